This design comes from an exercise in tuning for small area, a short achievable clock period and few clock cycles on the open sky130 flow, not from production work.
At most, simulation tests tie the RTL to the original design; equivalence was not proved.
Runs are listed by start time; runs that overlapped did not see each other's results, and the first one shown may already differ from the original design.
Some runs may be left out. An edit can pass the tests and still lose a function that they never use.
The RTL of runs 1 and 2 was laid out without a check of its function.
Power is estimated from default activity; no workload was simulated.

==> flow/design.v <==
module RISCV(clk,
            rst_n,
            mem_wen_D,
            mem_addr_D,
            mem_wdata_D,
            mem_rdata_D,
            mem_addr_I,
            mem_rdata_I
    );
    input             clk, rst_n ;
    output            mem_wen_D  ;
    output     [29:0] mem_addr_D ;
    output     [63:0] mem_wdata_D;
    input      [63:0] mem_rdata_D;
    output     [29:0] mem_addr_I ;
    input      [31:0] mem_rdata_I;
    integer k;
    reg        e_valid;
    reg [31:2] e_pc;
    reg [63:0] e_a;         
    reg [63:0] e_b;         
    reg [63:0] e_s;         
    reg [20:0] e_imm;       
    reg [4:0]  e_rd;
    reg        e_we;        
    reg        e_ld, e_sd, e_br, e_bne, e_jal, e_jalr;
    reg        e_add, e_sub, e_sll, e_slt, e_xor, e_srl, e_sra, e_or, e_and;
    reg [63:0] rf [1:31];
    wire [63:0] ld_data = {mem_rdata_D[7:0],   mem_rdata_D[15:8],  mem_rdata_D[23:16], mem_rdata_D[31:24],
                           mem_rdata_D[39:32], mem_rdata_D[47:40], mem_rdata_D[55:48], mem_rdata_D[63:56]};
    wire [31:0] imm32 = {{11{e_imm[20]}}, e_imm};
    wire [31:0] agu   = e_a[31:0] + imm32;            
    wire [31:0] btgt  = {e_pc, 2'b00} + imm32;        
    wire [32:2] pc4   = {1'b0, e_pc} + 31'd1;
    wire [63:0] sum   = e_a + (e_sub ? ~e_b : e_b) + {63'd0, e_sub};
    wire        lt    = $signed(e_a) < $signed(e_b);
    wire [5:0]  sh    = e_b[5:0];
    wire [63:0] sl    = e_a << sh;
    wire [63:0] sr    = $signed({e_sra & e_a[63], e_a}) >>> sh;
    reg  [63:0] alu;
    always @(*) begin
        alu = 64'd0;
        if (e_add | e_sub) alu = alu | sum;
        if (e_slt)         alu = alu | {63'd0, lt};
        if (e_xor)         alu = alu | (e_a ^ e_b);
        if (e_or)          alu = alu | (e_a | e_b);
        if (e_and)         alu = alu | (e_a & e_b);
        if (e_sll)         alu = alu | sl;
        if (e_srl | e_sra) alu = alu | sr;
        if (e_jal | e_jalr) alu = alu | {31'd0, pc4, 2'b00};
    end
    wire [63:0] wb = e_ld ? ld_data : alu;
    wire taken = e_jal | (e_br & ((e_a == e_s) ^ e_bne));
    wire [31:2] npc = !e_valid ? e_pc :
                      e_jalr   ? agu[31:2] :
                      taken    ? btgt[31:2] : pc4[31:2];
    assign mem_addr_I  = npc;
    assign mem_wen_D   = e_valid & e_sd;
    assign mem_addr_D  = agu[31:2];
    assign mem_wdata_D = {e_s[7:0],   e_s[15:8],  e_s[23:16], e_s[31:24],
                          e_s[39:32], e_s[47:40], e_s[55:48], e_s[63:56]};
    wire wr = e_valid & e_we;
    always @(posedge clk) begin
        for (k = 1; k < 32; k = k + 1)
            if (!rst_n || (wr && e_rd == k))
                rf[k] <= rst_n ? wb : 64'd0;
    end
    wire [31:0] ins = {mem_rdata_I[7:0], mem_rdata_I[15:8], mem_rdata_I[23:16], mem_rdata_I[31:24]};
    wire [4:0]  op  = ins[6:2];
    wire [2:0]  f3  = ins[14:12];
    wire [4:0]  rs1 = ins[19:15];
    wire [4:0]  rs2 = ins[24:20];
    wire [4:0]  rd  = ins[11:7];
    wire d_r    = op == 5'b01100;
    wire d_i    = op == 5'b00100;
    wire d_ld   = op == 5'b00000;
    wire d_sd   = op == 5'b01000;
    wire d_br   = op == 5'b11000;
    wire d_jal  = op == 5'b11011;
    wire d_jalr = op == 5'b11001;
    reg [63:0] r1, r2;
    always @(*) begin
        r1 = 64'd0;
        r2 = 64'd0;
        for (k = 1; k < 32; k = k + 1) begin
            if (rs1 == k) r1 = rf[k];
            if (rs2 == k) r2 = rf[k];
        end
        if (wr && e_rd == rs1) r1 = wb;
        if (wr && e_rd == rs2) r2 = wb;
    end
    wire [11:0] imm_i = ins[31:20];
    wire [11:0] imm_s = {ins[31:25], ins[11:7]};
    wire [12:0] imm_b = {ins[31], ins[7], ins[30:25], ins[11:8], 1'b0};
    wire [20:0] imm_j = {ins[31], ins[19:12], ins[20], ins[30:21], 1'b0};
    always @(posedge clk) begin
        if (!rst_n) begin
            e_valid <= 1'b0;
            e_pc    <= 30'd0;
        end else begin
            e_valid <= 1'b1;
            e_pc    <= npc;
        end
        e_a   <= r1;
        e_s   <= r2;
        e_b   <= d_i ? {{52{imm_i[11]}}, imm_i} : r2;
        e_imm <= d_sd ? {{9{imm_s[11]}}, imm_s} :
                 d_br ? {{8{imm_b[12]}}, imm_b} :
                 d_jal ? imm_j : {{9{imm_i[11]}}, imm_i};
        e_rd  <= rd;
        e_we  <= (d_r | d_i | d_ld | d_jal | d_jalr) & (rd != 5'd0);
        e_ld  <= d_ld;
        e_sd  <= d_sd;
        e_br  <= d_br;
        e_bne <= f3[0];
        e_jal <= d_jal;
        e_jalr <= d_jalr;
        e_add <= (d_r & f3 == 3'b000 & !ins[30]) | (d_i & f3 == 3'b000);
        e_sub <= d_r & f3 == 3'b000 & ins[30];
        e_sll <= (d_r | d_i) & f3 == 3'b001;
        e_slt <= (d_r | d_i) & f3 == 3'b010;
        e_xor <= (d_r | d_i) & f3 == 3'b100;
        e_srl <= (d_r | d_i) & f3 == 3'b101 & !ins[30];
        e_sra <= (d_r | d_i) & f3 == 3'b101 & ins[30];
        e_or  <= (d_r | d_i) & f3 == 3'b110;
        e_and <= (d_r | d_i) & f3 == 3'b111;
    end
endmodule
==> flow/run.sh <==
#!/bin/bash
# synth_recipe.tcl (not shown) runs the flow's synth.tcl, then flattens the netlist and writes it again
# the make line also repeats each setting of config.mk as NAME=value (left out here)
make -C /OpenROAD-flow-scripts/flow DESIGN_CONFIG=/design/flow/config.mk WORK_HOME=/design/flow/orfs CLKGATE_MAP_FILE= SYNTH_SCRIPT=/design/flow/synth_recipe.tcl finish
==> flow/config.mk <==
export PLATFORM = sky130hd
export DESIGN_NAME = RISCV
export DESIGN_NICKNAME = RISCV
export VERILOG_FILES = /design/flow/design.v
export SDC_FILE = /design/flow/constraint.sdc
export NUM_CORES = 8
export LEC_CHECK = 0
export CAP_MARGIN = 35
export CORE_MARGIN = 2
export CORE_UTILIZATION = 40
export SETUP_SLACK_MARGIN = 0.5
export SLEW_MARGIN = 35
==> flow/constraint.sdc <==
create_clock -name core_clock -period 17.0 [get_ports {clk}]
set_input_delay 3.4000 -clock core_clock [delete_from_list [all_inputs] [get_ports {clk}]]
set_output_delay 3.4000 -clock core_clock [all_outputs]
set_load 0.01 [all_outputs]
==> impl_metrics.tcl, run 1 <==
set metrics [dict create \
    drv_slew 0 \
    finalHoldViolations 0 \
    io_pins 223 \
    ys.warnings.count 2 \
    die_area_sq_um 302000 \
    netlist_area_sq_um 119000 \
    p_sw_share_pct 33.6 \
    clock_power_share_pct 33.9 \
    peakVddDrop_mv 0.0962 \
    fill_cells 27200 \
    status "no timing/DRC/antenna violations" \
    slowest_stage "dfxtp_1" \
    final_nets 11100 \
    multi_input_area_sq_um 51300 \
    min_period_ps 9810 \
    routed_wl_mm 610 \
    syn_inst 10500 \
    fmax_ghz 0.102 \
    grt_pass1_vias 97500 \
    die_w_um 550 \
    via_per_inst 7.18 \
    setup_ws_ps 7190 \
    place_congestion 1.04 \
    drive_gt1_share_pct 13.2 \
    start_kind "flop" \
    critPathMaxStageDelay_ps 750 \
    r2r_cells 13 \
    finalSetupTns_ps 0 \
    cp_num_cells 12 \
    required_ps 13600 \
    synth_nets 10900 \
    postCtsSetupRepairBufs 0 \
    pwr-share-seq_pct 41.6 \
    seq_area_frac_synth_pct 54.4 \
    cts_resized 0 \
    tightestPinTransition_ps 1140 \
    grt_pass1_wl_mm 822 \
    ys_types 118 \
    critPathBufInv 2 \
    cts_buffers 247 \
    ant_nets 0 \
    ys_ff_latch 2249 \
    num_rows 200 \
    intPower_mw 10.6 \
    power.leakage_nw 49.4 \
    firstDrtPassIters 13 \
    grt_max_degree 62 \
    finClkSkew_ps 135 \
    min_period_over_period_pct 57.7 \
    avgSynthCellArea_sq_um 11.3 \
    core-area_sq_um 297000 \
    clk_latency_ps 980 \
    htreeDepth 4 \
    layout_commonest_cell "edfxtp_1" \
    antenna_found_initial 48 \
    clock-sinks 2249 \
    synth-edff-count 1984 \
    holdPathStages 2 \
    pwr-share-comb_pct 24.5 \
    syn_to_final_growth_pct 13.9 \
    cts-root-buf "clkbuf_16" \
    powerDensity_nw_per_um2 118 \
    tritoncts "yes" \
    arrival_ps 6410 \
    setup_violations 0 \
    end_kind "primary output" \
    min_path_type "flop to flop" \
    gr-total-overflow 0 \
    power.switching_mw 5.37 \
    synth_ff_type "edfxtp_1" \
    dr.first_iter.drc_count 21800 \
    slew_headroom_pct 22.3 \
    post_drt_wl_per_cell_um 41.2 \
    cp_top_family "simple AND/OR/NAND/NOR gates" \
    clk_pin_slew_worst_paths_ps 70 \
    post-place-ws_ps 8050 \
    drv_cap 0 \
    grt_setup_unrepaired "false" \
    ctsHoldBuffers 0 \
    dieHeight_um 550 \
    hpwl_mm 422 \
    worst_path_most_repeated_cell "mux2i_1" \
    layout_common_cells "edfxtp_1 (1984), nor2_1 (778), a21oi_1 (660), o21ai_0 (605), a22oi_1 (543)" \
    drc_errors 0 \
    clk_path_buf_depth 4 \
    seq_area_sq_um 64900 \
    critical_path_class "flop to primary output" \
    gr-usage-all-layers_pct 38.8 \
    async_flop_share_pct 0 \
    vias 106000 \
    port_buffers 220 \
    critPathMaxFanout 39 \
    start_util_pct 40.2 \
    crit_chain "xor2_1 -> nor4_1 -> nand4_1 -> nor4_4 -> mux2i_1 -> nor2_4 -> buf_4 -> or4b_2 -> mux2i_1 -> a2111oi_1 -> o22ai_1 -> clkdlybuf4s50_1" \
]
worst min-delay path, stage by stage (launching register included):
cell and delay (ps):
dfxtp_1 340, nand2_1 90, a31oi_1 80
power groups by stage:
stage	clock, mW	combinational (mW)	sequential, mW
2_1_floorplan	0	2.00	6.69
3_3_place_gp	0	3.70	6.74
3_5_place_dp	0	3.72	6.76
4_1_cts	5.42	3.74	6.64
5_1_grt	5.63	3.99	6.68
6_report	5.43	3.92	6.67
synthesized netlist by cell type, types with 46 or more instances:
master,number,share of area (%)
a221oi_1,189,1.4
a22oi_1,543,3.4
ha_1,315,3.3
a31oi_1,124,0.65
o21a_1,63,0.40
mux4_2,143,2.7
a21o_1,96,0.60
edfxtp_1,1984,50
dfxtp_1,265,4.4
clkbuf_1,556,1.8
a222oi_1,78,0.65
nand2_1,559,1.8
nand2b_1,72,0.38
and2_1,70,0.37
xor2_1,171,1.3
o221ai_1,113,0.83
a211oi_1,143,0.90
a221o_1,46,0.39
a21oi_1,667,2.8
nor2b_1,49,0.26
buf_2,157,0.66
a2111oi_0,55,0.40
buf_1,92,0.29
mux2_2,115,1.1
o22ai_1,471,2.5
mux2i_1,244,2.0
nor2_1,868,2.7
nand3_1,176,0.74
o21ai_0,648,2.7
o211ai_1,70,0.44
nor3_1,205,0.86
and3_1,92,0.48
nor4_1,69,0.36
nand4_1,94,0.49
xnor2_1,71,0.52
inv_1,220,0.69
final timing paths:
kind | startpoint | end | slack, ps
worst max-delay path | e_a[62] | mem_addr_I[28] | 7190
worst min-delay path | e_pc[22] | e_pc[22] | 560
worst max register to register | e_b[0] | rf[30][52] | 9600
worst min register to register | e_pc[22] | e_pc[22] | 560
state kept, by name, summed over array words and instances, names as in the netlist, 5 cells and up:
signal / count
e_pc: 30
e_s: 64
e_b: 64
e_rd: 5
e_imm: 21
rf: 1984
e_a: 64
cell families after synthesis:
family,count (synthesis),synth area share [%]
fa+ha+maj,317,3.34
compound gates,3753,21.4
mux,516,6.10
simple gates,2396,9.35
buf+inv,1052,3.63
flops,2249,54.4
xor+xnor,242,1.78
per-layer routing:
layer / wire, um / up-vias / track usage [%]
li1: - / 42000 / -
met5: 110 / - / 0
met1: 222000 / 52700 / 50.9
met4: 43000 / 18 / 21.7
met3: 88600 / 1737 / 11.7
met2: 257000 / 9956 / 57.2
final cells by class:
cell class | count | share of cell area, %
sequential | 2249 | 47.8
multi-input combinational | 7224 | 37.7
clock buffer | 308 | 4.82
timing repair buffer | 700 | 4.33
tap | 3939 | 3.63
clock inverter | 146 | 1.03
inverter | 226 | 0.628
antenna | 28 | 0.0516
stage by stage:
stage	instance area (sq um)	instances	hold WS [ps]	util [%]	total power [mW]
finish	136000	14800	561	45.8	16.0
global route	136000	14800	563	45.8	16.3
CTS	136000	14800	548	45.7	15.8
detailed placement	128000	14300	538	43.0	10.5
global placement	127000	14300	523	42.9	10.4
floorplan	119000	10500	490	-	8.69
==> run 2: changes to the inputs <==
--- a/flow/design.v
+++ b/flow/design.v
@@ -19,7 +19,6 @@
     reg [31:2] e_pc;
     reg [63:0] e_a;         
     reg [63:0] e_b;         
-    reg [63:0] e_s;         
     reg [20:0] e_imm;       
     reg [4:0]  e_rd;
     reg        e_we;        
@@ -33,14 +32,17 @@
     wire [31:0] btgt  = {e_pc, 2'b00} + imm32;        
     wire [32:2] pc4   = {1'b0, e_pc} + 31'd1;
     wire [63:0] sum   = e_a + (e_sub ? ~e_b : e_b) + {63'd0, e_sub};
-    wire        lt    = $signed(e_a) < $signed(e_b);
+    wire        lt    = (e_a[63] ^ e_b[63]) ? e_a[63] : sum[63];
     wire [5:0]  sh    = e_b[5:0];
-    wire [63:0] sl    = e_a << sh;
-    wire [63:0] sr    = $signed({e_sra & e_a[63], e_a}) >>> sh;
+    reg  [63:0] a_rev, sl;
+    always @(*) for (k = 0; k < 64; k = k + 1) a_rev[k] = e_a[63-k];
+    wire [63:0] sin   = e_sll ? a_rev : e_a;
+    wire [63:0] sr    = $signed({e_sra & e_a[63], sin}) >>> sh;
+    always @(*) for (k = 0; k < 64; k = k + 1) sl[k] = sr[63-k];
     reg  [63:0] alu;
     always @(*) begin
         alu = 64'd0;
-        if (e_add | e_sub) alu = alu | sum;
+        if (e_add | (e_sub & !e_slt)) alu = alu | sum;
         if (e_slt)         alu = alu | {63'd0, lt};
         if (e_xor)         alu = alu | (e_a ^ e_b);
         if (e_or)          alu = alu | (e_a | e_b);
@@ -50,15 +52,15 @@
         if (e_jal | e_jalr) alu = alu | {31'd0, pc4, 2'b00};
     end
     wire [63:0] wb = e_ld ? ld_data : alu;
-    wire taken = e_jal | (e_br & ((e_a == e_s) ^ e_bne));
+    wire taken = e_jal | (e_br & ((e_a == e_b) ^ e_bne));
     wire [31:2] npc = !e_valid ? e_pc :
                       e_jalr   ? agu[31:2] :
                       taken    ? btgt[31:2] : pc4[31:2];
     assign mem_addr_I  = npc;
     assign mem_wen_D   = e_valid & e_sd;
     assign mem_addr_D  = agu[31:2];
-    assign mem_wdata_D = {e_s[7:0],   e_s[15:8],  e_s[23:16], e_s[31:24],
-                          e_s[39:32], e_s[47:40], e_s[55:48], e_s[63:56]};
+    assign mem_wdata_D = {e_b[7:0],   e_b[15:8],  e_b[23:16], e_b[31:24],
+                          e_b[39:32], e_b[47:40], e_b[55:48], e_b[63:56]};
     wire wr = e_valid & e_we;
     always @(posedge clk) begin
         for (k = 1; k < 32; k = k + 1)
@@ -83,8 +85,8 @@
         r1 = 64'd0;
         r2 = 64'd0;
         for (k = 1; k < 32; k = k + 1) begin
-            if (rs1 == k) r1 = rf[k];
-            if (rs2 == k) r2 = rf[k];
+            r1 = r1 | (rf[k] & {64{rs1 == k}});
+            r2 = r2 | (rf[k] & {64{rs2 == k}});
         end
         if (wr && e_rd == rs1) r1 = wb;
         if (wr && e_rd == rs2) r2 = wb;
@@ -102,7 +104,6 @@
             e_pc    <= npc;
         end
         e_a   <= r1;
-        e_s   <= r2;
         e_b   <= d_i ? {{52{imm_i[11]}}, imm_i} : r2;
         e_imm <= d_sd ? {{9{imm_s[11]}}, imm_s} :
                  d_br ? {{8{imm_b[12]}}, imm_b} :
@@ -116,7 +117,7 @@
         e_jal <= d_jal;
         e_jalr <= d_jalr;
         e_add <= (d_r & f3 == 3'b000 & !ins[30]) | (d_i & f3 == 3'b000);
-        e_sub <= d_r & f3 == 3'b000 & ins[30];
+        e_sub <= (d_r & f3 == 3'b000 & ins[30]) | ((d_r | d_i) & f3 == 3'b010);
         e_sll <= (d_r | d_i) & f3 == 3'b001;
         e_slt <= (d_r | d_i) & f3 == 3'b010;
         e_xor <= (d_r | d_i) & f3 == 3'b100;
==> flow/flow/run.sh (new file) <==
#!/bin/bash
set -euo pipefail
MARGIN=11
sed -E "s/SETUP_SLACK_MARGIN=[^ ]+/SETUP_SLACK_MARGIN=$MARGIN/" standard.sh > standard_margin.sh
grep -q "SETUP_SLACK_MARGIN=$MARGIN" standard_margin.sh
bash standard_margin.sh > make_flow.log 2>&1
==> flow/standard.sh (new file) <==
#!/bin/bash
# synth_recipe.tcl (not shown) runs the flow's synth.tcl, then flattens the netlist and writes it again
# the make line also repeats each setting of config.mk as NAME=value (left out here)
make -C /OpenROAD-flow-scripts/flow DESIGN_CONFIG=/design/flow/config.mk WORK_HOME=/design/flow/orfs CLKGATE_MAP_FILE= SYNTH_SCRIPT=/design/flow/synth_recipe.tcl "${@:-finish}"
--- a/flow/config.mk
+++ b/flow/config.mk
@@ -8,5 +8,5 @@
 export CAP_MARGIN = 35
 export CORE_MARGIN = 2
 export CORE_UTILIZATION = 40
-export SETUP_SLACK_MARGIN = 0.5
+export SETUP_SLACK_MARGIN = 5
 export SLEW_MARGIN = 35
removed: flow/run.sh
==> run 2 against run 1 <==
Net effect:
- still clean on timing, DRC and antenna
- combinational power fell by 19%
- die area is 9.9% lower
- clock power shrank 4.4%
- sequential power is 3% lower
- synthesized area fell by 9.9%
- routed wire length is 0.61% higher
- total power shrank 7.4%
- critical path type is now flop to flop
- largest cell class unchanged
- largest power group unchanged
==> impl_metrics.tcl, run 2 <==
set metrics [dict create \
    fill_cells 23200 \
    synth_xor_area_share_pct 1.51 \
    end_kind "flop" \
    synth-compound-area-share_pct 21.8 \
    synth_area_leaders "edfxtp_1 (55%), a22oi_1 (6.1%), a221oi_1 (4.1%), a22o_1 (4.0%), dfxtp_1 (3.7%)" \
    post-place-ws_ps 8530 \
    synth_ff_type "edfxtp_1" \
    die_area_sq_um 273000 \
    hpwl_mm 340 \
    slowest_stage "nor4_4" \
    place_area_sq_um 116000 \
    synthMuxAreaShare_pct 3.65 \
    async_flop_share_pct 0 \
    seq_area_frac_synth_pct 59.2 \
    synth_nets 8816 \
    place_congestion 1.06 \
    r2r-start "e_b[35]" \
    tightestPinTransition_ps 1280 \
    grt_setup_unrepaired "true" \
    core-area_sq_um 267000 \
    finClkSkew_ps 113 \
    synth.top_cell.area_share_pct 55.5 \
    worst_path_most_repeated_cell "buf_4" \
    start_util_pct 40.2 \
    ctsHoldBuffers 0 \
    clock-sinks 2185 \
    gr-usage-all-layers_pct 43.1 \
    p_sw_share_pct 31.4 \
    start_kind "flop" \
    setup_ws_ps 8870 \
    final_nets 9211 \
    holdPathStages 2 \
    critical_path_class "flop to flop" \
    grt_pass1_wl_mm 804 \
    antenna_found_initial 43 \
    tritoncts "yes" \
    reg2reg_slack_ps 8870 \
    vias 101000 \
    yosys.area_share.simple_pct 7.81 \
    intPower_mw 10.2 \
    synth_common_cells "edfxtp_1 (1984), a22oi_1 (868), clkbuf_1 (514)" \
    cts_buffers 222 \
    pwr-share-seq_pct 43.7 \
    die_w_um 522 \
    placed_cells 11900 \
    required_ps 17830 \
    finalSetupTns_ps 0 \
    clk_latency_ps 960 \
    route.top_layer_used "met5" \
    drc_errors 0 \
    grt_pass1_vias 92300 \
    min-delay-start "e_pc[21]" \
    synthAdderAreaFrac_pct 2.95 \
    ys_types 94 \
    avgSynthCellArea_sq_um 12.7 \
    syn_to_final_growth_pct 20.3 \
    dr.first_iter.drc_count 24500 \
    largest_reg_flops 1984 \
    post-synth-top-count-cell "edfxtp_1" \
    clk_pin_slew_worst_paths_ps 70 \
    powerDensity_nw_per_um2 115 \
    synth_top_family_by_area "compound AO/OA/AOI/OAI gates" \
    grt_max_degree 67 \
    via_per_inst 8.02 \
    drv_slew 0 \
    post_drt_wl_per_cell_um 48.6 \
    synth-edff-count 1984 \
    final_cells 12600 \
    clock_power_share_pct 35.0 \
    netlist_area_sq_um 107000 \
    power.leakage_nw 46.2 \
    met1_length_mm 200 \
    htreeDepth 4 \
    setup_violations 0 \
    firstDrtPassIters 22 \
    cts-root-buf "clkbuf_16" \
    layout_common_cells "edfxtp_1 (1984), a22oi_1 (868), a221oi_1 (498), a22o_1 (487), nand2_1 (372)" \
    drive_gt1_share_pct 19.1 \
    largest-register "rf" \
    min_to "e_pc[21]" \
    critPathMaxStageDelay_ps 530 \
    num_rows 190 \
    r2r_cells 53 \
    status "no timing/DRC/antenna violations" \
    port_buffers 220 \
    fmax_ghz 0.123 \
    finalHoldViolations 0 \
    slew_headroom_pct 14.6 \
    timing.rr.end "e_pc[9]" \
    routed-wl-met3_mm 114 \
    drv_cap 0 \
    design_area_sq_um 129000 \
    syn_inst 8466 \
    dieHeight_um 522 \
    clk_path_buf_depth 4 \
    ant_nets 0 \
    ys_ff_latch 2185 \
    min_period_ps 8130 \
    io_pins 223 \
    layout_commonest_cell "edfxtp_1" \
    power.switching_mw 4.65 \
    min_period_over_period_pct 47.8 \
    peakVddDrop_mv 0.0995 \
    final_util_pct 48.3 \
    ys.warnings.count 2 \
    gr-total-overflow 0 \
    critPathMaxFanout 3 \
    pwr-share-comb_pct 21.4 \
    arrival_ps 8960 \
    routed_wl_mm 614 \
    min_path_type "flop to flop" \
    seq_area_sq_um 63900 \
    multi_input_area_sq_um 43700 \
    synth_top_cell_by_area "edfxtp_1" \
    largest_registers "rf: 1984 flops, e_a: 64 flops, e_b: 64 flops" \
    wl_met2_mm 240 \
]
run 2: worst max path at each step:
stage	slack (ps)	end	startpoint	depth (start not counted)
2_1_floorplan	10690	mem_addr_I[17]	e_b[2]	17
3_3_place_gp	8540	e_b[46]	mem_rdata_I[12]	12
3_5_place_dp	8530	mem_addr_I[16]	e_a[62]	11
4_1_cts	9150	mem_addr_I[25]	e_b[35]	13
5_1_grt	8850	e_pc[9]	e_b[35]	53
6_report	8870	e_pc[9]	e_b[35]	53
run 2: logic make-up after synthesis:
kind of cell / after synthesis
multiplexers: 253
adder cells (fa/ha/maj): 252
AND/OR/NAND/NOR: 1683
XOR/XNOR: 185
AO/OA/AOI/OAI: 3067
buffers and inverters: 841
flip-flops: 2185
run 2: what timing repair did:
action / in CTS / in global routing
cloned: 7 / 5
buffers inserted: 176 / 57
gates resized for setup: 871 / 189
setup endpoints to repair: 779 / 514
pin swaps: 96 / 65
run 2: per-layer routing:
layer  track usage (%)  up-vias
met3              21.0     3747
met2              59.4    12500
met4              30.0       44
li1                  -    36000
met5             0.720        -
met1              52.3    49100
run 2: critical path: cells and delay by family (launching register included):
| family | cells | cell delay, ps |
|---|---|---|
| fa+ha+maj | 1 | 250 |
| flops | 1 | 460 |
| simple gates | 3 | 1250 |
| compound gates | 4 | 520 |
| xor+xnor | 1 | 250 |
| buf+inv | 44 | 5250 |
run 2: layout make-up:
class | count | share of cell area, %
multi-input combinational | 5441 | 33.9
tap | 3552 | 3.44
timing repair buffer | 802 | 6.74
clock inverter | 150 | 1.28
clock buffer | 258 | 4.48
sequential | 2185 | 49.5
inverter | 208 | 0.638
antenna | 46 | 0.0891
timing repair inverter | 1 | 0.00872
run 2: stage by stage:
step                      hold slack, ps  total power [mW]
after global placement               584              9.13
after CTS                            600              14.5
after detailed placement             588              9.15
after global routing                 647              15.0
after floorplan                      518              7.80
final                                629              14.8
run 2: power by group through the flow:
stage / logic [mW] / clock network, mW / registers (mW)
6_report: 3.17 / 5.19 / 6.48
5_1_grt: 3.17 / 5.32 / 6.48
4_1_cts: 2.88 / 5.13 / 6.45
3_5_place_dp: 2.55 / 0 / 6.60
3_3_place_gp: 2.54 / 0 / 6.59
2_1_floorplan: 1.32 / 0 / 6.48
==> run 3: changes to the inputs <==
==> flow/design.v (replaced) <==
module RISCV(clk,
            rst_n,
            mem_wen_D,
            mem_addr_D,
            mem_wdata_D,
            mem_rdata_D,
            mem_addr_I,
            mem_rdata_I
    );
    input             clk, rst_n ;
    output            mem_wen_D  ;
    output     [29:0] mem_addr_D ;
    output     [63:0] mem_wdata_D;
    input      [63:0] mem_rdata_D;
    output     [29:0] mem_addr_I ;
    input      [31:0] mem_rdata_I;
    integer k;
    reg [63:0] e_a;         
    reg [63:0] e_b;         
    reg [31:2] e_agu;       
    reg [31:2] e_btgt;      
    reg [32:2] e_pc4;       
    reg        e_taken;     
    reg        e_jalr;
    reg [4:0]  e_rd;
    reg        e_we;        
    reg        e_ld, e_sd, e_link;
    reg [8:0]  e_op;        
    reg  [63:0]   rf [1:31];
    reg  [1983:0] rf_flat;
    always @(*)
        for (k = 1; k < 32; k = k + 1)
            rf_flat[64*(k-1) +: 64] = rf[k];
    wire [63:0] wb;
    wire [29:0] npc;
    stage_e se (
        .e_a(e_a), .e_b(e_b), .e_agu(e_agu), .e_btgt(e_btgt), .e_pc4(e_pc4),
        .e_taken(e_taken), .e_jalr(e_jalr), .e_ld(e_ld), .e_link(e_link), .e_op(e_op),
        .mem_rdata_D(mem_rdata_D), .wb(wb), .npc(npc));
    assign mem_addr_I  = npc;
    assign mem_wen_D   = e_sd;
    assign mem_addr_D  = e_agu;
    assign mem_wdata_D = {e_b[7:0],   e_b[15:8],  e_b[23:16], e_b[31:24],
                          e_b[39:32], e_b[47:40], e_b[55:48], e_b[63:56]};
    always @(posedge clk) begin
        for (k = 1; k < 32; k = k + 1)
            if (!rst_n || (e_we && e_rd == k))
                rf[k] <= rst_n ? wb : 64'd0;
    end
    wire [63:0] f_a, f_b;
    wire [29:0] f_agu, f_btgt;
    wire [30:0] f_pc4;
    wire        f_taken, f_jalr, f_we, f_ld, f_sd, f_link, f_stall;
    wire [4:0]  f_rd;
    wire [8:0]  f_op;
    stage_f sf (
        .mem_rdata_I(mem_rdata_I), .rf_flat(rf_flat), .wb(wb), .e_rd(e_rd), .e_we(e_we),
        .npc(npc),
        .f_a(f_a), .f_b(f_b), .f_agu(f_agu), .f_btgt(f_btgt), .f_pc4(f_pc4),
        .f_taken(f_taken), .f_jalr(f_jalr), .f_rd(f_rd), .f_we(f_we), .f_ld(f_ld),
        .f_sd(f_sd), .f_link(f_link), .f_op(f_op), .f_stall(f_stall));
    always @(posedge clk) begin
        if (!rst_n || f_stall) begin
            e_pc4   <= rst_n ? {1'b0, npc} : 31'd0;
            e_taken <= 1'b0;
            e_jalr  <= 1'b0;
            e_we    <= 1'b0;
            e_sd    <= 1'b0;
        end else begin
            e_pc4   <= f_pc4;
            e_taken <= f_taken;
            e_jalr  <= f_jalr;
            e_we    <= f_we;
            e_sd    <= f_sd;
        end
        e_agu  <= f_agu;
        e_btgt <= f_btgt;
        e_a    <= f_a;
        e_b    <= f_b;
        e_rd   <= f_rd;
        e_ld   <= f_ld;
        e_link <= f_link;
        e_op   <= f_op;
    end
endmodule
module stage_e(e_a, e_b, e_agu, e_btgt, e_pc4, e_taken, e_jalr, e_ld, e_link, e_op,
               mem_rdata_D, wb, npc);
    input  [63:0] e_a, e_b;
    input  [29:0] e_agu, e_btgt;
    input  [30:0] e_pc4;
    input         e_taken, e_jalr, e_ld, e_link;
    input  [8:0]  e_op;
    input  [63:0] mem_rdata_D;
    output [63:0] wb;
    output [29:0] npc;
    wire [63:0] ld_data = {mem_rdata_D[7:0],   mem_rdata_D[15:8],  mem_rdata_D[23:16], mem_rdata_D[31:24],
                           mem_rdata_D[39:32], mem_rdata_D[47:40], mem_rdata_D[55:48], mem_rdata_D[63:56]};
    wire        sub   = e_op[1] | e_op[3];
    wire [63:0] sum   = e_a + (sub ? ~e_b : e_b) + {63'd0, sub};
    wire        lt    = (e_a[63] ^ e_b[63]) ? e_a[63] : sum[63];
    wire [5:0]  sh    = e_b[5:0];
    wire [63:0] sl    = e_a << sh;
    wire [63:0] sr    = $signed({e_op[6] & e_a[63], e_a}) >>> sh;
    reg  [63:0] alu;
    always @(*) begin
        alu = 64'd0;
        if (e_op[0] | e_op[1])  alu = alu | sum;
        if (e_op[3])                  alu = alu | {63'd0, lt};
        if (e_op[4])                  alu = alu | (e_a ^ e_b);
        if (e_op[7])                   alu = alu | (e_a | e_b);
        if (e_op[8])                  alu = alu | (e_a & e_b);
        if (e_op[2])                  alu = alu | sl;
        if (e_op[5] | e_op[6])  alu = alu | sr;
        if (e_link)                         alu = alu | {31'd0, e_pc4, 2'b00};
    end
    assign wb  = e_ld ? ld_data : alu;
    assign npc = e_jalr  ? e_agu  :
                 e_taken ? e_btgt : e_pc4[29:0];
endmodule
module stage_f(mem_rdata_I, rf_flat, wb, e_rd, e_we, npc,
               f_a, f_b, f_agu, f_btgt, f_pc4, f_taken, f_jalr, f_rd, f_we, f_ld,
               f_sd, f_link, f_op, f_stall);
    input  [31:0]   mem_rdata_I;
    input  [1983:0] rf_flat;
    input  [63:0]   wb;
    input  [4:0]    e_rd;
    input           e_we;
    input  [29:0]   npc;
    output [63:0]   f_a, f_b;
    output [29:0]   f_agu, f_btgt;
    output [30:0]   f_pc4;
    output          f_taken, f_jalr, f_we, f_ld, f_sd, f_link, f_stall;
    output [4:0]    f_rd;
    output [8:0]    f_op;
    integer k;
    wire [31:0] ins = {mem_rdata_I[7:0], mem_rdata_I[15:8], mem_rdata_I[23:16], mem_rdata_I[31:24]};
    wire [4:0]  op  = ins[6:2];
    wire [2:0]  f3  = ins[14:12];
    wire [4:0]  rs1 = ins[19:15];
    wire [4:0]  rs2 = ins[24:20];
    wire [4:0]  rd  = ins[11:7];
    wire d_r    = op == 5'b01100;
    wire d_i    = op == 5'b00100;
    wire d_ld   = op == 5'b00000;
    wire d_sd   = op == 5'b01000;
    wire d_br   = op == 5'b11000;
    wire d_jal  = op == 5'b11011;
    wire d_jalr = op == 5'b11001;
    wire [63:0] q1, q2;
    rf_read u_rd (.rf_flat(rf_flat), .rs1(rs1), .rs2(rs2), .q1(q1), .q2(q2));
    wire [63:0] r1 = (e_we && e_rd == rs1) ? wb : q1;
    wire [63:0] r2 = (e_we && e_rd == rs2) ? wb : q2;
    wire [31:0] imm_i = {{20{ins[31]}}, ins[31:20]};
    wire [31:0] imm_s = {{20{ins[31]}}, ins[31:25], ins[11:7]};
    wire [31:0] imm_b = {{20{ins[31]}}, ins[7], ins[30:25], ins[11:8], 1'b0};
    wire [31:0] imm_j = {{12{ins[31]}}, ins[19:12], ins[20], ins[30:21], 1'b0};
    wire [31:2] agu;
    agu_add u_agu (.a(q1[31:0]), .imm(d_sd ? imm_s[11:0] : imm_i[11:0]), .s(agu));
    wire [31:0] btgt = {npc, 2'b00} + (d_br ? imm_b : imm_j);
    assign f_stall = e_we & (e_rd == rs1) & (d_ld | d_sd | d_jalr);
    assign f_agu   = agu;
    assign f_btgt  = btgt[31:2];
    assign f_pc4   = {1'b0, npc} + 31'd1;
    wire eq;
    br_eq u_eq (.q1(q1), .q2(q2), .wb(wb), .fwd1(e_we && e_rd == rs1), .fwd2(e_we && e_rd == rs2), .eq(eq));
    assign f_taken = d_jal | (d_br & (eq ^ f3[0]));
    assign f_jalr  = d_jalr;
    assign f_we    = (d_r | d_i | d_ld | d_jal | d_jalr) & (rd != 5'd0);
    assign f_sd    = d_sd;
    assign f_a     = r1;
    assign f_b     = d_i ? {{32{imm_i[31]}}, imm_i} : r2;
    assign f_rd    = rd;
    assign f_ld    = d_ld;
    assign f_link  = d_jal | d_jalr;
    assign f_op[0] = (d_r & f3 == 3'b000 & !ins[30]) | (d_i & f3 == 3'b000);
    assign f_op[1] = d_r & f3 == 3'b000 & ins[30];
    assign f_op[2] = (d_r | d_i) & f3 == 3'b001;
    assign f_op[3] = (d_r | d_i) & f3 == 3'b010;
    assign f_op[4] = (d_r | d_i) & f3 == 3'b100;
    assign f_op[5] = (d_r | d_i) & f3 == 3'b101 & !ins[30];
    assign f_op[6] = (d_r | d_i) & f3 == 3'b101 & ins[30];
    assign f_op[7]  = (d_r | d_i) & f3 == 3'b110;
    assign f_op[8] = (d_r | d_i) & f3 == 3'b111;
endmodule
module rf_read(rf_flat, rs1, rs2, q1, q2);
    input  [1983:0] rf_flat;
    input  [4:0]    rs1, rs2;
    output [63:0]   q1, q2;
    rf_port p1 (.rf_flat(rf_flat), .rs(rs1), .q(q1));
    rf_port p2 (.rf_flat(rf_flat), .rs(rs2), .q(q2));
endmodule
module rf_port(rf_flat, rs, q);
    input  [1983:0] rf_flat;
    input  [4:0]    rs;
    output reg [63:0] q;
    wire [2047:0] r = {rf_flat, 64'd0};      
    reg  [511:0]  l1;
    integer g;
    always @(*) begin
        for (g = 0; g < 8; g = g + 1)
            case (rs[1:0])
                2'd0:    l1[64*g +: 64] = r[256*g       +: 64];
                2'd1:    l1[64*g +: 64] = r[256*g +  64 +: 64];
                2'd2:    l1[64*g +: 64] = r[256*g + 128 +: 64];
                default: l1[64*g +: 64] = r[256*g + 192 +: 64];
            endcase
        q = 64'd0;
        for (g = 0; g < 8; g = g + 1)
            q = q | (l1[64*g +: 64] & {64{rs[4:2] == g}});
    end
endmodule
module agu_add(a, imm, s);
    input  [31:0] a;
    input  [11:0] imm;
    output [31:2] s;
    wire [12:0]  lo     = {1'b0, a[11:0]} + {1'b0, imm};
    wire [31:12] hi_inc = a[31:12] + 20'd1;
    wire [31:12] hi_dec = a[31:12] - 20'd1;
    wire [31:12] hi     = (lo[12] == imm[11]) ? a[31:12] : lo[12] ? hi_inc : hi_dec;
    assign s = {hi, lo[11:2]};
endmodule
module br_eq(q1, q2, wb, fwd1, fwd2, eq);
    input  [63:0] q1, q2, wb;
    input         fwd1, fwd2;
    output        eq;
    wire [63:0] r1 = fwd1 ? wb : q1;
    wire [63:0] r2 = fwd2 ? wb : q2;
    assign eq = r1 == r2;
endmodule
==> flow/flow/run.sh (replaced) <==
#!/bin/bash
set -euo pipefail
here=$(pwd)
MARGIN=11.5
rm -rf scripts_local
cp -r "$FLOW_HOME/scripts" scripts_local
cp flow/abc_speed.script scripts_local/abc_speed.script
sed -E "s#SETUP_SLACK_MARGIN=[^ ]+#SETUP_SLACK_MARGIN=$MARGIN ADDER_MAP_FILE= SCRIPTS_DIR=$here/scripts_local#" standard.sh > standard_own.sh
grep -q "SETUP_SLACK_MARGIN=$MARGIN" standard_own.sh
bash standard_own.sh > make_flow.log 2>&1
==> flow/flow/abc_speed.script (new file) <==
&get -n
&st
&dch
&nf -R 1000
&put
buffer -c
topo
stime -c
upsize -c
dnsize -c
--- a/flow/config.mk
+++ b/flow/config.mk
@@ -10,3 +10,4 @@
 export CORE_UTILIZATION = 40
 export SETUP_SLACK_MARGIN = 5
 export SLEW_MARGIN = 35
+export SYNTH_HIERARCHICAL = 1
==> run 3 against run 2 <==
Net effect:
- clock power shrank 3%
- still clean
- critical path type is now primary input to flop
- synthesized area grew 4.8%
- largest power group unchanged
- routed wire length shrank 3.7%
==> impl_metrics.tcl, run 3 <==
set metrics [dict create \
    tritoncts "yes" \
    pwr-share-seq_pct 44.3 \
    largest_reg_flops 1984 \
    slew_headroom_pct 24.4 \
    die_w_um 534 \
    core-area_sq_um 280000 \
    post-place-ws_ps 6390 \
    powerDensity_nw_per_um2 113 \
    min_path_type "flop to flop" \
    ant_nets 0 \
    crit_chain "buf_16 -> and2_4 -> buf_16 -> buf_12 -> a22oi_1 -> a21oi_1 -> nor4_1 -> nand2_2 -> mux2i_1 -> xnor2_1 -> nand4_1 -> nor4_2 -> buf_4 -> nand2_1 -> nor3_4 -> xor2_1 -> a22o_1 -> and2_1" \
    clk_latency_ps 970 \
    antenna_found_initial 41 \
    synth.top_cell.area_share_pct 52.9 \
    ys.warnings.count 10 \
    drv_cap 0 \
    end_kind "flop" \
    syn_inst 10600 \
    p_total_mw 15.1 \
    syn_to_final_growth_pct 19.4 \
    worst_path_most_repeated_cell "buf_16" \
    clock-sinks 2223 \
    largest-register "rf" \
    start_util_pct 40.3 \
    min_to "e_a[57]" \
    intPower_mw 10.2 \
    arrival_ps 8020 \
    fmax_ghz 0.138 \
    tightestPinTransition_ps 1130 \
    synth-compound-area-share_pct 20.8 \
    finalHoldViolations 0 \
    min-delay-start "rf[7][57]" \
    port_buffers 220 \
    routed_wl_mm 591 \
    async_flop_share_pct 0 \
    post-synth-top-count-cell "edfxtp_1" \
    post_drt_wl_per_cell_um 40.3 \
    power.switching_mw 4.95 \
    gr-total-overflow 0 \
    hpwl_mm 338 \
    firstDrtPassIters 15 \
    cts_buffers 238 \
    r2r-start "e_op[1]" \
    start_kind "primary input" \
    layout_commonest_cell "edfxtp_1" \
    synth_common_cells "edfxtp_1 (1984), nand2_1 (1943), a21oi_1 (1468)" \
    synth_nets 10700 \
    clk_path_buf_depth 4 \
    pwr-share-comb_pct 22.3 \
    p_sw_share_pct 32.7 \
    netlist_area_sq_um 113000 \
    critical_path_class "primary input to flop" \
    clk_pin_slew_worst_paths_ps 60 \
    vias 105000 \
    required_ps 17790 \
    r2r_cells 24 \
    slowest_stage "nor4_1" \
    io_pins 223 \
    num_rows 194 \
    status "no timing/DRC/antenna violations" \
    critPathMaxFanout 140 \
    ys_ff_latch 2223 \
    dr.first_iter.drc_count 24800 \
    gr-usage-all-layers_pct 39.4 \
    grt_pass1_wl_mm 789 \
    setup_ws_ps 9770 \
    power.leakage_nw 45.9 \
    grt_max_degree 152 \
    via_per_inst 7.14 \
    largest_registers "rf: 1984 flops, e_a: 64 flops, e_b: 64 flops" \
    synth_area_leaders "edfxtp_1 (53%), a222oi_1 (8.0%), a21oi_1 (6.5%), nand2_1 (6.5%), dfxtp_1 (4.3%)" \
    ctsHoldBuffers 0 \
    grt_setup_unrepaired "true" \
    setup_violations 0 \
    drive_gt1_share_pct 14.8 \
    finClkSkew_ps 119 \
    synth_xor_area_share_pct 3.30 \
    htreeDepth 4 \
    peakVddDrop_mv 0.110 \
    finalSetupTns_ps 0 \
    synthMuxAreaShare_pct 2.73 \
    min_period_over_period_pct 42.5 \
    layout_common_cells "edfxtp_1 (1984), nand2_1 (1888), a21oi_1 (1448), a222oi_1 (902), o21ai_0 (440)" \
    synth_ff_type "edfxtp_1" \
    min_period_ps 7230 \
    final_nets 10900 \
    critPathMaxStageDelay_ps 410 \
    synth_top_cell_by_area "edfxtp_1" \
    holdPathStages 6 \
    synth_top_family_by_area "compound AO/OA/AOI/OAI gates" \
    place_congestion 1.06 \
    avgSynthCellArea_sq_um 10.7 \
    drv_slew 0 \
    final_util_pct 48.1 \
    yosys.area_share.simple_pct 12.2 \
    cts-root-buf "clkbuf_16" \
    design_area_sq_um 134000 \
    dieHeight_um 534 \
    drc_errors 0 \
    synthAdderAreaFrac_pct 0.0823 \
    ys_types 100 \
    synth-edff-count 1984 \
    place_area_sq_um 119000 \
    die_area_sq_um 286000 \
    clock_power_share_pct 33.4 \
    reg2reg_slack_ps 9900 \
    grt_pass1_vias 96000 \
    seq_area_frac_synth_pct 57.2 \
    timing.rr.end "e_taken" \
]
==> run 3: cell types whose count changed in the layout (fill, tap and decap cells not counted), moves of 215 or more <==
cell,change
nand2_1,+1516
a222oi_1,+773
o21ai_0,+287
a21oi_1,+1169
nand4_1,-215
ha_1,-217
a221oi_1,-479
a22o_1,-486
a22oi_1,-743
==> run 3: power by group through the flow <==
stage	sequential (mW)	clock (mW)	combinational (mW)
after floorplan	6.57	0	1.58
after global placement	6.77	0	2.75
after detailed placement	6.79	0	2.76
after CTS	6.67	5.05	3.15
after global routing	6.70	5.26	3.44
final	6.70	5.05	3.38
==> run 3: area by class of cell <==
cell class,instances,area (sq um)
Antenna cell,17,42.5
Inverter,58,236
Sequential cell,2223,64500
Timing Repair Buffer,867,11100
Multi-Input combinational cell,7366,46600
Clock buffer,295,6200
Clock inverter,135,1120
Tap cell,3724,4660
Fill cell,25000,145000
==> run 3: critical path: cells and delay by family <==
family / cells / cell delay, ps
xor+xnor: 2 / 280
mux: 1 / 260
compound gates: 3 / 630
simple gates: 8 / 2050
buf+inv: 4 / 940
==> run 3: through the flow <==
step,hold WS (ps),instances
floorplan,687,10600
global placement,779,13800
detailed placement,790,13800
CTS,771,14600
global route,838,14700
finish,799,14700
==> run 3: routing by layer <==
metal | track usage, % | wire (um)
met5 | 0 | 141
met4 | 24.1 | 42700
met3 | 13.5 | 94800
met2 | 55.1 | 239000
met1 | 52.4 | 214000
==> run 3: logic make-up (layout without fill, tap and decap cells) <==
family | count (synthesis) | count (layout)
AOI/OAI and AO/OA | 3473 | 3473
and+or+nand+nor | 3166 | 3177
DFF | 2223 | 2223
buffers and inverters | 990 | 1355
xor gates and xnor gates | 406 | 407
muxes | 300 | 300
adders and majority gates | 9 | 9
other | 0 | 17
==> run 3: what timing repair did <==
action / in CTS / in global routing
gates resized for setup: 818 / 153
setup endpoints to repair: 1929 / 748
gates cloned: 91 / 1
setup buffers: 247 / 53
pin swaps: 145 / 62
==> run 3: how the worst max path moves through the flow <==
stage	end	startpoint	cells past startpoint	slack, ps
after floorplan	e_agu[29]	mem_rdata_I[23]	22	9950
after global placement	e_agu[29]	mem_rdata_I[8]	23	6350
after detailed placement	e_agu[29]	mem_rdata_I[8]	23	6390
after CTS	e_taken	mem_rdata_I[23]	18	10140
after global routing	e_agu[29]	mem_rdata_I[23]	26	9790
final	e_taken	mem_rdata_I[23]	18	9770
==> run 3: modules after synthesis (local to each module, per instance), a selection <==
module | area (sq um) | flip-flops and latches | copies in the design
br_eq | 2120 | 0 | 1
rf_port | 11700 | 0 | 2
agu_add | 1430 | 0 | 1
RISCV | 65600 | 2223 | 1
stage_f | 4510 | 0 | 1
stage_e | 15500 | 0 | 1
Testbench counts for the RTL of run 3, summed over its fixed seeds: cycles 140,026.
==> run 4: changes to the inputs <==
--- a/flow/design.v
+++ b/flow/design.v
@@ -17,10 +17,13 @@
     integer k;
     reg [63:0] e_a;         
     reg [63:0] e_b;         
-    reg [31:2] e_agu;       
+    reg [11:2]  e_alo;
+    reg [31:12] e_ahi, e_ahi_inc, e_ahi_dec;
+    reg         e_asel_inc, e_asel_dec;
     reg [31:2] e_btgt;      
     reg [32:2] e_pc4;       
-    reg        e_taken;     
+    reg        e_jal, e_br, e_bne;
+    reg        e_eq;        
     reg        e_jalr;
     reg [4:0]  e_rd;
     reg        e_we;        
@@ -33,9 +36,11 @@
             rf_flat[64*(k-1) +: 64] = rf[k];
     wire [63:0] wb;
     wire [29:0] npc;
+    wire [31:12] ahi = e_asel_inc ? e_ahi_inc : e_asel_dec ? e_ahi_dec : e_ahi;
+    wire [29:0] e_agu = {ahi, e_alo};
     stage_e se (
         .e_a(e_a), .e_b(e_b), .e_agu(e_agu), .e_btgt(e_btgt), .e_pc4(e_pc4),
-        .e_taken(e_taken), .e_jalr(e_jalr), .e_ld(e_ld), .e_link(e_link), .e_op(e_op),
+        .e_jal(e_jal), .e_br(e_br), .e_bne(e_bne), .e_eq(e_eq), .e_jalr(e_jalr), .e_ld(e_ld), .e_link(e_link), .e_op(e_op),
         .mem_rdata_D(mem_rdata_D), .wb(wb), .npc(npc));
     assign mem_addr_I  = npc;
     assign mem_wen_D   = e_sd;
@@ -48,34 +53,47 @@
                 rf[k] <= rst_n ? wb : 64'd0;
     end
     wire [63:0] f_a, f_b;
-    wire [29:0] f_agu, f_btgt;
+    wire [29:0] f_btgt;
+    wire [11:2]  f_alo;
+    wire [31:12] f_ahi, f_ahi_inc, f_ahi_dec;
+    wire         f_asel_inc, f_asel_dec;
     wire [30:0] f_pc4;
-    wire        f_taken, f_jalr, f_we, f_ld, f_sd, f_link, f_stall;
+    wire        f_eq, f_jal, f_br, f_bne, f_jalr, f_we, f_ld, f_sd, f_link, f_stall;
     wire [4:0]  f_rd;
     wire [8:0]  f_op;
     stage_f sf (
         .mem_rdata_I(mem_rdata_I), .rf_flat(rf_flat), .wb(wb), .e_rd(e_rd), .e_we(e_we),
         .npc(npc),
-        .f_a(f_a), .f_b(f_b), .f_agu(f_agu), .f_btgt(f_btgt), .f_pc4(f_pc4),
-        .f_taken(f_taken), .f_jalr(f_jalr), .f_rd(f_rd), .f_we(f_we), .f_ld(f_ld),
+        .f_a(f_a), .f_b(f_b), .f_alo(f_alo), .f_ahi(f_ahi), .f_ahi_inc(f_ahi_inc),
+        .f_ahi_dec(f_ahi_dec), .f_asel_inc(f_asel_inc), .f_asel_dec(f_asel_dec), .f_btgt(f_btgt), .f_pc4(f_pc4),
+        .f_jal(f_jal), .f_br(f_br), .f_bne(f_bne), .f_eq(f_eq), .f_jalr(f_jalr), .f_rd(f_rd), .f_we(f_we), .f_ld(f_ld),
         .f_sd(f_sd), .f_link(f_link), .f_op(f_op), .f_stall(f_stall));
     always @(posedge clk) begin
         if (!rst_n || f_stall) begin
             e_pc4   <= rst_n ? {1'b0, npc} : 31'd0;
-            e_taken <= 1'b0;
+            e_jal   <= 1'b0;
+            e_br    <= 1'b0;
             e_jalr  <= 1'b0;
             e_we    <= 1'b0;
             e_sd    <= 1'b0;
         end else begin
             e_pc4   <= f_pc4;
-            e_taken <= f_taken;
+            e_jal   <= f_jal;
+            e_br    <= f_br;
             e_jalr  <= f_jalr;
             e_we    <= f_we;
             e_sd    <= f_sd;
         end
-        e_agu  <= f_agu;
+        e_alo      <= f_alo;
+        e_ahi      <= f_ahi;
+        e_ahi_inc  <= f_ahi_inc;
+        e_ahi_dec  <= f_ahi_dec;
+        e_asel_inc <= f_asel_inc;
+        e_asel_dec <= f_asel_dec;
         e_btgt <= f_btgt;
         e_a    <= f_a;
+        e_bne  <= f_bne;
+        e_eq   <= f_eq;
         e_b    <= f_b;
         e_rd   <= f_rd;
         e_ld   <= f_ld;
@@ -83,12 +101,12 @@
         e_op   <= f_op;
     end
 endmodule
-module stage_e(e_a, e_b, e_agu, e_btgt, e_pc4, e_taken, e_jalr, e_ld, e_link, e_op,
+module stage_e(e_a, e_b, e_agu, e_btgt, e_pc4, e_jal, e_br, e_bne, e_eq, e_jalr, e_ld, e_link, e_op,
                mem_rdata_D, wb, npc);
     input  [63:0] e_a, e_b;
     input  [29:0] e_agu, e_btgt;
     input  [30:0] e_pc4;
-    input         e_taken, e_jalr, e_ld, e_link;
+    input         e_jal, e_br, e_bne, e_eq, e_jalr, e_ld, e_link;
     input  [8:0]  e_op;
     input  [63:0] mem_rdata_D;
     output [63:0] wb;
@@ -114,11 +132,12 @@
         if (e_link)                         alu = alu | {31'd0, e_pc4, 2'b00};
     end
     assign wb  = e_ld ? ld_data : alu;
+    wire   e_taken = e_jal | (e_br & (e_eq ^ e_bne));
     assign npc = e_jalr  ? e_agu  :
                  e_taken ? e_btgt : e_pc4[29:0];
 endmodule
 module stage_f(mem_rdata_I, rf_flat, wb, e_rd, e_we, npc,
-               f_a, f_b, f_agu, f_btgt, f_pc4, f_taken, f_jalr, f_rd, f_we, f_ld,
+               f_a, f_b, f_eq, f_jal, f_br, f_bne, f_alo, f_ahi, f_ahi_inc, f_ahi_dec, f_asel_inc, f_asel_dec, f_btgt, f_pc4, f_jalr, f_rd, f_we, f_ld,
                f_sd, f_link, f_op, f_stall);
     input  [31:0]   mem_rdata_I;
     input  [1983:0] rf_flat;
@@ -127,9 +146,12 @@
     input           e_we;
     input  [29:0]   npc;
     output [63:0]   f_a, f_b;
-    output [29:0]   f_agu, f_btgt;
+    output [29:0]   f_btgt;
+    output [11:2]   f_alo;
+    output [31:12]  f_ahi, f_ahi_inc, f_ahi_dec;
+    output          f_asel_inc, f_asel_dec;
     output [30:0]   f_pc4;
-    output          f_taken, f_jalr, f_we, f_ld, f_sd, f_link, f_stall;
+    output          f_eq, f_jal, f_br, f_bne, f_jalr, f_we, f_ld, f_sd, f_link, f_stall;
     output [4:0]    f_rd;
     output [8:0]    f_op;
     integer k;
@@ -154,16 +176,17 @@
     wire [31:0] imm_s = {{20{ins[31]}}, ins[31:25], ins[11:7]};
     wire [31:0] imm_b = {{20{ins[31]}}, ins[7], ins[30:25], ins[11:8], 1'b0};
     wire [31:0] imm_j = {{12{ins[31]}}, ins[19:12], ins[20], ins[30:21], 1'b0};
-    wire [31:2] agu;
-    agu_add u_agu (.a(q1[31:0]), .imm(d_sd ? imm_s[11:0] : imm_i[11:0]), .s(agu));
+    agu_add u_agu (.a(q1[31:0]), .imm(d_sd ? imm_s[11:0] : imm_i[11:0]),
+                   .lo(f_alo), .hi(f_ahi), .hi_inc(f_ahi_inc), .hi_dec(f_ahi_dec),
+                   .sel_inc(f_asel_inc), .sel_dec(f_asel_dec));
     wire [31:0] btgt = {npc, 2'b00} + (d_br ? imm_b : imm_j);
     assign f_stall = e_we & (e_rd == rs1) & (d_ld | d_sd | d_jalr);
-    assign f_agu   = agu;
     assign f_btgt  = btgt[31:2];
     assign f_pc4   = {1'b0, npc} + 31'd1;
-    wire eq;
-    br_eq u_eq (.q1(q1), .q2(q2), .wb(wb), .fwd1(e_we && e_rd == rs1), .fwd2(e_we && e_rd == rs2), .eq(eq));
-    assign f_taken = d_jal | (d_br & (eq ^ f3[0]));
+    br_eq u_eq (.q1(q1), .q2(q2), .wb(wb), .fwd1(e_we && e_rd == rs1), .fwd2(e_we && e_rd == rs2), .eq(f_eq));
+    assign f_jal   = d_jal;
+    assign f_br    = d_br;
+    assign f_bne   = f3[0];
     assign f_jalr  = d_jalr;
     assign f_we    = (d_r | d_i | d_ld | d_jal | d_jalr) & (rd != 5'd0);
     assign f_sd    = d_sd;
@@ -209,15 +232,19 @@
             q = q | (l1[64*g +: 64] & {64{rs[4:2] == g}});
     end
 endmodule
-module agu_add(a, imm, s);
-    input  [31:0] a;
-    input  [11:0] imm;
-    output [31:2] s;
-    wire [12:0]  lo     = {1'b0, a[11:0]} + {1'b0, imm};
-    wire [31:12] hi_inc = a[31:12] + 20'd1;
-    wire [31:12] hi_dec = a[31:12] - 20'd1;
-    wire [31:12] hi     = (lo[12] == imm[11]) ? a[31:12] : lo[12] ? hi_inc : hi_dec;
-    assign s = {hi, lo[11:2]};
+module agu_add(a, imm, lo, hi, hi_inc, hi_dec, sel_inc, sel_dec);
+    input  [31:0]  a;
+    input  [11:0]  imm;
+    output [11:2]  lo;
+    output [31:12] hi, hi_inc, hi_dec;
+    output         sel_inc, sel_dec;
+    wire [12:0] sum = {1'b0, a[11:0]} + {1'b0, imm};
+    assign lo      = sum[11:2];
+    assign hi      = a[31:12];
+    assign hi_inc  = a[31:12] + 20'd1;
+    assign hi_dec  = a[31:12] - 20'd1;
+    assign sel_inc = sum[12] & !imm[11];
+    assign sel_dec = !sum[12] & imm[11];
 endmodule
 module br_eq(q1, q2, wb, fwd1, fwd2, eq);
     input  [63:0] q1, q2, wb;
==> flow/flow/run.sh (replaced) <==
#!/bin/bash
# The standard layout (standard.sh, ORFS), with these changes to how it is made:
#  - synthesis maps logic with ABC: modules on the critical paths each with a delay target
#    (flow/abc_per_module.tcl), the rest with flow/abc_speed.script (area-oriented);
#  - synthesis does not extract full/half adder cells (ADDER_MAP_FILE empty), so ABC sees
#    the adders' logic and its timing.
# Flip-flops are mapped exactly as in the standard synthesis. Each tool's log is in
# orfs/logs/; make's own output is in make_flow.log.
set -euo pipefail
here=$(pwd)
MARGIN=11.5
PER_MODULE="rf_port=1200 agu_add=800 br_eq=600 stage_e=2500 stage_f=1500"
rm -rf scripts_local
cp -r "$FLOW_HOME/scripts" scripts_local
cp flow/abc_speed.script scripts_local/abc_speed.script
sed -i "s#^  log_cmd abc {\*}\$abc_args\$#  source $here/flow/abc_per_module.tcl#" scripts_local/synth.tcl
grep -q "abc_per_module.tcl" scripts_local/synth.tcl
sed -E "s#SETUP_SLACK_MARGIN=[^ ]+#SETUP_SLACK_MARGIN=$MARGIN ADDER_MAP_FILE= SCRIPTS_DIR=$here/scripts_local 'ABC_PER_MODULE=$PER_MODULE'#" standard.sh > standard_own.sh
grep -q "SETUP_SLACK_MARGIN=$MARGIN" standard_own.sh
bash standard_own.sh > make_flow.log 2>&1
==> flow/flow/abc_per_module.tcl (new file) <==
# Replaces synth.tcl's single "abc" call. The modules named in ABC_PER_MODULE
# (module=target_ps ...) are mapped first, each with ABC's delay-constrained
# mapper at its own delay target; then the rest with the default script
# (abc_speed.script). Flip-flops are already mapped at this point, so the
# registers are those of the standard synthesis.
if { [env_var_exists_and_non_empty ABC_PER_MODULE] } {
  foreach item $::env(ABC_PER_MODULE) {
    lassign [split $item =] mod target
    set scr $::env(OBJECTS_DIR)/abc_$mod.script
    set f [open $scr w]
    puts $f "&get -n\n&st\n&dch\n&nf -D $target\n&put\nbuffer -c\ntopo\nstime -c\nupsize -c\ndnsize -c"
    close $f
    log_cmd abc {*}[lreplace $abc_args 1 1 $scr] $mod
  }
}
log_cmd abc {*}$abc_args
--- a/flow/config.mk
+++ b/flow/config.mk
@@ -8,6 +8,7 @@
 export CAP_MARGIN = 35
 export CORE_MARGIN = 2
 export CORE_UTILIZATION = 40
+export CTS_BUF_LIST = sky130_fd_sc_hd__clkbuf_8
 export SETUP_SLACK_MARGIN = 5
 export SLEW_MARGIN = 35
 export SYNTH_HIERARCHICAL = 1
==> run 4 against run 3 <==
Net effect:
- still clean
- via count decreased by 3.9%
- critical path depth fell by 5
- flip-flop and latch count up 45
- fmax rose by 15%
- critical endpoint is now e_eq
- largest power group unchanged
==> impl_metrics.tcl, run 4 <==
set metrics [dict create \
    min_period_over_period_pct 37.0 \
    min_path_type "flop to flop" \
    place_congestion 1.03 \
    final_cells 14600 \
    clk_latency_ps 1080 \
    placed_cells 13600 \
    post_drt_wl_per_cell_um 38.6 \
    clk_pin_slew_worst_paths_ps 60 \
    layout_common_cells "edfxtp_1 (1984), nand2_1 (1253), mux4_2 (669), o21ai_0 (594), a21oi_1 (483)" \
    worst_path_most_repeated_cell "buf_16" \
    whs_ps 819 \
    slew_headroom_pct 28.6 \
    min_period_ps 6290 \
    gr-usage-all-layers_pct 34.7 \
    finalHoldViolations 0 \
    critPathMaxFanout 23 \
    start_kind "primary input" \
    power.leakage_nw 51.3 \
    gr-total-overflow 0 \
    firstDrtPassIters 10 \
    tightestPinTransition_ps 1070 \
    fmax_ghz 0.159 \
    dr.first_iter.drc_count 16800 \
    layout_commonest_cell "edfxtp_1" \
    synth_common_cells "edfxtp_1 (1984), nand2_1 (1262), o21ai_0 (693)" \
    via_per_inst 6.92 \
    final_nets 10300 \
    slowest_stage "mux4_2" \
    htreeDepth 5 \
    critPathMaxStageDelay_ps 520 \
    start_util_pct 40.2 \
    critical_path_class "primary input to flop" \
    ctsHoldBuffers 0 \
    ys_types 110 \
    grt_max_degree 112 \
    ant_nets 0 \
    largest_reg_flops 1984 \
    core-area_sq_um 306000 \
    largest_registers "rf: 1984 flops, e_a: 64 flops, e_b: 64 flops" \
    drive_gt1_share_pct 23.7 \
    vias 101000 \
    drv_slew 0 \
    setup_violations 0 \
    crit_chain "buf_16 -> buf_16 -> buf_16 -> mux4_2 -> a22oi_1 -> and3_1 -> nand4_1 -> mux2i_1 -> xnor2_1 -> nand4_1 -> nor4_2 -> nand2_2 -> nor3_2" \
    post-place-ws_ps 7340 \
    powerDensity_nw_per_um2 104 \
    cp_top_family "simple AND/OR/NAND/NOR gates" \
    antenna_found_initial 39 \
    status "no timing/DRC/antenna violations" \
    die_w_um 558 \
    required_ps 17870 \
    netlist_area_sq_um 123000 \
    clk_path_buf_depth 4 \
    peakVddDrop_mv 0.0706 \
    cts-root-buf "clkbuf_8" \
    ys_ff_latch 2268 \
    tritoncts "yes" \
    async_flop_share_pct 0 \
    largest-register "rf" \
    grt_pass1_wl_mm 756 \
    drc_errors 0 \
    clock-sinks 2268 \
    arrival_ps 7160 \
    post-synth-top-count-cell "edfxtp_1" \
    end_kind "flop" \
    hpwl_mm 331 \
    setup_ws_ps 10710 \
    synth_area_leaders "edfxtp_1 (49%), mux4_2 (12%), dfxtp_1 (4.6%), nand2_1 (3.9%), mux2i_1 (2.9%)" \
    critPathBufInv 3 \
    synth.top_cell.area_share_pct 48.5 \
    synth_ff_type "edfxtp_1" \
    routed_wl_mm 563 \
    die_area_sq_um 311000 \
    avgSynthCellArea_sq_um 12.5 \
    num_rows 203 \
    io_pins 223 \
    synth_top_cell_by_area "edfxtp_1" \
    finClkSkew_ps 135 \
    synth_nets 9947 \
    ys.warnings.count 10 \
    grt_setup_unrepaired "true" \
    dieHeight_um 558 \
    p_total_mw 15.0 \
    syn_inst 9849 \
    seq_area_frac_synth_pct 53.2 \
    drv_cap 0 \
    synth-edff-count 1984 \
    finalSetupTns_ps 0 \
    grt_pass1_vias 95900 \
    cts_buffers 370 \
    port_buffers 220 \
    syn_to_final_growth_pct 17.1 \
]
==> run 4: cell count changes in the layout (fill, tap and decap cells not counted), moves of 228 or more <==
cell,change
a21oi_1,-965
nand2_1,-635
a222oi_1,-760
mux4_2,+668
clkbuf_16,-228
clkbuf_8,+384
==> run 4: per-stage QoR <==
stage | instance area [sq um] | utilization (%)
final | 144000 | 47.0
after global routing | 144000 | 47.0
after CTS | 142000 | 46.6
after detailed placement | 130000 | 42.5
after global placement | 129000 | 42.4
after floorplan | 124000 | -
==> run 4: logic make-up (layout without fill, tap and decap cells) <==
kind of cell / Yosys count / in the layout / synth area share, %
adder cells (fa/ha/maj): 10 / 10 / 0.0816
AO/OA/AOI/OAI: 2392 / 2392 / 12.9
XOR/XNOR: 339 / 339 / 3.34
flip-flops: 2268 / 2268 / 53.2
other: 0 / 28 / 0
multiplexers: 1123 / 1123 / 16.1
AND/OR/NAND/NOR: 2736 / 2743 / 10.6
buffers and inverters: 981 / 1581 / 3.79
==> run 4: worst paths after layout <==
check / startpoint / endpoint / slack, ps / cells after the start
setup / recovery: mem_rdata_I[12] / e_eq / 10710 / 13
hold / removal: rf[7][37] / e_a[37] / 820 / 5
setup reg to reg: e_op[1] / e_eq / 10950 / 17
hold reg to reg: rf[7][37] / e_a[37] / 820 / 5
==> run 4: per-module statistics from Yosys, one instance, submodules excluded, a selection <==
| module | cell area (sq um) | flip-flops and latches | cells |
|---|---|---|---|
| RISCV | 66900 | 2268 | 2573 |
| stage_e | 18100 | 0 | 2799 |
| rf_port | 14800 | 0 | 1590 |
| stage_f | 4710 | 0 | 868 |
| br_eq | 2120 | 0 | 228 |
| agu_add | 1320 | 0 | 201 |
==> run 4: routing by layer <==
layer,wire length [um],part of all wire [%],vias to the layer above,global-route usage (%)
met5,305,0.054,-,0
met4,40000,7.1,36,20.4
met3,79700,14,1900,10.4
met1,196000,35,51100,43.9
met2,247000,44,8415,52.8
li1,-,-,39500,-
==> run 4: power breakdown <==
part | leakage, nW | total [mW] | internal (mW) | switching, mW
registers | 22.9 | 6.74 | 6.41 | 0.335
logic | 24.4 | 3.45 | 1.28 | 2.17
clock network | 4.02 | 4.76 | 2.47 | 2.29
total | 51.3 | 15.0 | 10.2 | 4.80
==> run 4: layout make-up <==
cell class              count  area, sq um
fillers                 27000       162000
flip-flops and latches   2268        65500
multi-input cells        6607        55100
repair buffers            819        10400
clock buffers             385         5300
well taps                4100         5130
clock inverters           272         1820
inverters                 104          427
diodes                     28         70.1
repair inverters            1         8.76
==> run 4: worst reg2reg max path, stage by stage, from the launching register on <==
cell and delay (ps):
dfxtp_2 490, or2_2 170, buf_4 510, xnor3_2 460, or4_4 590, nor2_2 140
o21ai_2 110, a2111oi_4 530, o2111ai_1 300, and3_1 260, o311ai_2 710, a21oi_4 350
mux2i_1 300, xnor2_1 140, nand4_1 180, nor4_2 340, nand2_2 210, nor3_2 160
==> run 4: what timing repair did <==
action / CTS / global route
gates cloned: 75 / 12
gates resized for setup: 829 / 160
pin swaps: 71 / 49
buffers inserted: 148 / 57
setup endpoints to repair: 1900 / 321
Testbench counts for the RTL of run 4, summed over its fixed seeds: cycles 140,026.
==> run 5: changes to the inputs <==
--- a/flow/design.v
+++ b/flow/design.v
@@ -20,10 +20,9 @@
     reg [11:2]  e_alo;
     reg [31:12] e_ahi, e_ahi_inc, e_ahi_dec;
     reg         e_asel_inc, e_asel_dec;
-    reg [31:2] e_btgt;      
+    reg [31:2] e_n1, e_n0;  
     reg [32:2] e_pc4;       
-    reg        e_jal, e_br, e_bne;
-    reg        e_eq;        
+    reg [1:0]  e_eqh;       
     reg        e_jalr;
     reg [4:0]  e_rd;
     reg        e_we;        
@@ -39,8 +38,8 @@
     wire [31:12] ahi = e_asel_inc ? e_ahi_inc : e_asel_dec ? e_ahi_dec : e_ahi;
     wire [29:0] e_agu = {ahi, e_alo};
     stage_e se (
-        .e_a(e_a), .e_b(e_b), .e_agu(e_agu), .e_btgt(e_btgt), .e_pc4(e_pc4),
-        .e_jal(e_jal), .e_br(e_br), .e_bne(e_bne), .e_eq(e_eq), .e_jalr(e_jalr), .e_ld(e_ld), .e_link(e_link), .e_op(e_op),
+        .e_a(e_a), .e_b(e_b), .e_agu(e_agu), .e_n1(e_n1), .e_n0(e_n0), .e_pc4(e_pc4),
+        .e_eqh(e_eqh), .e_jalr(e_jalr), .e_ld(e_ld), .e_link(e_link), .e_op(e_op),
         .mem_rdata_D(mem_rdata_D), .wb(wb), .npc(npc));
     assign mem_addr_I  = npc;
     assign mem_wen_D   = e_sd;
@@ -53,33 +52,34 @@
                 rf[k] <= rst_n ? wb : 64'd0;
     end
     wire [63:0] f_a, f_b;
-    wire [29:0] f_btgt;
+    wire [29:0] f_n1, f_n0;
+    wire [1:0]  f_eqh;
     wire [11:2]  f_alo;
     wire [31:12] f_ahi, f_ahi_inc, f_ahi_dec;
     wire         f_asel_inc, f_asel_dec;
     wire [30:0] f_pc4;
-    wire        f_eq, f_jal, f_br, f_bne, f_jalr, f_we, f_ld, f_sd, f_link, f_stall;
+    wire        f_jalr, f_we, f_ld, f_sd, f_link, f_stall;
     wire [4:0]  f_rd;
     wire [8:0]  f_op;
     stage_f sf (
         .mem_rdata_I(mem_rdata_I), .rf_flat(rf_flat), .wb(wb), .e_rd(e_rd), .e_we(e_we),
         .npc(npc),
         .f_a(f_a), .f_b(f_b), .f_alo(f_alo), .f_ahi(f_ahi), .f_ahi_inc(f_ahi_inc),
-        .f_ahi_dec(f_ahi_dec), .f_asel_inc(f_asel_inc), .f_asel_dec(f_asel_dec), .f_btgt(f_btgt), .f_pc4(f_pc4),
-        .f_jal(f_jal), .f_br(f_br), .f_bne(f_bne), .f_eq(f_eq), .f_jalr(f_jalr), .f_rd(f_rd), .f_we(f_we), .f_ld(f_ld),
+        .f_ahi_dec(f_ahi_dec), .f_asel_inc(f_asel_inc), .f_asel_dec(f_asel_dec), .f_n1(f_n1), .f_n0(f_n0), .f_pc4(f_pc4),
+        .f_eqh(f_eqh), .f_jalr(f_jalr), .f_rd(f_rd), .f_we(f_we), .f_ld(f_ld),
         .f_sd(f_sd), .f_link(f_link), .f_op(f_op), .f_stall(f_stall));
     always @(posedge clk) begin
         if (!rst_n || f_stall) begin
             e_pc4   <= rst_n ? {1'b0, npc} : 31'd0;
-            e_jal   <= 1'b0;
-            e_br    <= 1'b0;
+            e_n1    <= rst_n ? npc : 30'd0;
+            e_n0    <= rst_n ? npc : 30'd0;
             e_jalr  <= 1'b0;
             e_we    <= 1'b0;
             e_sd    <= 1'b0;
         end else begin
             e_pc4   <= f_pc4;
-            e_jal   <= f_jal;
-            e_br    <= f_br;
+            e_n1    <= f_n1;
+            e_n0    <= f_n0;
             e_jalr  <= f_jalr;
             e_we    <= f_we;
             e_sd    <= f_sd;
@@ -90,10 +90,8 @@
         e_ahi_dec  <= f_ahi_dec;
         e_asel_inc <= f_asel_inc;
         e_asel_dec <= f_asel_dec;
-        e_btgt <= f_btgt;
         e_a    <= f_a;
-        e_bne  <= f_bne;
-        e_eq   <= f_eq;
+        e_eqh  <= f_eqh;
         e_b    <= f_b;
         e_rd   <= f_rd;
         e_ld   <= f_ld;
@@ -101,12 +99,13 @@
         e_op   <= f_op;
     end
 endmodule
-module stage_e(e_a, e_b, e_agu, e_btgt, e_pc4, e_jal, e_br, e_bne, e_eq, e_jalr, e_ld, e_link, e_op,
+module stage_e(e_a, e_b, e_agu, e_n1, e_n0, e_pc4, e_eqh, e_jalr, e_ld, e_link, e_op,
                mem_rdata_D, wb, npc);
     input  [63:0] e_a, e_b;
-    input  [29:0] e_agu, e_btgt;
+    input  [29:0] e_agu, e_n1, e_n0;
+    input  [1:0]  e_eqh;
     input  [30:0] e_pc4;
-    input         e_jal, e_br, e_bne, e_eq, e_jalr, e_ld, e_link;
+    input         e_jalr, e_ld, e_link;
     input  [8:0]  e_op;
     input  [63:0] mem_rdata_D;
     output [63:0] wb;
@@ -132,12 +131,10 @@
         if (e_link)                         alu = alu | {31'd0, e_pc4, 2'b00};
     end
     assign wb  = e_ld ? ld_data : alu;
-    wire   e_taken = e_jal | (e_br & (e_eq ^ e_bne));
-    assign npc = e_jalr  ? e_agu  :
-                 e_taken ? e_btgt : e_pc4[29:0];
+    assign npc = e_jalr ? e_agu : (&e_eqh) ? e_n1 : e_n0;
 endmodule
 module stage_f(mem_rdata_I, rf_flat, wb, e_rd, e_we, npc,
-               f_a, f_b, f_eq, f_jal, f_br, f_bne, f_alo, f_ahi, f_ahi_inc, f_ahi_dec, f_asel_inc, f_asel_dec, f_btgt, f_pc4, f_jalr, f_rd, f_we, f_ld,
+               f_a, f_b, f_eqh, f_alo, f_ahi, f_ahi_inc, f_ahi_dec, f_asel_inc, f_asel_dec, f_n1, f_n0, f_pc4, f_jalr, f_rd, f_we, f_ld,
                f_sd, f_link, f_op, f_stall);
     input  [31:0]   mem_rdata_I;
     input  [1983:0] rf_flat;
@@ -146,12 +143,13 @@
     input           e_we;
     input  [29:0]   npc;
     output [63:0]   f_a, f_b;
-    output [29:0]   f_btgt;
+    output [29:0]   f_n1, f_n0;
+    output [1:0]    f_eqh;
     output [11:2]   f_alo;
     output [31:12]  f_ahi, f_ahi_inc, f_ahi_dec;
     output          f_asel_inc, f_asel_dec;
     output [30:0]   f_pc4;
-    output          f_eq, f_jal, f_br, f_bne, f_jalr, f_we, f_ld, f_sd, f_link, f_stall;
+    output          f_jalr, f_we, f_ld, f_sd, f_link, f_stall;
     output [4:0]    f_rd;
     output [8:0]    f_op;
     integer k;
@@ -181,12 +179,12 @@
                    .sel_inc(f_asel_inc), .sel_dec(f_asel_dec));
     wire [31:0] btgt = {npc, 2'b00} + (d_br ? imm_b : imm_j);
     assign f_stall = e_we & (e_rd == rs1) & (d_ld | d_sd | d_jalr);
-    assign f_btgt  = btgt[31:2];
+    wire   t1 = d_jal | (d_br & !f3[0]);
+    wire   t0 = d_jal | (d_br & f3[0]);
+    assign f_n1    = t1 ? btgt[31:2] : f_pc4[29:0];
+    assign f_n0    = t0 ? btgt[31:2] : f_pc4[29:0];
     assign f_pc4   = {1'b0, npc} + 31'd1;
-    br_eq u_eq (.q1(q1), .q2(q2), .wb(wb), .fwd1(e_we && e_rd == rs1), .fwd2(e_we && e_rd == rs2), .eq(f_eq));
-    assign f_jal   = d_jal;
-    assign f_br    = d_br;
-    assign f_bne   = f3[0];
+    br_eq u_eq (.q1(q1), .q2(q2), .wb(wb), .fwd1(e_we && e_rd == rs1), .fwd2(e_we && e_rd == rs2), .eqh(f_eqh));
     assign f_jalr  = d_jalr;
     assign f_we    = (d_r | d_i | d_ld | d_jal | d_jalr) & (rd != 5'd0);
     assign f_sd    = d_sd;
@@ -246,11 +244,12 @@
     assign sel_inc = sum[12] & !imm[11];
     assign sel_dec = !sum[12] & imm[11];
 endmodule
-module br_eq(q1, q2, wb, fwd1, fwd2, eq);
+module br_eq(q1, q2, wb, fwd1, fwd2, eqh);
     input  [63:0] q1, q2, wb;
     input         fwd1, fwd2;
-    output        eq;
+    output [1:0]  eqh;
     wire [63:0] r1 = fwd1 ? wb : q1;
     wire [63:0] r2 = fwd2 ? wb : q2;
-    assign eq = r1 == r2;
-endmodule
+    assign eqh[0] = r1[31:0]  == r2[31:0];
+    assign eqh[1] = r1[63:32] == r2[63:32];
+endmodule
==> flow/flow/run.sh (replaced) <==
#!/bin/bash
# The standard layout (standard.sh, ORFS), with these changes to how it is made:
#  - synthesis maps logic with ABC: modules on the critical paths each with a delay target
#    (flow/abc_per_module.tcl), the rest with flow/abc_speed.script (area-oriented);
#  - synthesis does not extract full/half adder cells (ADDER_MAP_FILE empty), so ABC sees
#    the adders' logic and its timing;
#  - the clock delay buffers (clkdlybuf4s*) are not used, in addition to the platform's
#    don't-use cells, so that port buffers are not sized into them.
# Flip-flops are mapped exactly as in the standard synthesis. Each tool's log is in
# orfs/logs/; make's own output is in make_flow.log.
set -euo pipefail
here=$(pwd)
MARGIN=11.5
PER_MODULE="rf_port=1200 agu_add=800 br_eq=600 stage_e=2500 stage_f=1500"
DONT_USE="$(grep -A40 'DONT_USE_CELLS +=' "$FLOW_HOME/platforms/sky130hd/config.mk" | grep -o 'sky130_fd_sc_hd__[a-z0-9_]*' | tr '\n' ' ')"
for c in 15_1 15_2 18_1 18_2 25_1 25_2 50_1 50_2; do DONT_USE="$DONT_USE sky130_fd_sc_hd__clkdlybuf4s$c"; done
rm -rf scripts_local
cp -r "$FLOW_HOME/scripts" scripts_local
cp flow/abc_speed.script scripts_local/abc_speed.script
sed -i "s#^  log_cmd abc {\*}\$abc_args\$#  source $here/flow/abc_per_module.tcl#" scripts_local/synth.tcl
grep -q "abc_per_module.tcl" scripts_local/synth.tcl
sed -E "s#SETUP_SLACK_MARGIN=[^ ]+#SETUP_SLACK_MARGIN=$MARGIN ADDER_MAP_FILE= SCRIPTS_DIR=$here/scripts_local 'ABC_PER_MODULE=$PER_MODULE' 'DONT_USE_CELLS=$DONT_USE'#" standard.sh > standard_own.sh
grep -q "SETUP_SLACK_MARGIN=$MARGIN" standard_own.sh
bash standard_own.sh > make_flow.log 2>&1
--- a/flow/config.mk
+++ b/flow/config.mk
@@ -12,3 +12,4 @@
 export SETUP_SLACK_MARGIN = 5
 export SLEW_MARGIN = 35
 export SYNTH_HIERARCHICAL = 1
+export TNS_END_PERCENT = 20
==> run 5 against run 4 <==
Net effect:
- via count up 2.7%
- fmax up 5.6%
- synthesized area up 0.94%
- critical path type unchanged
==> impl_metrics.tcl, run 5 <==
set metrics [dict create \
    status "no timing/DRC/antenna violations" \
    antenna_found_initial 34 \
    routed_wl_mm 571 \
    num_rows 204 \
    seq_area_frac_synth_pct 53.1 \
    clk_latency_ps 1120 \
    setup_violations 0 \
    synth_top_cell_by_area "edfxtp_1" \
    critPathMaxStageDelay_ps 490 \
    min_period_over_period_pct 35.1 \
    synth_ff_type "edfxtp_1" \
    clock-sinks 2296 \
    grt_setup_unrepaired "true" \
    place_congestion 1.06 \
    gr-total-overflow 0 \
    htreeDepth 5 \
    port_buffers 220 \
    arrival_ps 6870 \
    reg2reg_slack_ps 11110 \
    min-delay-start "rf[11][8]" \
    fmax_ghz 0.168 \
    end_kind "flop" \
    min_to "e_a[8]" \
    fill_cells 27400 \
    largest_reg_flops 1984 \
    synth_nets 10100 \
    start_kind "primary input" \
    final_nets 10600 \
    holdPathStages 5 \
    netlist_area_sq_um 124000 \
    r2r_cells 16 \
    slowest_stage "buf_6" \
    grt_max_degree 130 \
    firstDrtPassIters 17 \
    vias 104000 \
    layout_common_cells "edfxtp_1 (1984), nand2_1 (1245), o21ai_0 (707), mux4_2 (664), a21oi_1 (542)" \
    tritoncts "yes" \
    cts_buffers 375 \
    synth.top_cell.area_share_pct 48.1 \
    gr-usage-all-layers_pct 34.7 \
    die_w_um 561 \
    hpwl_mm 341 \
    syn_inst 10000 \
    synth_area_leaders "edfxtp_1 (48%), mux4_2 (12%), dfxtp_1 (5.0%), nand2_1 (3.8%), o21ai_0 (3.2%)" \
    start_util_pct 40.1 \
    clk_path_buf_depth 4 \
    required_ps 17910 \
    cts-root-buf "clkbuf_8" \
    powerDensity_nw_per_um2 103 \
    drc_errors 0 \
    post-place-ws_ps 7430 \
    io_pins 223 \
    critPathMaxFanout 24 \
    synth_common_cells "edfxtp_1 (1984), nand2_1 (1260), o21ai_0 (796)" \
    min_path_type "flop to flop" \
    core-area_sq_um 309000 \
    avgSynthCellArea_sq_um 12.4 \
    layout_commonest_cell "edfxtp_1" \
    peakVddDrop_mv 0.0666 \
    syn_to_final_growth_pct 15.7 \
    finalSetupTns_ps 0 \
    finalHoldViolations 0 \
    ys_ff_latch 2296 \
    largest-register "rf" \
    min_period_ps 5960 \
    power.leakage_nw 50.9 \
    dr.first_iter.drc_count 18800 \
    grt_pass1_wl_mm 771 \
    ys.warnings.count 10 \
    drive_gt1_share_pct 21.9 \
    finClkSkew_ps 183 \
    final_cells 14900 \
    post_drt_wl_per_cell_um 38.3 \
    timing.rr.end "e_eqh[1]" \
    via_per_inst 6.94 \
    post-synth-top-count-cell "edfxtp_1" \
    critical_path_class "primary input to flop" \
    ant_nets 0 \
    synth-edff-count 1984 \
    clk_pin_slew_worst_paths_ps 70 \
    slew_headroom_pct 23.6 \
    dieHeight_um 561 \
    drv_slew 0 \
    die_area_sq_um 314000 \
    r2r-start "e_b[3]" \
    grt_pass1_vias 97500 \
    drv_cap 0 \
    ys_types 113 \
    async_flop_share_pct 0 \
    placed_cells 13800 \
    tightestPinTransition_ps 1140 \
    worst_path_most_repeated_cell "buf_4" \
    largest_registers "rf: 1984 flops, e_a: 64 flops, e_b: 64 flops" \
    crit_chain "buf_4 -> buf_4 -> and3b_4 -> buf_4 -> buf_6 -> o21ai_0 -> o211ai_1 -> or3_1 -> mux2i_1 -> xor2_1 -> nor4_1 -> nand4_1 -> nor2_1" \
    setup_ws_ps 11040 \
]
-- run 5: cell count changes after synthesis, moves of 29 or more --
| cell | delta |
|---|---|
| a21oi_1 | +49 |
| a22o_1 | +92 |
| buf_1 | -29 |
| clkbuf_1 | +72 |
| inv_1 | -37 |
| nand3_1 | -30 |
| o21ai_0 | +103 |
| xnor2_1 | -46 |
| xor2_1 | +29 |
-- run 5: power breakdown --
part           internal [mW]  switching [mW]
Clock                   2.29            2.34
Sequential              6.46           0.382
Combinational           1.19            2.14
-- run 5: per-module statistics from Yosys (local to each module, per instance), a selection --
module / area, sq um / times used / cells inside / flops+latches
stage_e: 17600 / 1 / 2758 / 0
agu_add: 1350 / 1 / 201 / 0
br_eq: 2150 / 1 / 228 / 0
rf_port: 14700 / 2 / 1591 / 0
stage_f: 5440 / 1 / 1043 / 0
RISCV: 68000 / 1 / 2609 / 2296
-- run 5: logic make-up after synthesis --
logic type                 count (synthesis)  share of synthesized area, %
xor gates and xnor gates                 314                          3.05
adders and majority gates                  4                        0.0323
AOI/OAI and AO/OA                       2563                          13.6
and+or+nand+nor                         2757                          10.7
DFF                                     2296                          53.1
buffers and inverters                    963                          3.68
muxes                                   1124                          15.9
-- run 5: critical path: cells and delay by family --
kind,cells,cell delay [ps]
compound gates,2,430
xor+xnor,1,210
buf+inv,4,1420
mux,1,130
simple gates,5,1220
-- run 5: repair_timing --
action,CTS,global route
gates cloned,78,11
endpoints found under the setup margin,2097,1007
gates resized for setup,726,211
hold buffers,0,0
setup buffers,191,123
pin swaps,79,62
-- run 5: how the worst max path moves through the flow --
stage	startpoint	to	cells past startpoint
2_1_floorplan	rst_n	rf[16][0]	3
3_3_place_gp	mem_rdata_I[13]	e_eqh[0]	13
3_5_place_dp	mem_rdata_I[23]	e_eqh[1]	14
4_1_cts	e_b[0]	mem_wdata_D[56]	2
5_1_grt	e_asel_dec	mem_addr_I[24]	8
6_report	mem_rdata_I[14]	e_eqh[1]	13
-- run 5: stage by stage --
step                util (%)  total power [mW]  hold WS (ps)  area, sq um
global route            46.4              15.1           844       143000
floorplan                  -              8.55           705       124000
CTS                     45.9              14.6           751       142000
global placement        41.5              9.72           777       128000
detailed placement      41.7              9.77           774       129000
finish                  46.5              14.8           789       143000
-- run 5: routing by layer --
metal  routed length (um)  GRT usage, %  part of all wire [%]
met3                81200          9.87                    14
met2               248000          52.0                    43
met5                  313             0                 0.055
met4                43100          22.0                   7.6
met1               198000          44.4                    35
-- run 5: area by class of cell --
type	instances	area (sq um)	area share [%]
multi-input combinational	6773	55600	38.8
antenna	30	75.1	0.0524
clock buffer	392	5400	3.76
clock inverter	278	1490	1.04
sequential	2296	65900	45.9
tap	4120	5150	3.60
inverter	66	290	0.202
timing repair buffer	958	9510	6.63
Testbench counts for the RTL of run 5, summed over its fixed seeds: cycles 140,026.
==> run 6: changes to the inputs <==
--- a/flow/flow/run.sh
+++ b/flow/flow/run.sh
@@ -1,7 +1,8 @@
 #!/bin/bash
 # The standard layout (standard.sh, ORFS), with these changes to how it is made:
-#  - synthesis maps logic with ABC: modules on the critical paths each with a delay target
-#    (flow/abc_per_module.tcl), the rest with flow/abc_speed.script (area-oriented);
+#  - synthesis maps logic with ABC per module: the datapath modules with the delay-oriented
+#    mapper and a per-module delay relaxation (flow/abc_per_module.tcl), the rest with
+#    flow/abc_speed.script (area-oriented);
 #  - synthesis does not extract full/half adder cells (ADDER_MAP_FILE empty), so ABC sees
 #    the adders' logic and its timing;
 #  - the clock delay buffers (clkdlybuf4s*) are not used, in addition to the platform's
@@ -11,7 +12,7 @@
 set -euo pipefail
 here=$(pwd)
 MARGIN=11.5
-PER_MODULE="rf_port=1200 agu_add=800 br_eq=600 stage_e=2500 stage_f=1500"
+PER_MODULE="rf_port=50 agu_add=0 br_eq=0 stage_e=50 stage_f=50"
 DONT_USE="$(grep -A40 'DONT_USE_CELLS +=' "$FLOW_HOME/platforms/sky130hd/config.mk" | grep -o 'sky130_fd_sc_hd__[a-z0-9_]*' | tr '\n' ' ')"
 for c in 15_1 15_2 18_1 18_2 25_1 25_2 50_1 50_2; do DONT_USE="$DONT_USE sky130_fd_sc_hd__clkdlybuf4s$c"; done
 rm -rf scripts_local
==> flow/flow/abc_per_module.tcl (replaced) <==
# Replaces synth.tcl's single "abc" call. The modules named in ABC_PER_MODULE
# (module=relaxation ...) are mapped first, each with ABC's delay-oriented
# mapper &nf and its own delay relaxation (-R, in percent; 0 maps for the
# shortest delay); then the rest with the default script (abc_speed.script,
# area-oriented). Flip-flops are already mapped at this point, so the
# registers are those of the standard synthesis.
if { [env_var_exists_and_non_empty ABC_PER_MODULE] } {
  foreach item $::env(ABC_PER_MODULE) {
    lassign [split $item =] mod target
    set scr $::env(OBJECTS_DIR)/abc_$mod.script
    set f [open $scr w]
    puts $f "&get -n\n&st\n&dch\n&nf -R $target\n&put\nbuffer -c\ntopo\nstime -c\nupsize -c\ndnsize -c"
    close $f
    log_cmd abc {*}[lreplace $abc_args 1 1 $scr] $mod
  }
}
log_cmd abc {*}$abc_args
==> run 6 against run 5 <==
Net effect:
- still clean on timing, DRC and antenna
- clock-buffer cell count up 6
- register-to-register slack better by 80 ps
- clock skew down 57 ps
- die area down 5.8%
- hold slack better by 22 ps
- cell count up 3.5%
- sequential power down 0.6%
- highest routed layer unchanged
==> impl_metrics.tcl, run 6 <==
set metrics [dict create \
    pwr-share-seq_pct 47.2 \
    die_area_sq_um 296000 \
    htreeDepth 5 \
    min_to "e_a[61]" \
    synth_nets 11000 \
    cts_buffers 376 \
    power.switching_mw 4.81 \
    clk_path_buf_depth 4 \
    r2r-start "e_b[0]" \
    finalHoldViolations 0 \
    critPathMaxFanout 16 \
    setup_ws_ps 11100 \
    min_path_type "flop to flop" \
    largest-register "rf" \
    synth-compound-area-share_pct 21.5 \
    cts-root-buf "clkbuf_8" \
    syn_to_final_growth_pct 15.8 \
    largest_registers "rf: 1984 flops, e_a: 64 flops, e_b: 64 flops" \
    gr-total-overflow 0 \
    min-delay-start "rf[15][61]" \
    async_flop_share_pct 0 \
    netlist_area_sq_um 117000 \
    final_nets 11300 \
    post-place-ws_ps 7400 \
    num_rows 198 \
    powerDensity_nw_per_um2 107 \
    synthMuxAreaShare_pct 2.74 \
    power.leakage_nw 46.6 \
    antenna_found_initial 45 \
    min_period_over_period_pct 34.7 \
    post-synth-top-count-cell "edfxtp_1" \
    hpwl_mm 320 \
    fmax_ghz 0.169 \
    end_kind "flop" \
    seq_area_frac_synth_pct 56.4 \
    layout_common_cells "edfxtp_1 (1984), nand2_1 (1818), a21oi_1 (1484), a222oi_1 (902), o21ai_0 (492)" \
    min_period_ps 5900 \
    critical_path_class "primary input to flop" \
    via_per_inst 6.93 \
    clk_latency_ps 1090 \
    multi_input_area_sq_um 49100 \
    required_ps 17960 \
    p_sw_share_pct 33.4 \
    synth-edff-count 1984 \
    synth.top_cell.area_share_pct 51.1 \
    clock_power_share_pct 31.7 \
    clock-sinks 2296 \
    yosys.area_share.simple_pct 12.4 \
    routed_wl_mm 558 \
    grt_pass1_wl_mm 755 \
    slew_headroom_pct 20.5 \
    holdPathStages 6 \
    intPower_mw 9.61 \
    finalSetupTns_ps 0 \
    drc_errors 0 \
    timing.rr.end "e_eqh[1]" \
    seq_area_sq_um 65900 \
    fill_cells 26500 \
    ys.warnings.count 10 \
    drv_slew 0 \
    ys_ff_latch 2296 \
    clk_pin_slew_worst_paths_ps 60 \
    tightestPinTransition_ps 1190 \
    grt_setup_unrepaired "true" \
    vias 107000 \
    synth_top_cell_by_area "edfxtp_1" \
    synth_ff_type "edfxtp_1" \
    synth_xor_area_share_pct 2.77 \
    ctsHoldBuffers 0 \
    grt_max_degree 100 \
    dr.first_iter.drc_count 23100 \
    synth_common_cells "edfxtp_1 (1984), nand2_1 (1907), a21oi_1 (1500)" \
    firstDrtPassIters 22 \
    syn_inst 10900 \
    peakVddDrop_mv 0.0620 \
    synthAdderAreaFrac_pct 0.0257 \
    reg2reg_slack_ps 11190 \
    setup_violations 0 \
    arrival_ps 6870 \
    finClkSkew_ps 125 \
    start_util_pct 40.2 \
    port_buffers 220 \
    die_w_um 544 \
    start_kind "primary input" \
    r2r_cells 16 \
    dieHeight_um 544 \
    drv_cap 0 \
    tritoncts "yes" \
    place_congestion 1.07 \
    largest_reg_flops 1984 \
    ant_nets 0 \
    pwr-share-comb_pct 21.1 \
    ys_types 117 \
    synth_area_leaders "edfxtp_1 (51%), a222oi_1 (7.7%), a21oi_1 (6.4%), nand2_1 (6.1%), dfxtp_1 (5.4%)" \
    layout_commonest_cell "edfxtp_1" \
    status "no timing/DRC/antenna violations" \
    io_pins 223 \
    post_drt_wl_per_cell_um 36.2 \
    gr-usage-all-layers_pct 35.8 \
    drive_gt1_share_pct 15.0 \
    core-area_sq_um 291000 \
    grt_pass1_vias 98800 \
    synth_top_family_by_area "compound AO/OA/AOI/OAI gates" \
    avgSynthCellArea_sq_um 10.7 \
]
-- run 6: kinds of logic (layout without fill, tap and decap cells) --
group | after synthesis | in the layout
AO/OA/AOI/OAI | 3710 | 3710
XOR/XNOR | 321 | 321
adder cells (fa/ha/maj) | 3 | 3
buffers and inverters | 1058 | 1594
flip-flops | 2296 | 2296
multiplexers | 310 | 310
other | 0 | 41
AND/OR/NAND/NOR | 3240 | 3260
-- run 6: worst max-delay path by stage --
stage	startpoint	to	slack [ps]	cells after the start
finish	mem_rdata_I[14]	e_eqh[1]	11100	12
global route	mem_rdata_I[23]	e_eqh[1]	11150	15
floorplan	rst_n	rf[16][0]	10790	3
CTS	rst_n	rf[19][4]	11160	6
global placement	mem_rdata_I[23]	e_eqh[1]	7360	14
detailed placement	mem_rdata_I[23]	e_eqh[1]	7400	14
-- run 6: final cells by class --
class | count | share of cell area, %
flip-flops and latches | 2296 | 48.8
multi-input cells | 7604 | 36.3
repair buffers | 845 | 5.87
clock buffers | 398 | 4.06
well taps | 3900 | 3.61
clock inverters | 274 | 1.02
inverters | 75 | 0.239
diodes | 41 | 0.0760
repair inverters | 2 | 0.0130
-- run 6: what timing repair did --
item,in CTS,in global routing
gates cloned,60,15
pin swaps,145,86
setup endpoints to repair,1967,1220
resized for setup,809,211
buffers inserted,199,76
-- run 6: worst max-delay path, stage by stage --
cell	delay, ps
buf_2	290
buf_4	330
or3_4	500
buf_6	390
a21oi_1	80
nor4_1	470
nand2_1	350
mux2i_1	250
xor2_1	110
nor4_2	350
nand4_1	160
nor2_1	110
-- run 6: stage by stage --
stage	utilization, %	total power [mW]	hold slack (ps)	area (sq um)	instances
final	46.5	14.4	811	135000	15400
after global routing	46.5	14.7	850	135000	15400
after CTS	45.8	14.1	784	133000	15300
after detailed placement	41.5	9.44	799	121000	14400
after global placement	41.3	9.41	785	120000	14400
after floorplan	-	8.29	687	117000	10900
-- run 6: per-layer routing --
layer | vias up | track usage, % | share of wire, %
li1 | 43400 | - | -
met1 | 51800 | 44.6 | 34
met2 | 9561 | 53.5 | 43
met3 | 2141 | 10.8 | 15
met4 | 24 | 23.7 | 8.1
met5 | - | 0 | 0.087
-- run 6: Yosys stat by module, one instance, submodules excluded, excerpt --
module   area (sq um)  times used  flops+latches
RISCV           68000           1           2296
rf_port         11800           2              0
br_eq            2150           1              0
agu_add          1350           1              0
stage_f          5150           1              0
stage_e         16500           1              0
-- run 6: power by group through the flow --
| stage | combinational, mW | sequential [mW] | clock (mW) |
|---|---|---|---|
| floorplan | 1.56 | 6.73 | 0 |
| global placement | 2.53 | 6.88 | 0 |
| detailed placement | 2.54 | 6.89 | 0 |
| CTS | 2.79 | 6.77 | 4.58 |
| global route | 3.10 | 6.81 | 4.82 |
| finish | 3.04 | 6.80 | 4.57 |
==> run 7: changes to the inputs <==
--- a/flow/design.v
+++ b/flow/design.v
@@ -18,7 +18,7 @@
     reg [63:0] e_a;         
     reg [63:0] e_b;         
     reg [11:2]  e_alo;
-    reg [31:12] e_ahi, e_ahi_inc, e_ahi_dec;
+    reg [31:12] e_ahi_inc, e_ahi_dec;    
     reg         e_asel_inc, e_asel_dec;
     reg [31:2] e_n1, e_n0;  
     reg [32:2] e_pc4;       
@@ -35,7 +35,7 @@
             rf_flat[64*(k-1) +: 64] = rf[k];
     wire [63:0] wb;
     wire [29:0] npc;
-    wire [31:12] ahi = e_asel_inc ? e_ahi_inc : e_asel_dec ? e_ahi_dec : e_ahi;
+    wire [31:12] ahi = e_asel_inc ? e_ahi_inc : e_asel_dec ? e_ahi_dec : e_a[31:12];
     wire [29:0] e_agu = {ahi, e_alo};
     stage_e se (
         .e_a(e_a), .e_b(e_b), .e_agu(e_agu), .e_n1(e_n1), .e_n0(e_n0), .e_pc4(e_pc4),
@@ -55,7 +55,7 @@
     wire [29:0] f_n1, f_n0;
     wire [1:0]  f_eqh;
     wire [11:2]  f_alo;
-    wire [31:12] f_ahi, f_ahi_inc, f_ahi_dec;
+    wire [31:12] f_ahi_inc, f_ahi_dec;
     wire         f_asel_inc, f_asel_dec;
     wire [30:0] f_pc4;
     wire        f_jalr, f_we, f_ld, f_sd, f_link, f_stall;
@@ -64,7 +64,7 @@
     stage_f sf (
         .mem_rdata_I(mem_rdata_I), .rf_flat(rf_flat), .wb(wb), .e_rd(e_rd), .e_we(e_we),
         .npc(npc),
-        .f_a(f_a), .f_b(f_b), .f_alo(f_alo), .f_ahi(f_ahi), .f_ahi_inc(f_ahi_inc),
+        .f_a(f_a), .f_b(f_b), .f_alo(f_alo), .f_ahi_inc(f_ahi_inc),
         .f_ahi_dec(f_ahi_dec), .f_asel_inc(f_asel_inc), .f_asel_dec(f_asel_dec), .f_n1(f_n1), .f_n0(f_n0), .f_pc4(f_pc4),
         .f_eqh(f_eqh), .f_jalr(f_jalr), .f_rd(f_rd), .f_we(f_we), .f_ld(f_ld),
         .f_sd(f_sd), .f_link(f_link), .f_op(f_op), .f_stall(f_stall));
@@ -85,7 +85,6 @@
             e_sd    <= f_sd;
         end
         e_alo      <= f_alo;
-        e_ahi      <= f_ahi;
         e_ahi_inc  <= f_ahi_inc;
         e_ahi_dec  <= f_ahi_dec;
         e_asel_inc <= f_asel_inc;
@@ -116,8 +115,12 @@
     wire [63:0] sum   = e_a + (sub ? ~e_b : e_b) + {63'd0, sub};
     wire        lt    = (e_a[63] ^ e_b[63]) ? e_a[63] : sum[63];
     wire [5:0]  sh    = e_b[5:0];
-    wire [63:0] sl    = e_a << sh;
-    wire [63:0] sr    = $signed({e_op[6] & e_a[63], e_a}) >>> sh;
+    reg  [63:0] a_rev, sl;
+    integer k;
+    always @(*) for (k = 0; k < 64; k = k + 1) a_rev[k] = e_a[63-k];
+    wire [63:0] sin   = e_op[2] ? a_rev : e_a;
+    wire [63:0] sr    = $signed({e_op[6] & e_a[63], sin}) >>> sh;
+    always @(*) for (k = 0; k < 64; k = k + 1) sl[k] = sr[63-k];
     reg  [63:0] alu;
     always @(*) begin
         alu = 64'd0;
@@ -131,10 +134,12 @@
         if (e_link)                         alu = alu | {31'd0, e_pc4, 2'b00};
     end
     assign wb  = e_ld ? ld_data : alu;
-    assign npc = e_jalr ? e_agu : (&e_eqh) ? e_n1 : e_n0;
+    wire [29:0] nx1 = e_jalr ? e_agu : e_n1;
+    wire [29:0] nx0 = e_jalr ? e_agu : e_n0;
+    assign npc = (&e_eqh) ? nx1 : nx0;
 endmodule
 module stage_f(mem_rdata_I, rf_flat, wb, e_rd, e_we, npc,
-               f_a, f_b, f_eqh, f_alo, f_ahi, f_ahi_inc, f_ahi_dec, f_asel_inc, f_asel_dec, f_n1, f_n0, f_pc4, f_jalr, f_rd, f_we, f_ld,
+               f_a, f_b, f_eqh, f_alo, f_ahi_inc, f_ahi_dec, f_asel_inc, f_asel_dec, f_n1, f_n0, f_pc4, f_jalr, f_rd, f_we, f_ld,
                f_sd, f_link, f_op, f_stall);
     input  [31:0]   mem_rdata_I;
     input  [1983:0] rf_flat;
@@ -146,7 +151,7 @@
     output [29:0]   f_n1, f_n0;
     output [1:0]    f_eqh;
     output [11:2]   f_alo;
-    output [31:12]  f_ahi, f_ahi_inc, f_ahi_dec;
+    output [31:12]  f_ahi_inc, f_ahi_dec;
     output          f_asel_inc, f_asel_dec;
     output [30:0]   f_pc4;
     output          f_jalr, f_we, f_ld, f_sd, f_link, f_stall;
@@ -175,7 +180,7 @@
     wire [31:0] imm_b = {{20{ins[31]}}, ins[7], ins[30:25], ins[11:8], 1'b0};
     wire [31:0] imm_j = {{12{ins[31]}}, ins[19:12], ins[20], ins[30:21], 1'b0};
     agu_add u_agu (.a(q1[31:0]), .imm(d_sd ? imm_s[11:0] : imm_i[11:0]),
-                   .lo(f_alo), .hi(f_ahi), .hi_inc(f_ahi_inc), .hi_dec(f_ahi_dec),
+                   .lo(f_alo), .hi_inc(f_ahi_inc), .hi_dec(f_ahi_dec),
                    .sel_inc(f_asel_inc), .sel_dec(f_asel_dec));
     wire [31:0] btgt = {npc, 2'b00} + (d_br ? imm_b : imm_j);
     assign f_stall = e_we & (e_rd == rs1) & (d_ld | d_sd | d_jalr);
@@ -230,15 +235,14 @@
             q = q | (l1[64*g +: 64] & {64{rs[4:2] == g}});
     end
 endmodule
-module agu_add(a, imm, lo, hi, hi_inc, hi_dec, sel_inc, sel_dec);
+module agu_add(a, imm, lo, hi_inc, hi_dec, sel_inc, sel_dec);
     input  [31:0]  a;
     input  [11:0]  imm;
     output [11:2]  lo;
-    output [31:12] hi, hi_inc, hi_dec;
+    output [31:12] hi_inc, hi_dec;
     output         sel_inc, sel_dec;
     wire [12:0] sum = {1'b0, a[11:0]} + {1'b0, imm};
     assign lo      = sum[11:2];
-    assign hi      = a[31:12];
     assign hi_inc  = a[31:12] + 20'd1;
     assign hi_dec  = a[31:12] - 20'd1;
     assign sel_inc = sum[12] & !imm[11];
--- a/flow/config.mk
+++ b/flow/config.mk
@@ -9,6 +9,8 @@
 export CORE_MARGIN = 2
 export CORE_UTILIZATION = 40
 export CTS_BUF_LIST = sky130_fd_sc_hd__clkbuf_8
+export CTS_CLUSTER_DIAMETER = 50
+export CTS_CLUSTER_SIZE = 16
 export SETUP_SLACK_MARGIN = 5
 export SLEW_MARGIN = 35
 export SYNTH_HIERARCHICAL = 1
==> run 7 against run 6 <==
Net effect:
- still clean on timing, DRC and antenna
- design area fell by 3.9%
- flip-flop and latch count fell by 20
- first-iteration DRC count fell by 0.88%
- critical endpoint unchanged
==> impl_metrics.tcl, run 7 <==
set metrics [dict create \
    place_area_sq_um 118000 \
    syn_to_final_growth_pct 14.5 \
    peakVddDrop_mv 0.0792 \
    grt_pass1_vias 92900 \
    met2_usage_pct 51.3 \
    design_area_sq_um 130000 \
    clk_path_buf_depth 4 \
    clock-sinks 2276 \
    ys_ff_latch 2276 \
    synth_area_leaders "edfxtp_1 (53%), a222oi_1 (8.0%), a21oi_1 (6.3%), nand2_1 (5.9%), dfxtp_1 (5.2%)" \
    dr.first_iter.drc_count 22900 \
    min_period_over_period_pct 35.1 \
    synth_ff_type "edfxtp_1" \
    async_flop_share_pct 0 \
    hpwl_mm 307 \
    start_kind "primary input" \
    place_congestion 1.06 \
    dieHeight_um 536 \
    tritoncts "yes" \
    layout_common_cells "edfxtp_1 (1984), nand2_1 (1708), a21oi_1 (1382), a222oi_1 (902), o21ai_0 (460)" \
    htreeDepth 4 \
    use_met1_pct 43.6 \
    setup_violations 0 \
    grt_max_degree 99 \
    largest-register "rf" \
    clk_latency_ps 1100 \
    routed_wl_mm 526 \
    cts-root-buf "clkbuf_8" \
    finalHoldViolations 0 \
    synth.top_cell.area_share_pct 52.6 \
    setup_ws_ps 11040 \
    drv_cap 0 \
    start_util_pct 40.2 \
    required_ps 17940 \
    placed_cells 13800 \
    port_buffers 220 \
    largest_registers "rf: 1984 flops, e_a: 64 flops, e_b: 64 flops" \
    gr-total-overflow 0 \
    finClkSkew_ps 130 \
    gr-usage-all-layers_pct 34.2 \
    synth_top_cell_by_area "edfxtp_1" \
    seq_area_frac_synth_pct 57.8 \
    final_util_pct 46.0 \
    end_kind "flop" \
    drv_slew 0 \
    drc_errors 0 \
    synth_nets 10500 \
    final_nets 10700 \
    post_drt_wl_per_cell_um 36.1 \
    io_pins 223 \
    num_rows 195 \
    status "no timing/DRC/antenna violations" \
    core-area_sq_um 282000 \
    ys.warnings.count 10 \
    layout_commonest_cell "edfxtp_1" \
    netlist_area_sq_um 113000 \
    slew_headroom_pct 29.2 \
    final_cells 14600 \
    arrival_ps 6900 \
    min_period_ps 5960 \
    fmax_ghz 0.168 \
    grt_setup_unrepaired "true" \
    post-place-ws_ps 7760 \
    avgSynthCellArea_sq_um 10.9 \
    grt_use_met3_pct 10.8 \
    synth_common_cells "edfxtp_1 (1984), nand2_1 (1795), a21oi_1 (1420)" \
    ctsHoldBuffers 0 \
    die_w_um 536 \
    tightestPinTransition_ps 1050 \
    via_per_inst 6.99 \
    power.leakage_nw 43.6 \
    powerDensity_nw_per_um2 102 \
    drive_gt1_share_pct 14.6 \
    grt_pass1_wl_mm 706 \
    finalSetupTns_ps 0 \
    die_area_sq_um 287000 \
    critical_path_class "primary input to flop" \
    ant_nets 0 \
    post-synth-top-count-cell "edfxtp_1" \
    critPathMaxFanout 16 \
    busiest_layer "met2" \
    vias 102000 \
    syn_inst 10400 \
    antenna_found_initial 30 \
    clk_pin_slew_worst_paths_ps 90 \
    firstDrtPassIters 22 \
    ys_types 107 \
    synth-edff-count 1984 \
    cts_buffers 216 \
    min_path_type "flop to flop" \
    largest_reg_flops 1984 \
]
## run 7: changes by cell type after synthesis, sizes merged, moves of 22 or more
cell,before,now
clkbuf,622,582
nand3,185,136
o22ai,47,11
buf,360,305
a21oi,1510,1422
nor2,471,441
inv,73,97
o21ai,666,591
nand2,1929,1797
a2bb2oi,25,3
xnor2,144,172
## run 7: through the flow
stage	hold slack (ps)	power, mW
finish	838	13.2
global route	903	13.5
CTS	825	12.9
detailed placement	793	9.15
global placement	798	9.11
floorplan	657	8.06
## run 7: worst paths after layout
path | start | end | slack (ps) | cells past startpoint
worst max-delay path | mem_rdata_I[14] | e_eqh[1] | 11040 | 13
worst min-delay path | rf[2][61] | e_a[61] | 840 | 6
worst max register to register | e_op[3] | e_eqh[1] | 11070 | 20
worst min register to register | rf[2][61] | e_a[61] | 840 | 6
## run 7: final cells by class
class	count	area [sq um]
fill	25800	152000
timing repair buffer	908	7780
inverter	98	410
antenna	27	67.6
clock buffer	224	3080
tap	3743	4680
clock inverter	147	1490
sequential	2276	65600
multi-input combinational	7150	46700
## run 7: kinds of logic (layout without fill, tap and decap cells)
kind of cell / count (synthesis) / in the layout / share of synthesized area (%)
xor gates and xnor gates: 354 / 354 / 2.98
AOI/OAI and AO/OA: 3473 / 3473 / 20.8
muxes: 332 / 332 / 3.09
and+or+nand+nor: 2967 / 2988 / 11.4
DFF: 2276 / 2276 / 57.8
other: 0 / 27 / 0
adders and majority gates: 3 / 3 / 0.0265
buffers and inverters: 985 / 1377 / 3.92
## run 7: repair_timing
item | 4_1_cts | 5_1_grt
endpoints found under the setup margin | 2364 | 1773
buffers inserted | 174 | 143
gates resized for setup | 751 | 342
pin swaps | 103 | 151
gates cloned | 37 | 31
## run 7: per-module statistics from Yosys, one instance, submodules excluded, a selection
| module | cells inside | flip-flops and latches | area, sq um | times used |
|---|---|---|---|---|
| br_eq | 228 | 0 | 2150 | 1 |
| rf_port | 2014 | 0 | 11800 | 2 |
| RISCV | 2589 | 2276 | 67600 | 1 |
| stage_f | 1003 | 0 | 5150 | 1 |
| stage_e | 2361 | 0 | 13600 | 1 |
| agu_add | 181 | 0 | 1200 | 1 |
## run 7: worst max-delay path: stages
cell and delay (ps):
buf_2 240, buf_2 320, nand3_4 180, buf_2 380, buf_6 330, a21oi_1 80, nor4_1 460, nand2_2 280
mux2i_1 280, xor2_2 190, nor4_2 310, nand4_1 230, nor2_1 150
## run 7: metal layers
| metal | up-vias | part of all wire (%) |
|---|---|---|
| li1 | 41200 | - |
| met1 | 49700 | 34 |
| met2 | 9143 | 43 |
| met3 | 1860 | 16 |
| met4 | 31 | 7.1 |
| met5 | - | 0.055 |
## run 7: power by group
group | switching (mW) | internal, mW
Sequential | 0.326 | 6.39
Clock | 2.12 | 1.56
Combinational | 1.97 | 0.834
Testbench counts for the RTL of run 7, summed over its fixed seeds: cycles 140,026.
==> run 8: changes to the inputs <==
--- a/flow/config.mk
+++ b/flow/config.mk
@@ -14,4 +14,4 @@
 export SETUP_SLACK_MARGIN = 5
 export SLEW_MARGIN = 35
 export SYNTH_HIERARCHICAL = 1
-export TNS_END_PERCENT = 20
+export TNS_END_PERCENT = 5
==> run 8 against run 7 <==
Net effect:
- still clean on timing, DRC and antenna
- cell count down 0.75%
- largest power group unchanged
- clock-buffer cell count unchanged
- clock power barely moved
- first-iteration DRC count shrank 3.2%
- clock skew fell by 4.8 ps
- routed wire length shrank 0.88%
- flip-flop and latch count unchanged
- register-to-register slack better by 70 ps
- fmax is 0.64% lower
- sequential power about the same
- sequential share of layout area grew 0.54 points
==> impl_metrics.tcl, run 8 <==
set metrics [dict create \
    powerDensity_nw_per_um2 102 \
    die_area_sq_um 287000 \
    p_total_mw 13.1 \
    routed_wl_mm 521 \
    arrival_ps 6940 \
    layout_common_cells "edfxtp_1 (1984), nand2_1 (1715), a21oi_1 (1394), a222oi_1 (902), o21ai_0 (468)" \
    peakVddDrop_mv 0.0780 \
    layout_commonest_cell "edfxtp_1" \
    synth.top_cell.area_share_pct 52.6 \
    seq_area_frac_synth_pct 57.8 \
    synth_area_leaders "edfxtp_1 (53%), a222oi_1 (8.0%), a21oi_1 (6.3%), nand2_1 (5.9%), dfxtp_1 (5.2%)" \
    vias 101000 \
    whs_ps 836 \
    cp_top_family "simple AND/OR/NAND/NOR gates" \
    intPower_mw 8.75 \
    syn_to_final_growth_pct 13.3 \
    grt_pass1_vias 92600 \
    critPathMaxFanout 14 \
    grt_setup_unrepaired "true" \
    required_ps 17940 \
    reg2reg_slack_ps 11140 \
    die_w_um 536 \
    crit_chain "buf_2 -> or3_4 -> buf_1 -> a21oi_1 -> nor4_1 -> nand2_1 -> mux2i_1 -> xor2_2 -> nor4_4 -> nand4_1 -> nor2_1" \
    synth_nets 10500 \
    ys_ff_latch 2276 \
    min_period_over_period_pct 35.3 \
    final_util_pct 45.5 \
    drive_gt1_share_pct 13.5 \
    critical_path_class "primary input to flop" \
    synth-edff-count 1984 \
    p_sw_share_pct 33.4 \
    num_rows 195 \
    clk_path_buf_depth 4 \
    placed_cells 13800 \
    dr.first_iter.drc_count 22100 \
    final_nets 10700 \
    cts-root-buf "clkbuf_8" \
    setup_violations 0 \
    io_pins 223 \
    htreeDepth 4 \
    via_per_inst 6.99 \
    ys_types 107 \
    power.leakage_nw 43.0 \
    largest-register "rf" \
    avgSynthCellArea_sq_um 10.9 \
    drv_slew 0 \
    final_cells 14500 \
    finalHoldViolations 0 \
    min-delay-start "e_n0[4]" \
    dieHeight_um 536 \
    grt_max_degree 99 \
    drv_cap 0 \
    critPathMaxStageDelay_ps 740 \
    place_congestion 1.06 \
    clock-sinks 2276 \
    holdPathStages 3 \
    hpwl_mm 307 \
    fill_cells 25900 \
    ctsHoldBuffers 0 \
    ys.warnings.count 10 \
    clk_pin_slew_worst_paths_ps 80 \
    slew_headroom_pct 18.5 \
    gr-usage-all-layers_pct 34.2 \
    cts_buffers 216 \
    async_flop_share_pct 0 \
    finClkSkew_ps 126 \
    timing.rr.end "e_eqh[1]" \
    critPathBufInv 2 \
    seq_area_sq_um 65600 \
    end_kind "flop" \
    ant_nets 0 \
    finalSetupTns_ps 0 \
    post_drt_wl_per_cell_um 36.0 \
    min_period_ps 6000 \
    r2r-start "e_op[3]" \
    clk_latency_ps 1110 \
    gr-total-overflow 0 \
    multi_input_area_sq_um 46300 \
    grt_pass1_wl_mm 706 \
    drc_errors 0 \
    start_util_pct 40.2 \
    pwr-share-seq_pct 51.1 \
    min_to "e_n0[4]" \
    post-synth-top-count-cell "edfxtp_1" \
    syn_inst 10400 \
    synth_common_cells "edfxtp_1 (1984), nand2_1 (1795), a21oi_1 (1420)" \
    core-area_sq_um 282000 \
    slowest_stage "buf_1" \
    synth_top_cell_by_area "edfxtp_1" \
    power.switching_mw 4.39 \
    min_path_type "flop to flop" \
    clock_power_share_pct 28.0 \
    port_buffers 220 \
    antenna_found_initial 29 \
    tritoncts "yes" \
    firstDrtPassIters 17 \
    pwr-share-comb_pct 20.9 \
    status "no timing/DRC/antenna violations" \
    largest_reg_flops 1984 \
    fmax_ghz 0.167 \
    r2r_cells 20 \
    synth_ff_type "edfxtp_1" \
    netlist_area_sq_um 113000 \
    largest_registers "rf: 1984 flops, e_a: 64 flops, e_b: 64 flops" \
    tightestPinTransition_ps 1220 \
    start_kind "primary input" \
]
run 8: cell counts after synthesis:
Identical to the previous run, type by type.
run 8: area by class of cell:
cell class	instances	area share (%)
clock inverter	147	1.16
clock buffer	224	2.40
sequential	2276	51.1
multi-input combinational	7148	36.1
tap	3743	3.65
timing repair buffer	813	5.31
antenna	14	0.0273
inverter	98	0.320
run 8: timing repair:
action,4_1_cts,5_1_grt
buffers inserted,155,81
setup endpoints to repair,2364,1895
gates cloned,37,15
gates resized for setup,697,229
pin swaps,94,65
run 8: per-stage QoR:
step	area [sq um]	setup slack [ps]
floorplan	113000	10790
global placement	117000	7200
detailed placement	118000	7760
CTS	126000	11070
global route	128000	11050
finish	128000	11000
run 8: worst max-delay path by stage:
stage / startpoint / slack (ps) / cells past startpoint / to
floorplan: rst_n / 10790 / 3 / rf[16][0]
global placement: mem_rdata_I[13] / 7200 / 14 / e_eqh[0]
detailed placement: mem_rdata_I[8] / 7760 / 14 / e_eqh[0]
CTS: e_asel_dec / 11070 / 8 / mem_addr_D[18]
global route: e_asel_dec / 11050 / 8 / mem_addr_I[22]
finish: mem_rdata_I[15] / 11000 / 11 / e_eqh[1]
run 8: worst register-to-register path: cells and delay by family, from the launching register on:
family | cells | cell delay (ps)
compound gates | 5 | 1250
xor+xnor | 3 | 980
buf+inv | 3 | 1060
flops | 1 | 470
mux | 1 | 260
simple gates | 8 | 1740
run 8: routing by layer:
layer	GRT usage, %	vias up	part of all wire [%]
li1	-	40900	-
met1	43.7	49500	35
met2	51.4	8919	43
met3	10.6	1698	15
met4	19.3	24	6.8
met5	0	-	0.031
run 8: power groups by stage:
stage / registers, mW / logic, mW / clock network, mW
final: 6.71 / 2.75 / 3.68
after global routing: 6.73 / 2.81 / 3.88
after CTS: 6.69 / 2.52 / 3.68
after detailed placement: 6.82 / 2.33 / 0
after global placement: 6.80 / 2.32 / 0
after floorplan: 6.69 / 1.37 / 0
run 8: logic make-up after synthesis:
family          Yosys count  share of synthesized area (%)
compound gates         3473                           20.8
simple gates           2967                           11.4
flops                  2276                           57.8
buf+inv                 985                           3.92
xor+xnor                354                           2.98
mux                     332                           3.09
fa+ha+maj                 3                         0.0265
run 8: Yosys stat by module (local to each module, per instance), a selection:
module / times used / cells inside / flops+latches / cell area, sq um
stage_e: 1 / 2361 / 0 / 13600
br_eq: 1 / 228 / 0 / 2150
RISCV: 1 / 2589 / 2276 / 67600
stage_f: 1 / 1003 / 0 / 5150
rf_port: 2 / 2014 / 0 / 11800
agu_add: 1 / 181 / 0 / 1200
==> run 9: changes to the inputs <==
--- a/flow/design.v
+++ b/flow/design.v
@@ -112,8 +112,8 @@
     wire [63:0] ld_data = {mem_rdata_D[7:0],   mem_rdata_D[15:8],  mem_rdata_D[23:16], mem_rdata_D[31:24],
                            mem_rdata_D[39:32], mem_rdata_D[47:40], mem_rdata_D[55:48], mem_rdata_D[63:56]};
     wire        sub   = e_op[1] | e_op[3];
-    wire [63:0] sum   = e_a + (sub ? ~e_b : e_b) + {63'd0, sub};
-    wire        lt    = (e_a[63] ^ e_b[63]) ? e_a[63] : sum[63];
+    wire [63:0] sum   = e_a + e_b + {63'd0, sub};
+    wire        lt    = (e_a[63] == e_b[63]) ? e_a[63] : sum[63];
     wire [5:0]  sh    = e_b[5:0];
     reg  [63:0] a_rev, sl;
     integer k;
@@ -194,7 +194,7 @@
     assign f_we    = (d_r | d_i | d_ld | d_jal | d_jalr) & (rd != 5'd0);
     assign f_sd    = d_sd;
     assign f_a     = r1;
-    assign f_b     = d_i ? {{32{imm_i[31]}}, imm_i} : r2;
+    assign f_b     = (d_i ? {{32{imm_i[31]}}, imm_i} : r2) ^ {64{f_op[1] | f_op[3]}};
     assign f_rd    = rd;
     assign f_ld    = d_ld;
     assign f_link  = d_jal | d_jalr;
@@ -218,22 +218,27 @@
 module rf_port(rf_flat, rs, q);
     input  [1983:0] rf_flat;
     input  [4:0]    rs;
-    output reg [63:0] q;
-    wire [2047:0] r = {rf_flat, 64'd0};      
-    reg  [511:0]  l1;
-    integer g;
-    always @(*) begin
-        for (g = 0; g < 8; g = g + 1)
-            case (rs[1:0])
-                2'd0:    l1[64*g +: 64] = r[256*g       +: 64];
-                2'd1:    l1[64*g +: 64] = r[256*g +  64 +: 64];
-                2'd2:    l1[64*g +: 64] = r[256*g + 128 +: 64];
-                default: l1[64*g +: 64] = r[256*g + 192 +: 64];
-            endcase
-        q = 64'd0;
-        for (g = 0; g < 8; g = g + 1)
-            q = q | (l1[64*g +: 64] & {64{rs[4:2] == g}});
-    end
+    output [63:0]   q;
+    reg [31:1] sel;
+    integer k;
+    always @(*)
+        for (k = 1; k < 32; k = k + 1)
+            sel[k] = rs == k;
+    genvar b, g;
+    generate for (b = 0; b < 64; b = b + 1) begin : bit_
+        wire [9:0] n;
+        for (g = 0; g < 10; g = g + 1) begin : g3
+            aoi222 u (.a(rf_flat[64*(3*g)   + b]), .b(sel[3*g+1]),
+                      .c(rf_flat[64*(3*g+1) + b]), .d(sel[3*g+2]),
+                      .e(rf_flat[64*(3*g+2) + b]), .f(sel[3*g+3]), .y(n[g]));
+        end
+        assign q[b] = ~&n[3:0] | ~&n[7:4] | ~&n[9:8] | (rf_flat[64*30 + b] & sel[31]);
+    end endgenerate
+endmodule
+module aoi222(a, b, c, d, e, f, y);
+    input  a, b, c, d, e, f;
+    output y;
+    assign y = ~((a & b) | (c & d) | (e & f));
 endmodule
 module agu_add(a, imm, lo, hi_inc, hi_dec, sel_inc, sel_dec);
     input  [31:0]  a;
==> run 9 against run 8 <==
Net effect:
- clock skew down 10 ps
- sequential share of layout area increased by 1.3 points
- utilization increased by 2.1 points
- die area fell by 6.6%
- synthesized cell count down 23%
- via count down 5.1%
- setup slack got worse by 170 ps
- combinational power is 7% lower
- sequential power hardly changed
- clock power is 1% higher
- critical path type unchanged
- largest cell class unchanged
==> impl_metrics.tcl, run 9 <==
set metrics [dict create \
    ys_ff_latch 2276 \
    powerDensity_nw_per_um2 104 \
    grt_pass1_wl_mm 724 \
    clk_path_buf_depth 3 \
    ys_types 115 \
    design_area_sq_um 125000 \
    holdPathStages 3 \
    layout_commonest_cell "edfxtp_1" \
    htreeDepth 4 \
    drv_cap 0 \
    gr-total-overflow 0 \
    synth_common_cells "edfxtp_1 (1984), a222oi_1 (1282), nand2_1 (795)" \
    critPathMaxFanout 35 \
    vias 95900 \
    critical_path_class "primary input to flop" \
    antenna_found_initial 44 \
    peakVddDrop_mv 0.111 \
    setup_violations 0 \
    slowest_stage "a2111o_1" \
    finalHoldViolations 0 \
    largest_reg_flops 1984 \
    r2r_cells 17 \
    ant_nets 0 \
    end_kind "flop" \
    die_w_um 518 \
    required_ps 17990 \
    fmax_ghz 0.162 \
    hpwl_mm 326 \
    clk_pin_slew_worst_paths_ps 90 \
    worst_path_most_repeated_cell "buf_6" \
    cp_top_family "simple AND/OR/NAND/NOR gates" \
    grt_max_degree 85 \
    status "no timing/DRC/antenna violations" \
    cp-startpoint "mem_rdata_I[9]" \
    synth_area_leaders "edfxtp_1 (56%), a222oi_1 (12%), dfxtp_1 (5.5%), nand2_1 (2.8%), o21ai_0 (2.7%)" \
    routed_wl_mm 551 \
    drc_errors 0 \
    cts-root-buf "clkbuf_8" \
    min-delay-start "rf[31][57]" \
    min_path_type "flop to flop" \
    firstDrtPassIters 15 \
    seq_area_frac_synth_pct 61.9 \
    critPathMaxStageDelay_ps 560 \
    arrival_ps 7160 \
    r2r-start "e_a[26]" \
    final_nets 9149 \
    place_congestion 1.01 \
    place_area_sq_um 112000 \
    final_util_pct 47.6 \
    die_area_sq_um 268000 \
    largest-register "rf" \
    finalSetupTns_ps 0 \
    clk_latency_ps 1170 \
    largest_registers "rf: 1984 flops, e_a: 64 flops, e_b: 64 flops" \
    layout_common_cells "edfxtp_1 (1984), a222oi_1 (1282), nand2_1 (780), buf_1 (446), nor2_1 (411)" \
    min_period_over_period_pct 36.3 \
    cp_num_cells 16 \
    post_drt_wl_per_cell_um 43.2 \
    io_pins 223 \
    syn_inst 8018 \
    tritoncts "yes" \
    cts_buffers 213 \
    grt_setup_unrepaired "true" \
    start_util_pct 40.3 \
    netlist_area_sq_um 106000 \
    async_flop_share_pct 0 \
    via_per_inst 7.51 \
    port_buffers 220 \
    clock-sinks 2276 \
    crit_chain "buf_6 -> buf_12 -> nand2b_4 -> buf_4 -> nor2_4 -> buf_6 -> a222oi_1 -> nand4_1 -> a2111o_1 -> buf_6 -> nor4_4 -> and3_4 -> nand3_4 -> buf_1 -> nor3_2 -> xor2_1" \
    drive_gt1_share_pct 18.3 \
    avgSynthCellArea_sq_um 13.2 \
    synth.top_cell.area_share_pct 56.4 \
    finClkSkew_ps 115 \
    ctsHoldBuffers 0 \
    critPathBufInv 6 \
    synth-edff-count 1984 \
    syn_to_final_growth_pct 18.2 \
    placed_cells 11800 \
    drv_slew 0 \
    power.leakage_nw 43.4 \
    ys.warnings.count 10 \
    dieHeight_um 518 \
    num_rows 188 \
    final_cells 12800 \
    gr-usage-all-layers_pct 38.7 \
    synth_nets 8116 \
    dr.first_iter.drc_count 26100 \
    synth_top_cell_by_area "edfxtp_1" \
    tightestPinTransition_ps 1080 \
    slew_headroom_pct 28.1 \
    start_kind "primary input" \
    synth_ff_type "edfxtp_1" \
    min_period_ps 6170 \
    grt_pass1_vias 88400 \
    post-synth-top-count-cell "edfxtp_1" \
    core-area_sq_um 263000 \
]
-- run 9: what timing repair did --
action | 4_1_cts | 5_1_grt
gates cloned | 48 | 11
setup buffers | 394 | 136
pin swaps | 165 | 125
resized for setup | 665 | 292
hold endpoints to repair | 0 | 0
setup endpoints to repair | 1767 | 888
-- run 9: worst register-to-register path, stage by stage, from the launching register on --
cell	delay, ps
dfxtp_1	530
buf_1	480
xnor2_1	300
nor2_1	300
nand2_1	180
o41ai_2	750
a31oi_1	500
xnor2_1	300
a22oi_1	100
o221a_2	170
o21ai_0	110
a21oi_2	140
o21ai_0	710
mux2i_1	200
xor2_1	230
nor4_4	400
nand4_1	350
nor2_1	230
-- run 9: path summary, 6_finish.rpt --
path | slack, ps | to
max | 10830 | e_ahi_dec[30]
min | 720 | e_a[57]
max reg2reg | 10970 | e_eqh[1]
min reg2reg | 720 | e_a[57]
-- run 9: power by group --
part | switching [mW] | leakage, nW | internal (mW)
combinational | 1.80 | 18.0 | 0.756
clock | 2.18 | 2.43 | 1.56
sequential | 0.343 | 22.9 | 6.40
total | 4.33 | 43.4 | 8.71
-- run 9: final cells by class --
cell class	count	area (sq um)
Clock inverter	155	1720
Sequential cell	2276	65500
Fill cell	23100	138000
Clock buffer	219	3010
Antenna cell	39	97.6
Timing Repair Buffer	1110	8710
Multi-Input combinational cell	5396	41300
Inverter	54	241
Tap cell	3515	4400
-- run 9: cell families after synthesis --
family | synth area share [%]
flip-flops | 61.9
buffers and inverters | 1.87
AND/OR/NAND/NOR | 8.41
AO/OA/AOI/OAI | 21.0
adder cells (fa/ha/maj) | 0.0201
multiplexers | 3.56
XOR/XNOR | 3.24
-- run 9: Yosys stat by module, one instance, submodules excluded, excerpt --
module,times used,cells inside,area [sq um]
RISCV,1,2589,67600
agu_add,1,181,1200
aoi222,1280,1,10.0
br_eq,1,228,2150
rf_port,2,327,2100
stage_e,1,2005,12000
stage_f,1,1081,5750
-- run 9: metal layers --
layer  track usage, %  part of all wire, %  vias up
met5             1.48                 0.14        -
met4             31.4                   10       28
met3             15.8                   17     2697
met2             55.8                   41     9681
met1             45.2                   32    46800
li1                 -                    -    36700
-- run 9: stage by stage --
step	hold WS [ps]	power, mW	setup slack [ps]
6_report	716	13.0	10830
5_1_grt	727	13.3	10970
4_1_cts	685	12.8	11030
3_5_place_dp	650	9.00	8380
3_3_place_gp	636	8.97	8250
2_1_floorplan	576	7.98	10200
Testbench counts for the RTL of run 9, summed over its fixed seeds: cycles 140,026.
==> run 10: changes to the inputs <==
--- a/flow/flow/run.sh
+++ b/flow/flow/run.sh
@@ -11,7 +11,7 @@
 # orfs/logs/; make's own output is in make_flow.log.
 set -euo pipefail
 here=$(pwd)
-MARGIN=11.5
+MARGIN=11
 PER_MODULE="rf_port=50 agu_add=0 br_eq=0 stage_e=50 stage_f=50"
 DONT_USE="$(grep -A40 'DONT_USE_CELLS +=' "$FLOW_HOME/platforms/sky130hd/config.mk" | grep -o 'sky130_fd_sc_hd__[a-z0-9_]*' | tr '\n' ' ')"
 for c in 15_1 15_2 18_1 18_2 25_1 25_2 50_1 50_2; do DONT_USE="$DONT_USE sky130_fd_sc_hd__clkdlybuf4s$c"; done
==> run 10 against run 9 <==
Net effect:
- largest cell class unchanged
- flip-flop and latch count stayed put
- total power hardly changed
- clock skew is 31 ps lower
- highest routed layer unchanged
- utilization is 1.4 points lower
- clock-buffer cell count is 6 higher
==> impl_metrics.tcl, run 10 <==
set metrics [dict create \
    status "no timing/DRC/antenna violations" \
    ant_nets 0 \
    setup_violations 0 \
    largest_registers "rf: 1984 flops, e_a: 64 flops, e_b: 64 flops" \
    cts_buffers 219 \
    largest-register "rf" \
    post_drt_wl_per_cell_um 42.9 \
    grt_setup_unrepaired "true" \
    clk_pin_slew_worst_paths_ps 90 \
    place_area_sq_um 112000 \
    finalSetupTns_ps 0 \
    tritoncts "yes" \
    end_kind "flop" \
    place_congestion 1.01 \
    core-area_sq_um 263000 \
    async_flop_share_pct 0 \
    drc_errors 0 \
    fill_cells 23600 \
    min_period_ps 6340 \
    drv_slew 0 \
    die_w_um 518 \
    syn_inst 8018 \
    synth_common_cells "edfxtp_1 (1984), a222oi_1 (1282), nand2_1 (795)" \
    synth_top_cell_by_area "edfxtp_1" \
    arrival_ps 7380 \
    gr-total-overflow 0 \
    via_per_inst 7.54 \
    seq_area_frac_synth_pct 61.9 \
    synth.top_cell.area_share_pct 56.4 \
    layout_commonest_cell "edfxtp_1" \
    avgSynthCellArea_sq_um 13.2 \
    ys_types 115 \
    hpwl_mm 325 \
    die_area_sq_um 268000 \
    required_ps 18030 \
    routed_wl_mm 534 \
    dr.first_iter.drc_count 25600 \
    finalHoldViolations 0 \
    critPathMaxFanout 33 \
    firstDrtPassIters 19 \
    port_buffers 220 \
    power.leakage_nw 41.9 \
    netlist_area_sq_um 106000 \
    final_nets 8834 \
    synth_ff_type "edfxtp_1" \
    vias 93900 \
    drive_gt1_share_pct 15.6 \
    tightestPinTransition_ps 1080 \
    gr-usage-all-layers_pct 37.5 \
    layout_common_cells "edfxtp_1 (1984), a222oi_1 (1282), nand2_1 (783), nor2_1 (417), o21ai_0 (369)" \
    synth_nets 8116 \
    grt_max_degree 95 \
    synth-edff-count 1984 \
    post-synth-top-count-cell "edfxtp_1" \
    cts-root-buf "clkbuf_8" \
    clk_latency_ps 1140 \
    grt_pass1_vias 86500 \
    clk_path_buf_depth 3 \
    synth_area_leaders "edfxtp_1 (56%), a222oi_1 (12%), dfxtp_1 (5.5%), nand2_1 (2.8%), o21ai_0 (2.7%)" \
    largest_reg_flops 1984 \
    antenna_found_initial 33 \
    slew_headroom_pct 28.0 \
    critical_path_class "primary input to flop" \
    powerDensity_nw_per_um2 107 \
    start_util_pct 40.3 \
    peakVddDrop_mv 0.102 \
    grt_pass1_wl_mm 702 \
    ys_ff_latch 2276 \
    min_period_over_period_pct 37.3 \
    finClkSkew_ps 84.3 \
    io_pins 223 \
    clock-sinks 2276 \
    fmax_ghz 0.158 \
    drv_cap 0 \
    syn_to_final_growth_pct 14.7 \
    start_kind "primary input" \
    num_rows 188 \
    min_path_type "flop to flop" \
    dieHeight_um 518 \
    htreeDepth 4 \
    design_area_sq_um 121000 \
    ys.warnings.count 10 \
]
==> run 10: cell count changes in the layout (fill, tap and decap cells not counted), moves of 12 or more <==
| cell | change |
|---|---|
| buf_1 | -100 |
| buf_6 | -86 |
| buf_2 | -63 |
| buf_12 | -36 |
| buf_4 | -24 |
| o21ai_0 | +22 |
| o21ai_2 | -20 |
| and3_4 | -15 |
| buf_16 | -15 |
| a2111o_1 | +14 |
| a2111o_2 | -14 |
| diode_2 | -12 |
==> run 10: worst paths after layout <==
kind | start | to | slack [ps] | depth (start not counted)
setup / recovery | mem_rdata_I[15] | e_eqh[1] | 10660 | 13
hold reg to reg | rf[31][48] | e_a[48] | 690 | 3
setup reg to reg | e_op[2] | e_eqh[1] | 10860 | 15
hold / removal | rf[31][48] | e_a[48] | 690 | 3
==> run 10: logic make-up after synthesis <==
logic type	Yosys count	share of synthesized area (%)
multiplexers	359	3.56
AO/OA/AOI/OAI	2719	21.0
AND/OR/NAND/NOR	1905	8.41
flip-flops	2276	61.9
buffers and inverters	376	1.87
XOR/XNOR	381	3.24
adder cells (fa/ha/maj)	2	0.0201
==> run 10: Yosys stat by module (local to each module, per instance), a selection <==
module	area (sq um)	flops+latches	cells
rf_port	2100	0	327
stage_e	12000	0	2005
RISCV	67600	2276	2589
agu_add	1200	0	181
br_eq	2150	0	228
aoi222	10.0	0	1
stage_f	5750	0	1081
==> run 10: power breakdown <==
part | switching, mW | internal, mW | leakage, nW
clock | 2.21 | 1.66 | 2.56
sequential | 0.343 | 6.40 | 22.9
combinational | 1.75 | 0.683 | 16.4
==> run 10: repair_timing <==
action	in CTS	in global routing
resized for setup	375	215
hold buffers	0	0
cloned	20	8
pin swaps	80	110
setup endpoints to repair	1104	133
setup buffers	150	91
==> run 10: layout make-up <==
type	instances	area, sq um	share of cell area [%]
repair buffers	798	5680	4.68
clock buffers	225	3100	2.55
well taps	3515	4400	3.63
flip-flops and latches	2276	65500	54.0
diodes	27	67.6	0.0557
multi-input cells	5386	40400	33.3
inverters	54	235	0.194
clock inverters	169	1900	1.57
repair inverters	1	8.76	0.00722
==> run 10: worst max-delay path, cell delays in order <==
cell,delay (ps)
buf_1,150
buf_12,210
nand2b_4,130
nor3_4,620
buf_6,510
a222oi_1,250
nand4_1,210
a2111o_1,280
mux2i_1,140
xor2_1,200
nor4_2,380
nand4_1,530
nor2_1,240
==> run 10: routing by layer <==
metal  GRT usage, %  wire length, um  vias to the layer above
met3           15.9            88300                     2365
met2           54.5           222000                     9546
met4           27.5            49700                       34
met5           1.53             1040                        -
met1           44.1           173000                    45900
li1               -                -                    36000
==> run 10: through the flow <==
stage	utilization, %	hold WS (ps)	power, mW	cells	setup WS [ps]
2_1_floorplan	-	576	7.98	8018	10200
3_3_place_gp	42.7	658	8.98	11700	7690
3_5_place_dp	42.9	656	9.00	11800	7590
4_1_cts	45.6	685	12.8	12300	10730
5_1_grt	46.2	734	13.3	12400	10840
6_report	46.2	695	13.0	12500	10660

-- static timing again, ports no longer ideal --
How much do the figures lean on ideal ports? The routed layouts below were timed once more, with nothing changed but the port constraints.
Step 1: set_driving_cell puts a clkbuf_16 on clk and a buf_2 on each other input, an assumption about the parent block.
Step 2 moves the port delays by t, midway between the first and last clock arrival at a register: inputs arrive t later, outputs are due t later. That takes back most of the time a late clock gives input paths.
Three values: ideal ports, drivers, drivers and shift; two values: the first two.
| run | t, ns | setup slack, ns | worst setup path at the end |
|---|---|---|---|
| run 1 | 1.008 | 7.186 / 7.091 / 7.737 | input to register |
| run 2 | 1.012 | 8.869 / 8.807 / 8.869 | register to register |
| run 3 | 1.030 | 9.770 / 9.759 / 8.729 | input to register |
| run 4 | 1.127 | 10.706 / 10.597 / 9.471 | input to register |
| run 5 | 1.124 | 11.039 / 10.820 / 9.696 | input to register |
| run 6 | 1.137 | 11.095 / 11.105 / 10.027 | input to register |
| run 7 | 1.135 | 11.038 / 10.974 / 9.916 | input to register |
| run 8 | 1.159 | 11.000 / 10.983 / 9.824 | input to register |
| run 9 | 1.196 | 10.833 / 10.690 / 9.493 | input to register |
| run 10 | 1.203 | 10.656 / 10.738 / 9.535 | input to register |
After both steps setup and hold are still met in every run listed. The setup slack of run 5, which loses most, moves by -0.219 ns with the drivers and by -1.343 ns with both steps.
